Background: an optimization exercise with open tools, aiming at small area. Do not read the settings as production practice.
At most, simulation tests tie the RTL to the original design; equivalence was not proved.
Order is by start time. A run may have started before the one above it ended, and the first run may already hold edits.
The series may have gaps, and a smaller design here may also do less where the tests do not look.
Function not checked in runs 3 and 4: the RTL went through the layout flow alone.
Power is estimated from default activity; no workload was simulated.

[design/flow/run.sh]
#!/bin/bash
# synth_recipe.tcl (not shown) runs the flow's synth.tcl, then flattens the netlist and writes it again
# the make line also repeats each setting of config.mk as NAME=value (left out here)
make -C /OpenROAD-flow-scripts/flow DESIGN_CONFIG=/design/flow/config.mk WORK_HOME=/design/flow/orfs CLKGATE_MAP_FILE= SYNTH_SCRIPT=/design/flow/synth_recipe.tcl finish
[design/flow/config.mk]
export PLATFORM = sky130hd
export DESIGN_NAME = router_top
export DESIGN_NICKNAME = router_top
export VERILOG_FILES = /design/flow/design.v
export SDC_FILE = /design/flow/constraint.sdc
export NUM_CORES = 4
export LEC_CHECK = 0
export CAP_MARGIN = 20
export CORE_MARGIN = 2
export CORE_UTILIZATION = 40
export PLACE_DENSITY = 0.6
export SLEW_MARGIN = 20
[design/flow/constraint.sdc]
create_clock -name core_clock -period 5.0 [get_ports {clock}]
set_input_delay 1.0000 -clock core_clock [delete_from_list [all_inputs] [get_ports {clock}]]
set_output_delay 1.0000 -clock core_clock [all_outputs]
set_load 0.01 [all_outputs]
[design/flow/design.v]
module router_fsm(clock,resetn,pkt_valid,parity_done,data_in,soft_reset_0,soft_reset_1,soft_reset_2,fifo_full,low_pkt_valid,fifo_empty_0,fifo_empty_1,fifo_empty_2,busy,detect_add,ld_state,laf_state,full_state,write_enb_reg,rst_int_reg,lfd_state);
input clock,resetn,pkt_valid,parity_done,soft_reset_0,soft_reset_1,soft_reset_2,fifo_full,low_pkt_valid,fifo_empty_0,fifo_empty_1,fifo_empty_2;
input [1:0]data_in;
output busy,detect_add,ld_state,laf_state,full_state,write_enb_reg,rst_int_reg,lfd_state;
parameter DECODER_ADDRESS   = 3'b000,
	  WAIT_TILL_EMPTY   = 3'b001,
	  LOAD_FIRST_DATA   = 3'b010,
	  LOAD_DATA         = 3'b011,
	  FIFO_FULL_STATE   = 3'b100,
	  LOAD_AFTER_FULL   = 3'b101,
	  LOAD_PARITY       = 3'b110,
	  CHECK_PARITY_ERROR= 3'b111;
reg [1:0]addr;
reg [2:0]state,next_state;
always@(posedge clock)
begin
	if(!resetn)
		addr<=1'b0;
	else if(soft_reset_0 | soft_reset_1 | soft_reset_2)
		addr<=1'b0;
	else
		addr<=data_in;
end
always@(posedge clock)
begin
	if(!resetn)
		state <= DECODER_ADDRESS;
	else if (soft_reset_0 | soft_reset_1 | soft_reset_2)
		state <= DECODER_ADDRESS;
	else
		state <= next_state;
end
always@(*)
begin
	next_state = DECODER_ADDRESS;
	case (state)
		DECODER_ADDRESS : if ((pkt_valid & (data_in[1:0] == 0) & fifo_empty_0)|(pkt_valid & (data_in[1:0] == 1)& fifo_empty_1)|(pkt_valid & (data_in[1:0] == 2)& fifo_empty_2))
					next_state = LOAD_FIRST_DATA;
				else if ((pkt_valid & (data_in[1:0] == 0)& (!fifo_empty_0))|(pkt_valid & (data_in[1:0] == 1)& (!fifo_empty_1))|(pkt_valid & (data_in[1:0] == 2)& (!fifo_empty_2)))
					next_state = WAIT_TILL_EMPTY;
				else
					next_state = DECODER_ADDRESS;
		WAIT_TILL_EMPTY : if ((fifo_empty_0 && (addr == 0)) || (fifo_empty_1 && (addr == 1)) || (fifo_empty_2 && (addr == 2)))
					next_state = LOAD_FIRST_DATA;
				  else 
					next_state = WAIT_TILL_EMPTY;
		LOAD_FIRST_DATA : next_state = LOAD_DATA;
		LOAD_DATA       : if ((!fifo_full && !pkt_valid))
				  	next_state = LOAD_PARITY;
				else if (fifo_full)
					next_state = FIFO_FULL_STATE;
				else
					next_state = LOAD_DATA;
		FIFO_FULL_STATE : if (!fifo_full)
					next_state = LOAD_AFTER_FULL;
				else if (fifo_full)
					next_state = FIFO_FULL_STATE;
		LOAD_AFTER_FULL : if (!parity_done && !low_pkt_valid)
					next_state = LOAD_DATA;
				else if (!parity_done && low_pkt_valid)
					next_state = LOAD_PARITY;
				else if (parity_done)
					next_state = DECODER_ADDRESS;
		LOAD_PARITY     : next_state = CHECK_PARITY_ERROR;
		CHECK_PARITY_ERROR : if (fifo_full)
					next_state = FIFO_FULL_STATE;
				     else if (!fifo_full)
					next_state = DECODER_ADDRESS;
	endcase
end
assign detect_add = (state == DECODER_ADDRESS);
assign lfd_state = (state == LOAD_FIRST_DATA);
assign ld_state = (state == LOAD_DATA);
assign rst_int_reg = (state == CHECK_PARITY_ERROR);
assign laf_state = (state == FIFO_FULL_STATE);
assign write_enb_reg = (state == LOAD_DATA) || (state == LOAD_PARITY) || (state == LOAD_AFTER_FULL);
assign full_state = (state == FIFO_FULL_STATE);
assign busy = (state == LOAD_FIRST_DATA) || (state == FIFO_FULL_STATE) || (state == LOAD_AFTER_FULL) || (state == LOAD_PARITY) || (state == WAIT_TILL_EMPTY) || (state == CHECK_PARITY_ERROR);
endmodule
module router_syn(input clock,resetn,detect_add,full_0,full_1,full_2,empty_0,empty_1,empty_2,write_enb_reg,read_enb_0,read_enb_1,read_enb_2,input[1:0]data_in,output reg[2:0]write_enb,output vld_out_0,vld_out_1,vld_out_2,output reg fifo_full,soft_reset_0,soft_reset_1,soft_reset_2);
reg[1:0]temp;
reg[5:0]count_0,count_1,count_2;
always@(posedge clock)
begin
 if(!resetn)
  temp<=0;
 else if(detect_add)
  temp<=data_in;
 else
  temp<=temp;
end
always@(*)
begin
 case(temp)
  2'b00:fifo_full=full_0;
  2'b01:fifo_full=full_1;
  2'b10:fifo_full=full_2;
  default:fifo_full=0;
 endcase
end
assign vld_out_0 = ~empty_0;
assign vld_out_1 = ~empty_1;
assign vld_out_2 = ~empty_2;
always@(*)
begin
 if(write_enb_reg)
 begin
  case(temp)
   2'b00:write_enb=3'b001;
   2'b01:write_enb=3'b010;
   2'b10:write_enb=3'b100;
   default:write_enb=3'b000;
  endcase
 end
 else
  write_enb=0;
end
always@(posedge clock)
begin
 if(!resetn)
 begin
  count_0<=0;
  soft_reset_0<=0;
 end
 else if(vld_out_0)
 begin
         if(!read_enb_0 && count_0==5'd29)
  begin
   soft_reset_0<=1;
   count_0<=0;
  end
  else
  begin
   soft_reset_0<=0;
   count_0<=count_0+1'b1;
  end
 end
 else
  soft_reset_0<=0;
end
always@(posedge clock)
begin
 if(!resetn)
 begin
  count_1<=0;
  soft_reset_1<=0;
 end
 else if(vld_out_1)
 begin
         if(!read_enb_1 && count_1==5'd29)
  begin
    soft_reset_1<=1;
    count_1<=0;
  end
  else
  begin
   count_1<=count_1+1'b1;
   soft_reset_1<=0;
  end
 end
 else
  soft_reset_1<=0;
end
always@(posedge clock)
begin
 if(!resetn)
 begin
  count_2<=0;
  soft_reset_2<=0;
 end
 else if(vld_out_2)
 begin
         if(!read_enb_2 && count_2==5'd29)
  begin
    soft_reset_2<=1;
    count_2<=0;
  end
  else
  begin
   count_2<=count_2+1'b1;
   soft_reset_2<=0;
  end
 end
 else
  soft_reset_2<=0;
end
endmodule
module router_fifo(input clock,resetn,soft_reset,write_enb,read_enb,lfd_state,
input[7:0]data_in,output full,empty,output reg [7:0]data_out);
reg [3:0]wr_ptr,rd_ptr;
reg lfd;
reg [6:0]count;
integer i;
reg [8:0]mem[15:0];  
always@(posedge clock)
begin
	if(!resetn)
		lfd<=0;
	else if(soft_reset)
		lfd<=0;
	else
		lfd<=lfd_state;
end
always@(posedge clock)
begin
	if(!resetn || soft_reset)
		for(i=0;i<16;i=i+1)
		begin
		{mem[i],wr_ptr}<=0;
		end
	else if(write_enb && !full)
	begin
	mem[wr_ptr]<={lfd,data_in};
	wr_ptr<=wr_ptr+1;
	end
end
always@(posedge clock)
begin
	if(!resetn)
	begin
		{data_out,rd_ptr}<=0;
	end
	else if(soft_reset)
	begin
		data_out<=8'b0;
		rd_ptr<=0;
	end
	else if(read_enb && !empty)
	begin
	data_out<=mem[rd_ptr];
	rd_ptr<=rd_ptr+1;
	end
end
always@(posedge clock)
begin
	if(!resetn)
		count<=0;
	else if(soft_reset)
		count<=0;
	else if(read_enb && !empty)
	begin
	if(mem[rd_ptr[3:0]][8]==1'b1)
		count<=mem[0][7:2]+1'b1;
	else if(count!=0)
		count<=count-1'b1;
end
end
assign full=(wr_ptr==4'd15 && rd_ptr==4'd0) ? 1'b1 : 1'b0;
assign empty=(wr_ptr==rd_ptr) ? 1'b1 : 1'b0;
endmodule
module router_reg(clock,resetn,pkt_valid,data_in,fifo_full,rst_int_reg,detect_add,ld_state,laf_state,full_state,lfd_state,parity_done,low_pkt_valid,err,dout);
input clock,resetn,pkt_valid,fifo_full,rst_int_reg,detect_add,ld_state,laf_state,full_state,lfd_state;
input [7:0]data_in;
output reg parity_done,low_pkt_valid;
output reg [7:0]dout;
output reg err;
reg [7:0] header_reg,fifo_full_reg,internal_parity_reg,packet_parity_reg;
always@(posedge clock)
begin
	if (!resetn)
		header_reg <=0;
	else if (detect_add && pkt_valid && (data_in [1:0] != 2'b11))
		header_reg <= data_in;
end
always@(posedge clock)
begin
	if (!resetn)
		internal_parity_reg <= 0;
	else if (detect_add)
		internal_parity_reg <= 0;
	else if (lfd_state)
		internal_parity_reg <= internal_parity_reg ^ header_reg;
	else if (pkt_valid && ld_state && ~full_state)
		internal_parity_reg <= internal_parity_reg ^ data_in;
	else
		internal_parity_reg <= internal_parity_reg;
end
always@(posedge clock)
begin
	if (!resetn)
		packet_parity_reg <= 0;
	else if (detect_add)
		packet_parity_reg <= 0;
	else if (ld_state && ~pkt_valid)
		packet_parity_reg <= data_in;
	else
		packet_parity_reg <= packet_parity_reg;
end
always@(posedge clock)
begin
	if (!resetn)
		dout <= 0;
	else if (detect_add && pkt_valid && (data_in [1:0] != 2'b11))
		dout <= dout;
	else if (lfd_state)
		dout <= header_reg;
	else if (ld_state && (~fifo_full))
		dout <= data_in;
	else if (ld_state && fifo_full)
		dout <= dout;
	else if (laf_state)
		dout <= fifo_full_reg;
	else
		dout <= dout;
end
always@(posedge clock)
begin
	if (!resetn)
		parity_done <= 0;
	else if ((ld_state && !fifo_full && !pkt_valid)||(laf_state && low_pkt_valid && !parity_done))
		parity_done <= 1;
	else if (detect_add)
		parity_done <= 0;
	else
		parity_done <= 0;
end
always@(posedge clock)
begin
	if (!resetn)
		low_pkt_valid <= 0;
	else if (ld_state && !pkt_valid)
		low_pkt_valid <= 1;
end
always@(posedge clock)
begin
	if (!resetn)
		fifo_full_reg <= 0;
	else if(fifo_full)
		fifo_full_reg <= data_in;
end
always@(posedge clock)
begin
	if (parity_done)
		err <= 0;
	else if (packet_parity_reg != internal_parity_reg)
		err <= 1;
	else
		err <= 0;
end
endmodule
module router_top(clock,resetn,read_enb_0,read_enb_1,read_enb_2,pkt_valid,data_in,data_out_0,data_out_1,data_out_2,vld_out_0,vld_out_1,vld_out_2,err,busy);
input clock,resetn,read_enb_0,read_enb_1,read_enb_2,pkt_valid;
input [7:0] data_in;
output [7:0] data_out_0,data_out_1,data_out_2;
output vld_out_0,vld_out_1,vld_out_2;
output err,busy;
wire [7:0]dout;
wire [2:0] write_enb;
router_fsm fsm(.clock(clock),.resetn(resetn),.pkt_valid(pkt_valid),.parity_done(parity_done),.data_in(data_in[1:0]),.soft_reset_0(soft_reset_0),.soft_reset_1(soft_reset_1),.soft_reset_2(soft_reset_2),.fifo_full(fifo_full),.low_pkt_valid(low_pkt_valid),.fifo_empty_0(empty_0),.fifo_empty_1(empty_1),.fifo_empty_2(empty_2),.busy(busy),.detect_add(detect_add),.ld_state(ld_state),.laf_state(laf_state),.full_state(full_state),.write_enb_reg(write_enb_reg),.rst_int_reg(rst_int_reg),.lfd_state(lfd_state));
router_syn sync1(.detect_add(detect_add),.data_in(data_in[1:0]),.write_enb_reg(write_enb_reg),.clock(clock),.resetn(resetn),.vld_out_0(vld_out_0),.vld_out_1(vld_out_1),.vld_out_2(vld_out_2),.read_enb_0(read_enb_0),.read_enb_1(read_enb_1),.read_enb_2(read_enb_2),.write_enb(write_enb),.fifo_full(fifo_full),.empty_0(empty_0),.empty_1(empty_1),.empty_2(empty_2),.soft_reset_0(soft_reset_0),.soft_reset_1(soft_reset_1),.soft_reset_2(soft_reset_2),.full_0(full_0),.full_1(full_1),.full_2(full_2));
router_reg register(.clock(clock),.resetn(resetn),.pkt_valid(pkt_valid),.data_in(data_in),.fifo_full(fifo_full),.rst_int_reg(rst_int_reg),.detect_add(detect_add),.ld_state(ld_state),.laf_state(laf_state),.full_state(full_state),.lfd_state(lfd_state),.parity_done(parity_done),.low_pkt_valid(low_pkt_valid),.err(err),.dout(dout));
router_fifo F0(.clock(clock),.resetn(resetn),.write_enb(write_enb[0]),.soft_reset(soft_reset_0),.read_enb(read_enb_0),.data_in(dout),.lfd_state(lfd_state),.empty(empty_0),.full(full_0),.data_out(data_out_0));
router_fifo F1(.clock(clock),.resetn(resetn),.write_enb(write_enb[1]),.soft_reset(soft_reset_1),.read_enb(read_enb_1),.data_in(dout),.lfd_state(lfd_state),.empty(empty_1),.full(full_1),.data_out(data_out_1));
router_fifo F2(.clock(clock),.resetn(resetn),.write_enb(write_enb[2]),.soft_reset(soft_reset_2),.read_enb(read_enb_2),.data_in(dout),.lfd_state(lfd_state),.empty(empty_2),.full(full_2),.data_out(data_out_2));
endmodule
==> results of run 1 <==
## power by group through the flow
stage	Clock [mW]	Combinational (mW)	Sequential (mW)
3_5_place_dp	0	1.25	4.84
5_1_grt	4.30	1.35	4.77
6_report	4.08	1.26	4.75
4_1_cts	4.14	1.26	4.75
3_3_place_gp	0	1.24	4.83
2_1_floorplan	0	0.813	4.79
## final timing paths
| check | startpoint | end | cells past startpoint |
|---|---|---|---|
| setup / recovery | resetn | F1.mem[12][1]$_SDFFCE_PN0P_ | 5 |
| hold / removal | register.parity_done$_SDFF_PN0_ | register.err$_SDFF_PP0_ | 1 |
| setup reg to reg | fsm.state[1]$_SDFF_PP0_ | F1.mem[12][1]$_SDFFCE_PN0P_ | 4 |
| hold reg to reg | register.parity_done$_SDFF_PN0_ | register.err$_SDFF_PP0_ | 1 |
## layer usage
metal / share of wire, % / global-route usage, %
met1: 43 / 26.50
met2: 48 / 30.09
met3: 5.7 / 2.355
met4: 3.1 / 6.947
met5: 0 / 0
## stage by stage
stage	total power [mW]	utilization (%)
final	10.09	45.77
after floorplan	5.606	-
after global routing	10.42	45.77
after detailed placement	6.094	42.54
after global placement	6.074	42.54
after CTS	10.15	45.74
## cells by family (layout without fill, tap and decap cells)
kind of cell | after synthesis | count (layout) | synth area share, %
and+or+nand+nor | 642 | 642 | 14.90
DFF | 503 | 503 | 60.93
buffers and inverters | 239 | 260 | 4.230
AOI/OAI and AO/OA | 201 | 201 | 6.143
muxes | 113 | 113 | 10.21
xor gates and xnor gates | 59 | 59 | 2.263
adders and majority gates | 24 | 24 | 1.315
## synthesized netlist by cell type, types with 2 or more instances
| library cell | instances | area [um^2] |
|---|---|---|
| edfxtp_1 | 384 | 11530 |
| nor3_1 | 292 | 1461 |
| clkbuf_1 | 125 | 469.2 |
| dfxtp_1 | 119 | 2382 |
| nor4_1 | 101 | 631.9 |
| mux4_2 | 96 | 2162 |
| nor2_1 | 82 | 307.8 |
| o21ai_0 | 67 | 335.3 |
| nand3_1 | 50 | 250.2 |
| nand2_1 | 46 | 172.7 |
| buf_1 | 42 | 157.7 |
| buf_2 | 34 | 170.2 |
| xor2_1 | 34 | 297.8 |
| a221oi_1 | 32 | 280.3 |
| inv_1 | 31 | 116.4 |
| a21oi_1 | 29 | 145.1 |
| xnor2_1 | 25 | 219.0 |
| a22o_1 | 24 | 210.2 |
| ha_1 | 24 | 300.3 |
| mux2i_1 | 17 | 170.2 |
| nand2b_1 | 17 | 106.4 |
| nand4_1 | 15 | 93.84 |
| o31ai_1 | 13 | 97.59 |
| a22oi_1 | 9 | 67.56 |
| o221ai_1 | 8 | 70.07 |
| nand4_4 | 7 | 148.9 |
| and2_1 | 6 | 37.54 |
| nor2b_1 | 6 | 37.54 |
| buf_4 | 5 | 37.54 |
| and3_1 | 4 | 25.02 |
| or3_1 | 4 | 25.02 |
| a211oi_1 | 3 | 22.52 |
| nor4b_1 | 3 | 26.28 |
| and4_1 | 2 | 17.52 |
| nand3b_1 | 2 | 15.01 |
| o211ai_1 | 2 | 15.01 |
| or3b_2 | 2 | 17.52 |
## layout make-up
type,instances,area (um^2)
fillers,5089,30580
flip-flops and latches,503,13920
multi-input cells,1039,7973
clock buffers,80,1538
repair buffers,126,1049
well taps,756,945.9
clock inverters,22,265.3
inverters,32,120.1
## worst max-delay path, stage by stage
cell and delay [ns]:
clkdlybuf4s50_1 0.49, clkinv_1 0.34, nor2_2 0.54, nand4_4 0.43, o21ai_0 1.03
## cells in the final DEF (no fill, tap or decap), types with 4 or more instances in the layout
cell and count:
inv_2 8, clkbuf_16 55, a22oi_1 9, or3_1 4
nor3_1 292, bufinv_16 6, nor4_1 101, and2_1 6
clkbuf_8 6, dfxtp_1 116, a221oi_1 32, o21ai_0 58
ha_1 24, a21oi_1 29, nor2b_1 6, buf_4 83
nand2_1 46, inv_1 23, mux2i_1 17, mux4_2 96
nand2b_1 17, clkinv_1 4, xor2_1 34, edfxtp_1 384
o21ai_1 9, nand4_4 7, and3_1 4, nand4_1 15
a22o_1 24, nor2_1 79, o221ai_1 8, nor2_2 4
clkinv_2 10, o31ai_1 11, nand3_1 50, xnor2_1 25
clkdlybuf4s50_1 42, clkbuf_1 17
==> results.py, run 1 <==
metrics = {
    "status": {
        "outcome": "finished clean",
    },
    "global_route": {
        "grt_pass1_vias": 14670,
        "grtUsageTotal_pct": 18.85,
        "overflow": 0,
        "grt_pass1_wl_um": 87010,
        "antenna_found_initial": 0,
        "grt_start_max_net_pins": 50,
    },
    "synthesis": {
        "synth_seq_cells": 503,
        "ys_warn_count": 23,
        "synth_edf_count": 384,
        "syn-num-nets": 1819,
        "synth_flop_cell": "edfxtp_1",
        "synth.avg_cell_area_um2": 12.82,
        "synth.yosys.seq_area_share_pct": 60.93,
        "syn_inst": 1781,
        "async_flop_share_pct": 0,
        "synthDistinctLibCells": 56,
        "synth_area_um2": 22830,
    },
    "timing": {
        "drv_slew": 0,
        "min_period_over_period_pct": 72.80,
        "setup_slack_ns": 1.360,
        "period_needed_ns": 3.640,
        "setup_viol": 0,
        "setup-tns-final_ns": 0,
        "final-hold-violation-count": 0,
        "fin_worst_skew_ns": 0.009949,
        "worstMarginPinSlew_ns": 1.075,
        "fmax_mhz": 274.7,
        "rsz0062_at_grt": "no",
        "slew_headroom_pct": 27.59,
        "fin_hold_ws_ns": 0.4635,
    },
    "setup_path": {
        "critPathKind": "primary input to flip-flop",
        "cp-start-kind": "primary input",
        "regToRegSetupSlack_ns": 1.38,
        "crit_arrival_ns": 3.85,
        "path_max_fanout": 26,
        "crit_path_end_kind": "flip-flop",
        "required_ns": 5.21,
    },
    "finish": {
        "num_antenna_cells": 0,
        "syn2layout_area_growth_pct": 13.02,
        "final_layout_size_suffix_gt1_share_pct": 16.37,
        "nets": 1795,
        "design_area_um2": 25810,
        "fin_cells": 2558,
        "reg_top3": "F0.mem: 128 flops, F1.mem: 128 flops, F2.mem: 128 flops",
    },
    "clock_tree": {
        "cts_resized": 0,
        "cts_hold_buf": 0,
        "htreeDepth": 2,
        "cts.sinks": 503,
        "cts_setup_buffers": 0,
        "clockBufferDepth": 3,
        "clk_pin_slew_ns": 0.06,
        "numCtsBuffers": 55,
        "cts_root_buf": "clkbuf_16",
        "insertion_delay_ns": 0.59,
        "cts_tree": "built",
    },
    "floorplan": {
        "die_h_um": 242.9,
        "core-area_um2": 56390,
        "die-area_um2": 59010,
        "io_pins": 43,
        "start_util_pct": 40.50,
        "die_w_um": 242.9,
        "rows": 87,
    },
    "pwr": {
        "p_int_mw": 7.425,
        "cellPowerDensity_nw_per_um2": 391.0,
        "p_leak_nw": 8.203,
        "p_clk_share_pct": 40.4,
        "p_seq_share_pct": 47.1,
        "ir_drop_mv": 0.2608,
        "switching_share_pct": 26.42,
        "pwr-share-comb_pct": 12.5,
        "switchingPower_mw": 2.666,
    },
    "placement": {
        "hpwlAfterDp_um": 34370,
        "pre_cts_ws_ns": 0.6580,
        "dpl.cell_count": 2455,
        "gp_congestion": 0.8035,
        "port_buffers": 42,
        "placed_cell_area_um2": 23990,
    },
    "detailed_routing": {
        "drc": 0,
        "dr.first_iter.drc_count": 1179,
        "avgRoutedWirePerCell_um": 21.66,
        "vias": 14910,
        "drtPass1Iterations": 5,
        "ant_nets": 0,
        "viasPerCell": 5.829,
        "drt-total-wl_um": 55400,
    },
    "flow_run": {
        "drv_cap": 0,
    },
    "hold_path": {
        "hold_path_class": "flip-flop to flip-flop",
    },
}
==> inputs of run 2 (changes only) <==
==> design/flow/design.v (replaced) <==
module router_top(clock,resetn,read_enb_0,read_enb_1,read_enb_2,pkt_valid,data_in,data_out_0,data_out_1,data_out_2,vld_out_0,vld_out_1,vld_out_2,err,busy);
input clock,resetn,read_enb_0,read_enb_1,read_enb_2,pkt_valid;
input [7:0] data_in;
output [7:0] data_out_0,data_out_1,data_out_2;
output vld_out_0,vld_out_1,vld_out_2;
output reg err;
output busy;
localparam DECODER_ADDRESS    = 3'b000,
           WAIT_TILL_EMPTY    = 3'b001,
           LOAD_FIRST_DATA    = 3'b010,
           LOAD_DATA          = 3'b011,
           FIFO_FULL_STATE    = 3'b100,
           LOAD_AFTER_FULL    = 3'b101,
           LOAD_PARITY        = 3'b110,
           CHECK_PARITY_ERROR = 3'b111;
reg [2:0] state, next_state;
reg [1:0] addr, temp;
reg parity_done, low_pkt_valid, zero_par;
reg [7:0] dout, par;
wire [2:0] empty, full, soft_reset;
wire sr_any = |soft_reset;
wire s_dec  = (state == DECODER_ADDRESS);
wire s_wait = (state == WAIT_TILL_EMPTY);
wire s_lfd  = (state == LOAD_FIRST_DATA);
wire s_ld   = (state == LOAD_DATA);
wire s_full = (state == FIFO_FULL_STATE);
wire s_laf  = (state == LOAD_AFTER_FULL);
wire s_lp   = (state == LOAD_PARITY);
wire s_chk  = (state == CHECK_PARITY_ERROR);
reg fifo_full;
always @(*)
  case (temp)
    2'd0: fifo_full = full[0];
    2'd1: fifo_full = full[1];
    2'd2: fifo_full = full[2];
    default: fifo_full = 1'b0;
  endcase
reg empty_in, empty_addr;
always @(*) begin
  case (data_in[1:0])
    2'd0: empty_in = empty[0];
    2'd1: empty_in = empty[1];
    2'd2: empty_in = empty[2];
    default: empty_in = 1'b0;
  endcase
  case (addr)
    2'd0: empty_addr = empty[0];
    2'd1: empty_addr = empty[1];
    2'd2: empty_addr = empty[2];
    default: empty_addr = 1'b0;
  endcase
end
wire hdr_ok = pkt_valid & (data_in[1:0] != 2'b11);
always @(*) begin
  next_state = DECODER_ADDRESS;
  case (state)
    DECODER_ADDRESS:    next_state = hdr_ok ? (empty_in ? LOAD_FIRST_DATA : WAIT_TILL_EMPTY) : DECODER_ADDRESS;
    WAIT_TILL_EMPTY:    next_state = empty_addr ? LOAD_FIRST_DATA : WAIT_TILL_EMPTY;
    LOAD_FIRST_DATA:    next_state = LOAD_DATA;
    LOAD_DATA:          next_state = fifo_full ? FIFO_FULL_STATE : (pkt_valid ? LOAD_DATA : LOAD_PARITY);
    FIFO_FULL_STATE:    next_state = fifo_full ? FIFO_FULL_STATE : LOAD_AFTER_FULL;
    LOAD_AFTER_FULL:    next_state = parity_done ? DECODER_ADDRESS : (low_pkt_valid ? LOAD_PARITY : LOAD_DATA);
    LOAD_PARITY:        next_state = CHECK_PARITY_ERROR;
    CHECK_PARITY_ERROR: next_state = fifo_full ? FIFO_FULL_STATE : DECODER_ADDRESS;
  endcase
end
always @(posedge clock) begin
  if (!resetn || sr_any) begin
    state <= DECODER_ADDRESS;
    addr <= 2'b00;
  end else begin
    state <= next_state;
    addr <= data_in[1:0];
  end
end
always @(posedge clock)
  if (!resetn)
    temp <= 2'b00;
  else if (s_dec)
    temp <= data_in[1:0];
always @(posedge clock)
  if (!resetn)
    parity_done <= 1'b0;
  else
    parity_done <= (s_ld & ~fifo_full & ~pkt_valid) | (s_full & low_pkt_valid & ~parity_done);
always @(posedge clock)
  if (!resetn)
    low_pkt_valid <= 1'b0;
  else if (s_ld & ~pkt_valid)
    low_pkt_valid <= 1'b1;
always @(posedge clock)
  zero_par <= ~resetn | s_dec | s_wait;
always @(posedge clock)
  if (s_dec)
    par <= data_in;
  else if (s_ld)
    par <= par ^ data_in;
always @(posedge clock)
  err <= ~parity_done & ~zero_par & (|par);
always @(posedge clock)
  if (!(s_wait | s_lfd | s_laf | (s_full & ~fifo_full)))
    dout <= data_in;
assign busy = ~(s_dec | s_ld);
wire wr_any = (s_ld | s_lp | s_laf) & ~fifo_full;
router_fifo F0(.clock(clock), .resetn(resetn), .soft_reset(soft_reset[0]), .write_enb(wr_any & (temp == 2'd0)), .read_enb(read_enb_0), .data_in(dout), .empty(empty[0]), .full(full[0]), .data_out(data_out_0), .sr_out(soft_reset[0]));
router_fifo F1(.clock(clock), .resetn(resetn), .soft_reset(soft_reset[1]), .write_enb(wr_any & (temp == 2'd1)), .read_enb(read_enb_1), .data_in(dout), .empty(empty[1]), .full(full[1]), .data_out(data_out_1), .sr_out(soft_reset[1]));
router_fifo F2(.clock(clock), .resetn(resetn), .soft_reset(soft_reset[2]), .write_enb(wr_any & (temp == 2'd2)), .read_enb(read_enb_2), .data_in(dout), .empty(empty[2]), .full(full[2]), .data_out(data_out_2), .sr_out(soft_reset[2]));
assign vld_out_0 = ~empty[0];
assign vld_out_1 = ~empty[1];
assign vld_out_2 = ~empty[2];
endmodule
module router_fifo(input clock, resetn, soft_reset, write_enb, read_enb,
                   input [7:0] data_in, output empty, full,
                   output reg [7:0] data_out, output reg sr_out);
reg [3:0] wr_ptr, rd_ptr;
reg [5:0] count;
reg [7:0] mem [0:15];
assign full  = (wr_ptr == 4'd15) & (rd_ptr == 4'd0);
assign empty = (wr_ptr == rd_ptr);
always @(posedge clock)
  if (write_enb)
    mem[wr_ptr] <= data_in;
always @(posedge clock)
  if (!resetn || soft_reset)
    wr_ptr <= 4'd0;
  else if (write_enb)
    wr_ptr <= wr_ptr + 4'd1;
always @(posedge clock)
  if (!resetn || soft_reset) begin
    data_out <= 8'd0;
    rd_ptr <= 4'd0;
  end else if (read_enb && !empty) begin
    data_out <= mem[rd_ptr];
    rd_ptr <= rd_ptr + 4'd1;
  end
always @(posedge clock)
  if (!resetn) begin
    count <= 6'd0;
    sr_out <= 1'b0;
  end else if (!empty) begin
    if (!read_enb && count == 6'd29) begin
      sr_out <= 1'b1;
      count <= 6'd0;
    end else begin
      sr_out <= 1'b0;
      count <= count + 6'd1;
    end
  end else
    sr_out <= 1'b0;
endmodule
==> results.py, run 2 <==
metrics = {
    "synthesis": {
        "synth.yosys.seq_area_share_pct": 71.10,
        "synth_top_family_by_area": "multiplexers",
        "synth_edf_count": 400,
        "synthDistinctLibCells": 49,
        "synth_adder_area_share_pct": 1.568,
        "muxShareOfSynthArea_pct": 11.61,
        "synth_top_cell_area_share_pct": 62.74,
        "synth.top_cells.by_count": "400 x edfxtp_1, 96 x mux4_2, 80 x dfxtp_1",
        "synth_compound_area_share_pct": 3.862,
        "synth.avg_cell_area_um2": 17.34,
        "synth_area_um2": 19150,
        "ys_warn_count": 2,
        "syn_inst": 1104,
        "synthTopCellsByArea": "edfxtp_1 63%, mux4_2 11%, dfxtp_1 8.4%",
        "synth_seq_cells": 480,
        "synth_xor_area_share_pct": 2.242,
        "syn-num-nets": 1142,
        "synth_top_cell_by_area": "edfxtp_1",
        "synth_flop_cell": "edfxtp_1",
        "async_flop_share_pct": 0,
        "yosysMostFrequentCell": "edfxtp_1",
        "synthSimpleGateAreaFrac_pct": 7.149,
    },
    "clock_tree": {
        "cts.sinks": 480,
        "cts_tree": "built",
        "numCtsBuffers": 49,
        "cts_resized": 0,
        "insertion_delay_ns": 0.58,
        "cts_setup_buffers": 0,
        "cts_root_buf": "clkbuf_16",
        "clk_pin_slew_ns": 0.06,
        "htreeDepth": 2,
        "clockBufferDepth": 3,
        "cts_hold_buf": 0,
    },
    "timing": {
        "setup_viol": 0,
        "min_period_over_period_pct": 74.98,
        "drv_slew": 0,
        "rsz0062_at_grt": "no",
        "slew_headroom_pct": 34.78,
        "fin_worst_skew_ns": 0.01295,
        "worstMarginPinSlew_ns": 0.9784,
        "fin_hold_ws_ns": 0.4185,
        "fmax_mhz": 266.7,
        "setup-tns-final_ns": 0,
        "final-hold-violation-count": 0,
        "period_needed_ns": 3.749,
    },
    "flow_run": {
        "drv_cap": 0,
    },
    "setup_path": {
        "slowest_stage": "clkdlybuf4s50_1",
        "cp-start-kind": "flip-flop",
        "crit_arrival_ns": 2.75,
        "rr_worst_depth": 8,
        "crit_path_end_kind": "output pin",
        "path_max_fanout": 36,
        "critPathMaxStageDelay_ns": 0.72,
        "critPathKind": "flip-flop to output pin",
        "crit_path_cell_trace": "buf_4, xnor2_1, nand4_1, clkdlybuf4s50_1",
        "required_ns": 4.00,
    },
    "floorplan": {
        "core-area_um2": 47450,
        "start_util_pct": 40.35,
        "io_pins": 43,
        "die-area_um2": 49630,
        "rows": 80,
        "die_h_um": 222.8,
        "die_w_um": 222.8,
    },
    "finish": {
        "num_antenna_cells": 0,
        "layout_commonest_cell": "edfxtp_1",
        "reg_top3": "F0.mem: 128 flops, F1.mem: 128 flops, F2.mem: 128 flops",
        "nets": 1192,
        "final_layout_size_suffix_gt1_share_pct": 17.76,
        "fin_util_pct": 45.78,
        "layout_common_cells": "400 x edfxtp_1, 96 x mux4_2, 77 x dfxtp_1",
        "syn2layout_area_growth_pct": 13.44,
    },
    "hold_path": {
        "hold_path_class": "flip-flop to flip-flop",
        "min_delay_path_depth": 1,
    },
    "global_route": {
        "antenna_found_initial": 0,
        "grtUsageTotal_pct": 16.25,
        "grt_pass1_vias": 9948,
        "grt_start_max_net_pins": 49,
        "overflow": 0,
        "grt_pass1_wl_um": 60570,
    },
    "pwr": {
        "power.total_mw": 10.00,
        "ir_drop_mv": 0.4435,
        "cellPowerDensity_nw_per_um2": 460.4,
        "p_leak_nw": 6.799,
    },
    "placement": {
        "gp_congestion": 0.7633,
        "port_buffers": 42,
        "hpwlAfterDp_um": 23720,
    },
    "detailed_routing": {
        "drc": 0,
        "drtPass1Iterations": 5,
        "vias": 9717,
        "ant_nets": 0,
        "dr.first_iter.drc_count": 722,
        "drt-total-wl_um": 39570,
        "viasPerCell": 5.371,
        "avgRoutedWirePerCell_um": 21.87,
    },
    "status": {
        "outcome": "finished clean",
    },
}
[run 2: through the flow]
stage | cells | area (um^2) | setup WS, ns
2_1_floorplan | 1104 | 19150 | 2.142
3_3_place_gp | 1718 | 20090 | 1.712
3_5_place_dp | 1718 | 20090 | 1.651
4_1_cts | 1809 | 21700 | 1.116
5_1_grt | 1809 | 21720 | 1.033
6_report | 1809 | 21720 | 1.251
[run 2: area by class of cell]
type                    instances  area, um^2
fillers                      4077       25730
flip-flops and latches        480       13620
multi-input cells             542        5076
clock buffers                  61        1303
well taps                     615       769.5
repair buffers                 61       563.0
clock inverters                30       316.6
inverters                      20       75.07
[run 2: kinds of logic after synthesis]
logic type	Yosys count
flip-flops	480
AND/OR/NAND/NOR	262
AO/OA/AOI/OAI	105
multiplexers	102
buffers and inverters	82
XOR/XNOR	49
adder cells (fa/ha/maj)	24
[run 2: per-layer routing]
| metal | wire (um) | part of all wire [%] | GRT usage, % |
|---|---|---|---|
| met4 | 958 | 2.4 | 5.499 |
| met3 | 1791 | 4.5 | 2.671 |
| met2 | 18840 | 48 | 25.82 |
| met5 | 0 | 0 | 0 |
| met1 | 17980 | 45 | 22.88 |
[run 2: worst max-delay path, delay by kind of cell, from the launching register on]
kind | cells | cell delay (ns)
AND/OR/NAND/NOR | 1 | 0.50
flip-flops | 1 | 0.34
XOR/XNOR | 1 | 0.18
buffers and inverters | 2 | 1.16
[run 2: final timing paths]
kind	start	to	slack, ns
setup / recovery	F0.rd_ptr[1]$_SDFFE_PP0P_	vld_out_0	1.25
hold / removal	zero_par$_DFF_P_	err$_DFF_P_	0.42
setup reg to reg	F2.rd_ptr[1]$_SDFFE_PP0P_	F2.mem[6][3]$_DFFE_PP_	1.92
hold reg to reg	zero_par$_DFF_P_	err$_DFF_P_	0.42
[run 2: report_power, final]
| part | switching [mW] | internal [mW] | total [mW] |
|---|---|---|---|
| registers | 0.120 | 4.91 | 5.03 |
| logic | 0.885 | 0.389 | 1.27 |
| clock network | 1.53 | 2.17 | 3.69 |
==> inputs of run 3 (changes only) <==
--- a/design/flow/design.v
+++ b/design/flow/design.v
@@ -112,27 +112,48 @@
 module router_fifo(input clock, resetn, soft_reset, write_enb, read_enb,
                    input [7:0] data_in, output empty, full,
                    output reg [7:0] data_out, output reg sr_out);
-reg [3:0] wr_ptr, rd_ptr;
+reg [3:0] wr_ptr, lvl;
 reg [5:0] count;
-reg [7:0] mem [0:15];
-assign full  = (wr_ptr == 4'd15) & (rd_ptr == 4'd0);
-assign empty = (wr_ptr == rd_ptr);
+reg [7:0] mem [0:14];
+integer k;
+assign full  = (wr_ptr == 4'd15) & (lvl == 4'd14);
+assign empty = (lvl == 4'd15);
+wire rd = read_enb & ~empty;
+wire clr = ~resetn | soft_reset;
+wire [14:0] sel;
+reg [7:0] rdata;
+genvar g;
+generate
+  for (g = 0; g < 15; g = g + 1) begin : dec
+    assign sel[g] = (lvl == g) & ~clr;
+  end
+endgenerate
+always @(*) begin
+  rdata = 8'd0;
+  for (k = 0; k < 15; k = k + 1)
+    rdata = rdata | (mem[k] & {8{sel[k]}});
+end
 always @(posedge clock)
-  if (write_enb)
-    mem[wr_ptr] <= data_in;
-always @(posedge clock)
-  if (!resetn || soft_reset)
-    wr_ptr <= 4'd0;
-  else if (write_enb)
-    wr_ptr <= wr_ptr + 4'd1;
+  if (write_enb) begin
+    mem[0] <= data_in;
+    for (k = 1; k < 15; k = k + 1)
+      mem[k] <= mem[k-1];
+  end
 always @(posedge clock)
   if (!resetn || soft_reset) begin
-    data_out <= 8'd0;
-    rd_ptr <= 4'd0;
-  end else if (read_enb && !empty) begin
-    data_out <= mem[rd_ptr];
-    rd_ptr <= rd_ptr + 4'd1;
+    wr_ptr <= 4'd0;
+    lvl <= 4'd15;
+  end else begin
+    if (write_enb)
+      wr_ptr <= wr_ptr + 4'd1;
+    if (write_enb & ~rd)
+      lvl <= lvl + 4'd1;
+    else if (rd & ~write_enb)
+      lvl <= lvl - 4'd1;
   end
+always @(posedge clock)
+  if (clr | rd)
+    data_out <= rdata;
 always @(posedge clock)
   if (!resetn) begin
     count <= 6'd0;
--- a/design/flow/config.mk
+++ b/design/flow/config.mk
@@ -7,6 +7,9 @@
 export LEC_CHECK = 0
 export CAP_MARGIN = 20
 export CORE_MARGIN = 2
-export CORE_UTILIZATION = 40
-export PLACE_DENSITY = 0.6
+export CORE_UTILIZATION = 60
+export CTS_BUF_LIST = sky130_fd_sc_hd__clkbuf_8
+export CTS_CLUSTER_DIAMETER = 60
+export CTS_CLUSTER_SIZE = 16
+export PLACE_DENSITY = 0.7
 export SLEW_MARGIN = 20
==> results.py, run 3 <==
metrics = {
    "status": {
        "outcome": "finished clean",
    },
    "pwr": {
        "p_clk_share_pct": 22.7,
        "switchingPower_mw": 2.388,
        "cellPowerDensity_nw_per_um2": 445.3,
        "p_seq_share_pct": 62.2,
        "p_int_mw": 6.116,
        "p_leak_nw": 6.235,
        "pwr-share-comb_pct": 15.1,
        "switching_share_pct": 28.08,
        "ir_drop_mv": 0.4400,
    },
    "synthesis": {
        "async_flop_share_pct": 0,
        "synth_top_cell_by_area": "edfxtp_1",
        "synth_edf_count": 400,
        "yosysMostFrequentCell": "edfxtp_1",
        "synthDistinctLibCells": 57,
        "synth_seq_cells": 456,
        "synth_top_cell_area_share_pct": 68.41,
        "synth.top_cells.by_count": "400 x edfxtp_1, 108 x a22oi_1, 67 x nor2_1",
        "synthTopCellsByArea": "edfxtp_1 68%, dfxtp_1 6.4%, a22oi_1 4.6%",
        "synth_flop_cell": "edfxtp_1",
        "ys_warn_count": 3,
        "synth_area_um2": 17560,
        "synth.yosys.seq_area_share_pct": 74.80,
        "syn_inst": 1114,
        "synth.avg_cell_area_um2": 15.76,
        "syn-num-nets": 1155,
    },
    "timing": {
        "period_needed_ns": 3.635,
        "final-hold-violation-count": 0,
        "setup_viol": 0,
        "slew_headroom_pct": 30.09,
        "fin_hold_ws_ns": 0.4171,
        "worstMarginPinSlew_ns": 1.049,
        "rsz0062_at_grt": "no",
        "drv_slew": 0,
        "fin_worst_skew_ns": 0.02643,
        "fmax_mhz": 275.1,
        "min_period_over_period_pct": 72.71,
        "setup_slack_ns": 1.365,
    },
    "clock_tree": {
        "cts_setup_buffers": 0,
        "cts_resized": 0,
        "insertion_delay_ns": 0.56,
        "cts_hold_buf": 0,
        "numCtsBuffers": 36,
        "htreeDepth": 2,
        "cts_root_buf": "clkbuf_8",
        "cts.sinks": 456,
        "clk_pin_slew_ns": 0.10,
        "cts_tree": "built",
        "clockBufferDepth": 3,
    },
    "setup_path": {
        "crit_cells": 8,
        "crit_path_end_kind": "flip-flop",
        "crit_family": "buffers and inverters",
        "regToRegSetupSlack_ns": 1.36,
        "critPathBufInv": 3,
        "crit_path_cell_trace": "inv_1, ha_1, nand4_1, or3_1, nand4_1, nor2_4, buf_4, buf_4",
        "critPathMaxStageDelay_ns": 0.82,
        "critPathKind": "flip-flop to flip-flop",
        "required_ns": 5.20,
        "critPathCapture": "F2.mem[11][0]$_DFFE_PP_",
        "rr_worst_depth": 8,
        "cp-startpoint": "F2.lvl[0]$_SDFFE_PP1P_",
        "path_max_fanout": 84,
        "reg2reg_from": "F2.lvl[0]$_SDFFE_PP1P_",
        "slowest_stage": "buf_4",
        "crit_arrival_ns": 3.84,
        "cp-start-kind": "flip-flop",
        "reg2reg_to": "F2.mem[11][0]$_DFFE_PP_",
    },
    "finish": {
        "fin_util_pct": 66.36,
        "layout_common_cells": "400 x edfxtp_1, 108 x a22oi_1, 65 x nor2_1",
        "design_area_um2": 19100,
        "multi_input_area_um2": 4224,
        "regArea_um2": 13130,
        "final_layout_size_suffix_gt1_share_pct": 6.971,
        "num_antenna_cells": 0,
        "layout_commonest_cell": "edfxtp_1",
        "syn2layout_area_growth_pct": 8.779,
        "reg_top3": "F0.mem: 120 flops, F1.mem: 120 flops, F2.mem: 120 flops",
        "num-fill-cells": 2006,
        "nets": 1222,
        "fin_cells": 1589,
    },
    "placement": {
        "hpwlAfterDp_um": 23610,
        "dpl.cell_count": 1527,
        "port_buffers": 42,
        "gp_congestion": 0.8386,
        "pre_cts_ws_ns": 1.407,
        "placed_cell_area_um2": 18450,
    },
    "detailed_routing": {
        "ant_nets": 0,
        "drt-total-wl_um": 37190,
        "avgRoutedWirePerCell_um": 23.41,
        "viasPerCell": 6.417,
        "vias": 10200,
        "drtPass1Iterations": 7,
        "dr.first_iter.drc_count": 1272,
        "drc": 0,
    },
    "floorplan": {
        "rows": 62,
        "die_w_um": 175.1,
        "die_h_um": 175.1,
        "io_pins": 43,
        "die-area_um2": 30650,
        "start_util_pct": 61.01,
        "core-area_um2": 28780,
    },
    "global_route": {
        "grt_pass1_wl_um": 57720,
        "grt_pass1_vias": 9971,
        "overflow": 0,
        "grt_start_max_net_pins": 87,
        "grtUsageTotal_pct": 24.66,
        "antenna_found_initial": 0,
    },
    "flow_run": {
        "drv_cap": 0,
    },
    "hold_path": {
        "min_delay_path_depth": 1,
        "hold_path_class": "flip-flop to flip-flop",
    },
}
==> run 3: cell count changes after synthesis, sizes merged, moves of 15 or more <==
cell / change
and3: +17
dfxtp: -24
o21ai: -21
a221oi: -15
a22oi: +108
buf: -27
mux4: -94
==> run 3: per-layer routing <==
| metal | part of all wire [%] | vias to the layer above | track usage, % | wire, um |
|---|---|---|---|---|
| met5 | 0 | - | 0 | 0 |
| met4 | 2.5 | 0 | 7.222 | 937 |
| met3 | 8.0 | 66 | 4.460 | 2968 |
| met2 | 46 | 447 | 36.84 | 17050 |
| met1 | 44 | 5087 | 37.60 | 16240 |
| li1 | - | 4597 | - | - |
==> run 3: final cells by class <==
cell class / count / share of cell area [%]
sequential: 456 / 68.76
multi-input combinational: 614 / 22.12
timing repair buffer: 61 / 2.948
clock buffer: 37 / 2.666
tap: 384 / 2.516
clock inverter: 25 / 0.7599
inverter: 12 / 0.2358
==> run 3: through the flow <==
stage | TNS (ns) | power [mW]
detailed placement | 0 | 6.650
CTS | 0 | 8.551
floorplan | -3.576 | 6.031
finish | 0 | 8.504
global placement | 0 | 6.617
global route | 0 | 8.883
==> run 3: worst min path at each step <==
stage	from	endpoint	slack, ns
finish	zero_par$_DFF_P_	err$_DFF_P_	0.42
global route	zero_par$_DFF_P_	err$_DFF_P_	0.43
global placement	zero_par$_DFF_P_	err$_DFF_P_	0.40
detailed placement	zero_par$_DFF_P_	err$_DFF_P_	0.39
CTS	zero_par$_DFF_P_	err$_DFF_P_	0.41
floorplan	zero_par$_DFF_P_	err$_DFF_P_	0.37
==> run 3: power groups by stage <==
| stage | Combinational [mW] | Sequential [mW] | Clock (mW) |
|---|---|---|---|
| global placement | 1.26 | 5.36 | 0 |
| detailed placement | 1.28 | 5.37 | 0 |
| finish | 1.29 | 5.29 | 1.93 |
| CTS | 1.29 | 5.29 | 1.97 |
| global route | 1.42 | 5.35 | 2.11 |
| floorplan | 0.835 | 5.20 | 0 |
==> run 3: logic make-up (layout without fill, tap and decap cells) <==
kind of cell	count (synthesis)	after routing	share of synthesized area [%]
xor+xnor	34	34	1.696
flops	456	456	74.80
mux	19	19	1.268
buf+inv	44	135	1.247
fa+ha+maj	27	27	1.924
compound gates	223	223	9.492
simple gates	311	311	9.577
==> inputs of run 4 (changes only) <==
--- a/design/flow/config.mk
+++ b/design/flow/config.mk
@@ -8,8 +8,8 @@
 export CAP_MARGIN = 20
 export CORE_MARGIN = 2
 export CORE_UTILIZATION = 60
-export CTS_BUF_LIST = sky130_fd_sc_hd__clkbuf_8
-export CTS_CLUSTER_DIAMETER = 60
-export CTS_CLUSTER_SIZE = 16
+export CTS_BUF_LIST = sky130_fd_sc_hd__clkbuf_16
+export CTS_CLUSTER_DIAMETER = 100
+export CTS_CLUSTER_SIZE = 30
 export PLACE_DENSITY = 0.7
 export SLEW_MARGIN = 20
==> results.py, run 4 <==
metrics = {
    "hold_path": {
        "hold_path_class": "flip-flop to flip-flop",
        "min_delay_path_depth": 1,
    },
    "floorplan": {
        "core-area_um2": 28780,
        "die_h_um": 175.1,
        "die_w_um": 175.1,
        "rows": 62,
        "io_pins": 43,
        "die-area_um2": 30650,
        "start_util_pct": 61.01,
    },
    "finish": {
        "num-fill-cells": 1999,
        "layout_common_cells": "400 x edfxtp_1, 108 x a22oi_1, 65 x nor2_1",
        "reg_top3": "F0.mem: 120 flops, F1.mem: 120 flops, F2.mem: 120 flops",
        "final_layout_size_suffix_gt1_share_pct": 5.017,
        "fin_cells": 1560,
        "syn2layout_area_growth_pct": 8.209,
        "nets": 1205,
        "design_area_um2": 19000,
        "layout_commonest_cell": "edfxtp_1",
        "num_antenna_cells": 0,
    },
    "pwr": {
        "ir_drop_mv": 0.3565,
        "p_seq_share_pct": 63.1,
        "power.total_mw": 8.374,
        "switching_share_pct": 27.45,
        "cellPowerDensity_nw_per_um2": 440.7,
        "switchingPower_mw": 2.298,
        "pwr-share-comb_pct": 15.3,
        "p_int_mw": 6.075,
        "p_leak_nw": 6.156,
        "p_clk_share_pct": 21.6,
    },
    "synthesis": {
        "synth_flop_cell": "edfxtp_1",
        "synth_top_cell_by_area": "edfxtp_1",
        "ys_warn_count": 3,
        "synth_area_um2": 17560,
        "synth_edf_count": 400,
        "synth_top_cell_area_share_pct": 68.41,
        "synthDistinctLibCells": 57,
        "syn_inst": 1114,
        "syn-num-nets": 1155,
        "yosysMostFrequentCell": "edfxtp_1",
        "synth_seq_cells": 456,
        "synthTopCellsByArea": "edfxtp_1 68%, dfxtp_1 6.4%, a22oi_1 4.6%",
        "async_flop_share_pct": 0,
        "synth.avg_cell_area_um2": 15.76,
        "synth.top_cells.by_count": "400 x edfxtp_1, 108 x a22oi_1, 67 x nor2_1",
        "synth.yosys.seq_area_share_pct": 74.80,
    },
    "flow_run": {
        "drv_cap": 0,
    },
    "setup_path": {
        "crit_cells": 8,
        "rr_worst_depth": 8,
        "cp-start-kind": "flip-flop",
        "slowest_stage": "buf_4",
        "crit_family": "buffers and inverters",
        "regToRegSetupSlack_ns": 1.32,
        "crit_path_cell_trace": "inv_1, ha_1, nand4_1, or3_1, nand4_1, nor2_4, buf_4, buf_4",
        "path_max_fanout": 84,
        "crit_path_end_kind": "flip-flop",
        "critPathKind": "flip-flop to flip-flop",
        "crit_arrival_ns": 3.86,
        "critPathBufInv": 3,
        "critPathMaxStageDelay_ns": 0.81,
        "required_ns": 5.17,
    },
    "clock_tree": {
        "cts_setup_buffers": 0,
        "htreeDepth": 1,
        "clk_pin_slew_ns": 0.12,
        "insertion_delay_ns": 0.54,
        "cts.sinks": 456,
        "numCtsBuffers": 19,
        "cts_hold_buf": 0,
        "cts_root_buf": "clkbuf_16",
        "cts_resized": 0,
        "cts_tree": "built",
        "clockBufferDepth": 3,
    },
    "timing": {
        "min_period_over_period_pct": 73.64,
        "period_needed_ns": 3.682,
        "fin_worst_skew_ns": 0.03986,
        "setup-tns-final_ns": 0,
        "rsz0062_at_grt": "no",
        "slew_headroom_pct": 30.53,
        "drv_slew": 0,
        "setup_viol": 0,
        "final-hold-violation-count": 0,
        "fmax_mhz": 271.6,
        "worstMarginPinSlew_ns": 1.042,
    },
    "detailed_routing": {
        "viasPerCell": 6.459,
        "wl_met2_um": 17120,
        "avgRoutedWirePerCell_um": 23.53,
        "vias": 10080,
        "drtPass1Iterations": 6,
        "ant_nets": 0,
        "highest_layer": "met5",
        "drt-total-wl_um": 36710,
        "wl_met1_um": 16310,
        "drc": 0,
        "met3_length_um": 2582,
        "dr.first_iter.drc_count": 1275,
    },
    "global_route": {
        "overflow": 0,
        "grt_start_max_net_pins": 87,
        "grt_pass1_wl_um": 56950,
        "grt_pass1_vias": 9737,
        "antenna_found_initial": 1,
        "grtUsageTotal_pct": 24.12,
    },
    "placement": {
        "port_buffers": 42,
        "dpl.cell_count": 1527,
        "hpwlAfterDp_um": 23610,
        "placed_cell_area_um2": 18450,
        "gp_congestion": 0.8386,
    },
    "status": {
        "outcome": "finished clean",
    },
}
## run 4: cell types whose count changed in the layout (fill, tap and decap cells not counted), sizes merged
cell      before  now
clkinv         5    1
inv           29   25
bufinv         1    0
clkbuf        37   19
clkinvlp       2    0
## run 4: area by class of cell
| cell class | count | area (um^2) | area share (%) |
|---|---|---|---|
| Sequential cell | 456 | 13130 | 69.12 |
| Multi-Input combinational cell | 614 | 4224 | 22.23 |
| Timing Repair Buffer | 61 | 563.0 | 2.963 |
| Tap cell | 384 | 480.5 | 2.529 |
| Clock buffer | 19 | 475.5 | 2.502 |
| Clock inverter | 14 | 78.83 | 0.4149 |
| Inverter | 12 | 45.04 | 0.2371 |
## run 4: kinds of logic (layout without fill, tap and decap cells)
family	Yosys count	count (layout)	synth area share [%]
flops	456	456	74.80
buf+inv	44	106	1.247
xor+xnor	34	34	1.696
simple gates	311	311	9.577
fa+ha+maj	27	27	1.924
compound gates	223	223	9.492
mux	19	19	1.268
## run 4: metal layers
metal,global-route usage (%),vias up
met5,0,-
met4,5.035,2
met3,3.177,45
met2,37.15,409
met1,37.47,5048
li1,-,4572
## run 4: power by group through the flow
stage	Clock, mW	Combinational, mW	Sequential [mW]
floorplan	0	0.835	5.20
global placement	0	1.26	5.36
detailed placement	0	1.28	5.37
CTS	1.85	1.28	5.29
global route	1.97	1.42	5.35
finish	1.81	1.28	5.28
## run 4: final timing paths
check / from / to
min: zero_par$_DFF_P_ / err$_DFF_P_
max reg2reg: F2.lvl[0]$_SDFFE_PP1P_ / F2.mem[2][4]$_DFFE_PP_
max: F2.lvl[0]$_SDFFE_PP1P_ / F2.mem[2][4]$_DFFE_PP_
min reg2reg: zero_par$_DFF_P_ / err$_DFF_P_
## run 4: stage by stage
| step | worst slack (ns) | utilization, % | hold slack, ns |
|---|---|---|---|
| detailed placement | 1.407 | 64.09 | 0.3863 |
| CTS | 1.383 | 66.02 | 0.4095 |
| floorplan | -0.5532 | - | 0.3695 |
| finish | 1.318 | 66.02 | 0.4095 |
| global placement | 1.462 | 64.09 | 0.3967 |
| global route | 1.132 | 66.02 | 0.4143 |
==> inputs of run 5 (changes only) <==
--- a/design/flow/design.v
+++ b/design/flow/design.v
@@ -1,3 +1,9 @@
+module router_aoi222(input a1, a2, b1, b2, c1, c2, output y);
+assign y = ~((a1 & a2) | (b1 & b2) | (c1 & c2));
+endmodule
+module router_nand5(input a, b, c, d, e, output y);
+assign y = ~(a & b & c & d & e);
+endmodule
 module router_top(clock,resetn,read_enb_0,read_enb_1,read_enb_2,pkt_valid,data_in,data_out_0,data_out_1,data_out_2,vld_out_0,vld_out_1,vld_out_2,err,busy);
 input clock,resetn,read_enb_0,read_enb_1,read_enb_2,pkt_valid;
 input [7:0] data_in;
@@ -102,70 +108,81 @@
     dout <= data_in;
 assign busy = ~(s_dec | s_ld);
 wire wr_any = (s_ld | s_lp | s_laf) & ~fifo_full;
-router_fifo F0(.clock(clock), .resetn(resetn), .soft_reset(soft_reset[0]), .write_enb(wr_any & (temp == 2'd0)), .read_enb(read_enb_0), .data_in(dout), .empty(empty[0]), .full(full[0]), .data_out(data_out_0), .sr_out(soft_reset[0]));
-router_fifo F1(.clock(clock), .resetn(resetn), .soft_reset(soft_reset[1]), .write_enb(wr_any & (temp == 2'd1)), .read_enb(read_enb_1), .data_in(dout), .empty(empty[1]), .full(full[1]), .data_out(data_out_1), .sr_out(soft_reset[1]));
-router_fifo F2(.clock(clock), .resetn(resetn), .soft_reset(soft_reset[2]), .write_enb(wr_any & (temp == 2'd2)), .read_enb(read_enb_2), .data_in(dout), .empty(empty[2]), .full(full[2]), .data_out(data_out_2), .sr_out(soft_reset[2]));
+wire [7:0] dout_q [0:2];
+wire [2:0] read_enb = {read_enb_2, read_enb_1, read_enb_0};
+genvar gi, gk, gb;
+generate
+  for (gi = 0; gi < 3; gi = gi + 1) begin : fifo
+    reg [3:0] wr_ptr, lvl;
+    reg [5:0] count;
+    reg sr;
+    reg [7:0] mem [0:14];
+    reg [7:0] q;
+    wire we = wr_any & (temp == gi);
+    wire re = read_enb[gi];
+    wire emp = (lvl == 4'd15);
+    wire rd = re & ~emp;
+    wire clr = ~resetn | sr;
+    integer k;
+    assign empty[gi] = emp;
+    assign full[gi] = (wr_ptr == 4'd15) & (lvl == 4'd14);
+    assign soft_reset[gi] = sr;
+    assign dout_q[gi] = q;
+    always @(posedge clock)
+      if (we) begin
+        mem[0] <= dout;
+        for (k = 1; k < 15; k = k + 1)
+          mem[k] <= mem[k-1];
+      end
+    always @(posedge clock)
+      if (clr) begin
+        wr_ptr <= 4'd0;
+        lvl <= 4'd15;
+      end else begin
+        if (we)
+          wr_ptr <= wr_ptr + 4'd1;
+        if (we & ~rd)
+          lvl <= lvl + 4'd1;
+        else if (rd & ~we)
+          lvl <= lvl - 4'd1;
+      end
+    wire [14:0] sel;
+    for (gk = 0; gk < 15; gk = gk + 1) begin : dec
+      assign sel[gk] = (lvl == gk) & ~clr;
+    end
+    wire [7:0] rdata;
+    for (gb = 0; gb < 8; gb = gb + 1) begin : rbit
+      wire [4:0] y;
+      for (gk = 0; gk < 5; gk = gk + 1) begin : grp
+        router_aoi222 g(.a1(sel[3*gk]), .a2(mem[3*gk][gb]),
+                        .b1(sel[3*gk+1]), .b2(mem[3*gk+1][gb]),
+                        .c1(sel[3*gk+2]), .c2(mem[3*gk+2][gb]), .y(y[gk]));
+      end
+      router_nand5 n(.a(y[0]), .b(y[1]), .c(y[2]), .d(y[3]), .e(y[4]), .y(rdata[gb]));
+    end
+    always @(posedge clock)
+      if (clr | rd)
+        q <= rdata;
+    always @(posedge clock)
+      if (!resetn) begin
+        count <= 6'd0;
+        sr <= 1'b0;
+      end else if (!emp) begin
+        if (!re && count == 6'd29) begin
+          sr <= 1'b1;
+          count <= 6'd0;
+        end else begin
+          sr <= 1'b0;
+          count <= count + 6'd1;
+        end
+      end else
+        sr <= 1'b0;
+  end
+endgenerate
+assign data_out_0 = dout_q[0];
+assign data_out_1 = dout_q[1];
+assign data_out_2 = dout_q[2];
 assign vld_out_0 = ~empty[0];
 assign vld_out_1 = ~empty[1];
 assign vld_out_2 = ~empty[2];
 endmodule
-module router_fifo(input clock, resetn, soft_reset, write_enb, read_enb,
-                   input [7:0] data_in, output empty, full,
-                   output reg [7:0] data_out, output reg sr_out);
-reg [3:0] wr_ptr, lvl;
-reg [5:0] count;
-reg [7:0] mem [0:14];
-integer k;
-assign full  = (wr_ptr == 4'd15) & (lvl == 4'd14);
-assign empty = (lvl == 4'd15);
-wire rd = read_enb & ~empty;
-wire clr = ~resetn | soft_reset;
-wire [14:0] sel;
-reg [7:0] rdata;
-genvar g;
-generate
-  for (g = 0; g < 15; g = g + 1) begin : dec
-    assign sel[g] = (lvl == g) & ~clr;
-  end
-endgenerate
-always @(*) begin
-  rdata = 8'd0;
-  for (k = 0; k < 15; k = k + 1)
-    rdata = rdata | (mem[k] & {8{sel[k]}});
-end
-always @(posedge clock)
-  if (write_enb) begin
-    mem[0] <= data_in;
-    for (k = 1; k < 15; k = k + 1)
-      mem[k] <= mem[k-1];
-  end
-always @(posedge clock)
-  if (!resetn || soft_reset) begin
-    wr_ptr <= 4'd0;
-    lvl <= 4'd15;
-  end else begin
-    if (write_enb)
-      wr_ptr <= wr_ptr + 4'd1;
-    if (write_enb & ~rd)
-      lvl <= lvl + 4'd1;
-    else if (rd & ~write_enb)
-      lvl <= lvl - 4'd1;
-  end
-always @(posedge clock)
-  if (clr | rd)
-    data_out <= rdata;
-always @(posedge clock)
-  if (!resetn) begin
-    count <= 6'd0;
-    sr_out <= 1'b0;
-  end else if (!empty) begin
-    if (!read_enb && count == 6'd29) begin
-      sr_out <= 1'b1;
-      count <= 6'd0;
-    end else begin
-      sr_out <= 1'b0;
-      count <= count + 6'd1;
-    end
-  end else
-    sr_out <= 1'b0;
-endmodule
--- a/design/flow/config.mk
+++ b/design/flow/config.mk
@@ -13,3 +13,4 @@
 export CTS_CLUSTER_SIZE = 30
 export PLACE_DENSITY = 0.7
 export SLEW_MARGIN = 20
+export SYNTH_HIERARCHICAL = 1
==> results.py, run 5 <==
metrics = {
    "status": {
        "outcome": "finished clean",
    },
    "synthesis": {
        "synth.top_cells.by_count": "400 x edfxtp_1, 120 x a222oi_1, 59 x nor2_1",
        "synth_top_cell_by_area": "edfxtp_1",
        "synth_seq_cells": 456,
        "synth_flop_cell": "edfxtp_1",
        "synth_edf_count": 400,
        "syn-num-nets": 1030,
        "synthTopCellsByArea": "edfxtp_1 71%, a222oi_1 7.1%, dfxtp_1 6.6%",
        "yosysMostFrequentCell": "edfxtp_1",
        "synth_top_cell_area_share_pct": 71.17,
        "synth_area_um2": 16880,
        "synth.avg_cell_area_um2": 17.01,
        "synth.yosys.seq_area_share_pct": 77.81,
        "syn_inst": 992,
        "synthDistinctLibCells": 54,
        "async_flop_share_pct": 0,
        "ys_warn_count": 13,
    },
    "floorplan": {
        "die_w_um": 171.7,
        "core-area_um2": 27710,
        "start_util_pct": 60.92,
        "die_h_um": 171.7,
        "die-area_um2": 29490,
        "io_pins": 43,
        "rows": 61,
    },
    "clock_tree": {
        "cts.sinks": 456,
        "clockBufferDepth": 3,
        "cts_setup_buffers": 0,
        "cts_hold_buf": 0,
        "htreeDepth": 1,
        "cts_root_buf": "clkbuf_16",
        "cts_tree": "built",
        "cts_resized": 0,
        "clk_pin_slew_ns": 0.11,
        "numCtsBuffers": 19,
        "insertion_delay_ns": 0.54,
    },
    "detailed_routing": {
        "drtPass1Iterations": 8,
        "dr.first_iter.drc_count": 1402,
        "ant_nets": 0,
        "avgRoutedWirePerCell_um": 22.13,
        "drt-total-wl_um": 31820,
        "vias": 9222,
        "drc": 0,
        "viasPerCell": 6.413,
    },
    "pwr": {
        "p_leak_nw": 5.825,
        "power.total_mw": 7.736,
        "cellPowerDensity_nw_per_um2": 421.1,
        "ir_drop_mv": 0.2951,
    },
    "timing": {
        "drv_slew": 0,
        "slew_headroom_pct": 28.62,
        "final-hold-violation-count": 0,
        "fin_worst_skew_ns": 0.04133,
        "rsz0062_at_grt": "no",
        "min_period_over_period_pct": 72.19,
        "setup_slack_ns": 1.390,
        "period_needed_ns": 3.610,
        "fmax_mhz": 277.0,
        "worstMarginPinSlew_ns": 1.063,
        "setup_viol": 0,
    },
    "placement": {
        "hpwlAfterDp_um": 20910,
        "gp_congestion": 0.8343,
        "pre_cts_ws_ns": 0.9475,
        "port_buffers": 42,
    },
    "setup_path": {
        "required_ns": 5.41,
        "regToRegSetupSlack_ns": 1.62,
        "crit_arrival_ns": 4.02,
        "path_max_fanout": 14,
        "crit_path_end_kind": "flip-flop",
        "cp-start-kind": "primary input",
        "critPathKind": "primary input to flip-flop",
    },
    "global_route": {
        "antenna_found_initial": 0,
        "overflow": 0,
        "grtUsageTotal_pct": 21.78,
        "grt_pass1_wl_um": 49650,
        "grt_pass1_vias": 8871,
        "grt_start_max_net_pins": 73,
    },
    "finish": {
        "syn2layout_area_growth_pct": 8.844,
        "largest_reg_flops": 360,
        "num_antenna_cells": 0,
        "num-fill-cells": 1937,
        "nets": 1085,
        "reg_top3": "fifo.mem: 360 flops, fifo.q: 24 flops, fifo.count: 18 flops",
        "regMostFlops": "fifo.mem",
        "layout_commonest_cell": "edfxtp_1",
        "final_layout_size_suffix_gt1_share_pct": 5.189,
        "layout_common_cells": "400 x edfxtp_1, 120 x a222oi_1, 57 x nor2_1",
    },
    "flow_run": {
        "drv_cap": 0,
    },
    "hold_path": {
        "hold_path_class": "flip-flop to flip-flop",
    },
}
[run 5: layout make-up]
type                    count  area (um^2)  share of cell area [%]
well taps                 378        473.0                   2.575
inverters                  14        55.05                  0.2997
flip-flops and latches    456        13150                   71.56
multi-input cells         506         3652                   19.88
clock inverters            15        87.58                  0.4768
repair buffers             50        480.5                   2.615
clock buffers              19        475.5                   2.588
[run 5: per-layer routing]
metal  GRT usage (%)  vias to the layer above  part of all wire [%]
li1                -                     4233                     -
met4           4.532                        0                   1.9
met2           34.00                      357                    47
met1           33.22                     4595                    44
met3           3.083                       37                   7.3
met5               0                        -                     0
[run 5: final timing paths]
| check | from | endpoint | cells past startpoint |
|---|---|---|---|
| worst max-delay path | resetn | fifo[0].q[2]$_DFFE_PP_ | 9 |
| worst min-delay path | zero_par$_DFF_P_ | err$_DFF_P_ | 1 |
| worst max register to register | state[1]$_SDFF_PP0_ | fifo[0].mem[14][3]$_DFFE_PP_ | 6 |
| worst min register to register | zero_par$_DFF_P_ | err$_DFF_P_ | 1 |
[run 5: stage by stage]
| step | hold WS [ns] | utilization, % | instance area [um^2] | instances | TNS [ns] |
|---|---|---|---|---|---|
| after floorplan | 0.3695 | - | 16940 | 992 | -2.039 |
| after detailed placement | 0.3817 | 64.27 | 17810 | 1404 | 0 |
| after CTS | 0.4019 | 66.31 | 18370 | 1438 | 0 |
| after global placement | 0.3907 | 64.26 | 17800 | 1404 | 0 |
| final | 0.4039 | 66.31 | 18370 | 1438 | 0 |
| after global routing | 0.4373 | 66.31 | 18370 | 1438 | 0 |
[run 5: cells by family (layout without fill, tap and decap cells)]
group | Yosys count | in the layout | share of synthesized area [%]
and+or+nand+nor | 269 | 269 | 8.311
DFF | 456 | 456 | 77.81
AOI/OAI and AO/OA | 175 | 175 | 9.185
buffers and inverters | 30 | 98 | 0.9044
adders and majority gates | 24 | 24 | 1.779
muxes | 5 | 5 | 0.2965
xor gates and xnor gates | 33 | 33 | 1.712
[run 5: worst max-delay path: stages]
cell,delay [ns]
clkdlybuf4s50_1,0.72
clkinv_1,0.32
nor2_1,0.22
buf_4,0.23
nand2_1,0.15
nor3_1,0.81
a222oi_1,0.26
and3_1,0.23
nand3_1,0.07
[run 5: Yosys stat by module (local to each module, per instance)]
| module | copies in the design | area, um^2 | cells | flip-flops and latches |
|---|---|---|---|---|
| router_aoi222 | 120 | 10.01 | 1 | 0 |
| router_top | 1 | 15410 | 824 | 456 |
| router_nand5 | 24 | 11.26 | 2 | 0 |
[run 5: where the power goes]
part / leakage (nW) / internal, mW / switching [mW] / total [mW]
logic: 1.40 / 0.440 / 0.675 / 1.12
clock network: 0.319 / 0.719 / 1.09 / 1.81
registers: 4.11 / 4.56 / 0.256 / 4.81
==> inputs of run 6 (changes only) <==
==> design/flow/flow/run.sh (new file) <==
#!/bin/bash
# Own layout flow: the standard ORFS flow, with the ports buffered by the
# smallest buffer and a clock tree built without dummy loads. Make's output
# goes to flow_make.log; ORFS writes each step's log under orfs/logs/.
set -euo pipefail
CTS_ARGS="-sink_clustering_enable -repair_clock_nets -dont_use_dummy_load"
CTS_ARGS="$CTS_ARGS -buf_list sky130_fd_sc_hd__clkbuf_16"
CTS_ARGS="$CTS_ARGS -sink_clustering_size 30 -sink_clustering_max_diameter 100"
bash standard.sh "CTS_ARGS=$CTS_ARGS" \
  "BUFFER_PORTS_ARGS=-buffer_cell sky130_fd_sc_hd__buf_1" \
  finish > flow_make.log 2>&1
==> design/flow/standard.sh (new file) <==
#!/bin/bash
# synth_recipe.tcl (not shown) runs the flow's synth.tcl, then flattens the netlist and writes it again
# the make line also repeats each setting of config.mk as NAME=value (left out here)
make -C /OpenROAD-flow-scripts/flow DESIGN_CONFIG=/design/flow/config.mk WORK_HOME=/design/flow/orfs CLKGATE_MAP_FILE= SYNTH_SCRIPT=/design/flow/synth_recipe.tcl "${@:-finish}"
removed: design/flow/run.sh
==> results.py, run 6 <==
metrics = {
    "status": {
        "outcome": "finished clean",
    },
    "global_route": {
        "grt_pass1_wl_um": 49120,
        "grt_pass1_vias": 8780,
        "grtUsageTotal_pct": 21.58,
        "grt_start_max_net_pins": 124,
        "overflow": 0,
        "antenna_found_initial": 0,
    },
    "detailed_routing": {
        "ant_nets": 0,
        "vias": 9221,
        "drt-total-wl_um": 31320,
        "dr.first_iter.drc_count": 1488,
        "viasPerCell": 6.485,
        "avgRoutedWirePerCell_um": 22.03,
        "drtPass1Iterations": 7,
        "drc": 0,
    },
    "timing": {
        "fin_worst_skew_ns": 0.07309,
        "min_period_over_period_pct": 67.57,
        "slew_headroom_pct": 18.74,
        "worstMarginPinSlew_ns": 1.210,
        "period_needed_ns": 3.378,
        "setup_viol": 0,
        "fmax_mhz": 296.0,
        "rsz0062_at_grt": "no",
        "final-hold-violation-count": 0,
        "fin_hold_ws_ns": 0.4100,
        "setup-tns-final_ns": 0,
        "drv_slew": 0,
    },
    "finish": {
        "num_antenna_cells": 0,
        "nets": 1084,
        "reg_top3": "fifo.mem: 360 flops, fifo.q: 24 flops, fifo.count: 18 flops",
        "regMostFlops": "fifo.mem",
        "layout_commonest_cell": "edfxtp_1",
        "layout_common_cells": "400 x edfxtp_1, 120 x a222oi_1, 57 x nor2_1",
        "final_layout_size_suffix_gt1_share_pct": 4.885,
        "syn2layout_area_growth_pct": 6.769,
        "largest_reg_flops": 360,
    },
    "synthesis": {
        "synth_top_cell_by_area": "edfxtp_1",
        "synth_area_um2": 16880,
        "synth.yosys.seq_area_share_pct": 77.81,
        "syn-num-nets": 1030,
        "synthTopCellsByArea": "edfxtp_1 71%, a222oi_1 7.1%, dfxtp_1 6.6%",
        "async_flop_share_pct": 0,
        "synth.top_cells.by_count": "400 x edfxtp_1, 120 x a222oi_1, 59 x nor2_1",
        "synth.avg_cell_area_um2": 17.01,
        "yosysMostFrequentCell": "edfxtp_1",
        "synth_seq_cells": 456,
        "synth_flop_cell": "edfxtp_1",
        "synth_edf_count": 400,
        "syn_inst": 992,
        "synth_top_cell_area_share_pct": 71.17,
        "synthDistinctLibCells": 54,
        "ys_warn_count": 13,
    },
    "setup_path": {
        "crit_cells": 9,
        "crit_family": "simple AND/OR/NAND/NOR gates",
        "rr_worst_depth": 6,
        "regToRegSetupSlack_ns": 1.75,
        "slowest_stage": "nor3_1",
        "crit_path_end_kind": "flip-flop",
        "reg2reg_to": "fifo[1].mem[13][5]$_DFFE_PP_",
        "critPathMaxStageDelay_ns": 0.95,
        "critPathBufInv": 3,
        "critPathKind": "primary input to flip-flop",
        "critPathCapture": "fifo[2].q[2]$_DFFE_PP_",
        "reg2reg_from": "state[1]$_SDFF_PP0_",
        "cp-startpoint": "resetn",
        "crit_path_cell_trace": "buf_1, buf_4, clkinv_1, nor2_1, nand2_1, nor3_1, a222oi_1, and3_1, nand3_1",
        "crit_arrival_ns": 3.77,
        "cp-start-kind": "primary input",
        "path_max_fanout": 10,
        "required_ns": 5.39,
    },
    "clock_tree": {
        "cts_tree": "built",
        "htreeDepth": 1,
        "clockBufferDepth": 3,
        "cts.sinks": 456,
        "insertion_delay_ns": 0.53,
        "cts_hold_buf": 0,
        "clk_pin_slew_ns": 0.11,
        "numCtsBuffers": 19,
        "cts_setup_buffers": 0,
        "cts_resized": 0,
        "cts_root_buf": "clkbuf_16",
    },
    "hold_path": {
        "hold_path_class": "flip-flop to flip-flop",
    },
    "pwr": {
        "power.total_mw": 7.540,
        "cellPowerDensity_nw_per_um2": 418.4,
        "p_leak_nw": 5.628,
        "ir_drop_mv": 0.3124,
    },
    "floorplan": {
        "die_w_um": 171.7,
        "die-area_um2": 29490,
        "die_h_um": 171.7,
        "core-area_um2": 27710,
        "rows": 61,
        "start_util_pct": 60.92,
        "io_pins": 43,
    },
    "placement": {
        "gp_congestion": 0.8030,
        "port_buffers": 42,
        "hpwlAfterDp_um": 20200,
    },
    "flow_run": {
        "drv_cap": 0,
    },
}
==> run 6: worst min path at each step <==
stage,start,end,slack [ns],depth (start not counted)
after floorplan,zero_par$_DFF_P_,err$_DFF_P_,0.37,1
after global placement,zero_par$_DFF_P_,err$_DFF_P_,0.40,1
after detailed placement,zero_par$_DFF_P_,err$_DFF_P_,0.39,1
after CTS,zero_par$_DFF_P_,err$_DFF_P_,0.41,1
after global routing,zero_par$_DFF_P_,err$_DFF_P_,0.43,1
final,zero_par$_DFF_P_,err$_DFF_P_,0.41,1
==> run 6: layout make-up <==
type | count | area (um^2)
inverter | 14 | 55.05
timing repair buffer | 49 | 222.7
multi-input combinational | 506 | 3647
fill | 1948 | 9686
clock buffer | 19 | 475.5
tap | 378 | 473.0
sequential | 456 | 13150
==> run 6: modules after synthesis (local to each module, per instance) <==
module,times used,cells,cell area [um^2],flip-flops and latches
router_aoi222,120,1,10.01,0
router_nand5,24,2,11.26,0
router_top,1,824,15410,456
==> run 6: metrics by stage <==
| stage | utilization [%] | cells | worst slack (ns) | cell area (um^2) |
|---|---|---|---|---|
| after floorplan | - | 992 | -0.3457 | 16940 |
| after global placement | 63.32 | 1403 | 1.293 | 17540 |
| after detailed placement | 63.32 | 1403 | 1.179 | 17540 |
| after CTS | 65.04 | 1422 | 1.697 | 18020 |
| after global routing | 65.04 | 1422 | 1.456 | 18020 |
| final | 65.04 | 1422 | 1.622 | 18020 |
==> run 6: logic make-up after synthesis <==
kind of cell | share of synthesized area, %
DFF | 77.81
and+or+nand+nor | 8.311
AOI/OAI and AO/OA | 9.185
xor gates and xnor gates | 1.712
buffers and inverters | 0.9044
adders and majority gates | 1.779
muxes | 0.2965
==> run 6: power by group <==
group | leakage, nW | switching, mW | internal, mW | total, mW
registers | 4.11 | 0.263 | 4.56 | 4.82
logic | 1.29 | 0.671 | 0.328 | 0.999
clock network | 0.234 | 1.04 | 0.688 | 1.72
total | 5.63 | 1.97 | 5.57 | 7.54
==> run 6: layer usage <==
metal  vias up  part of all wire (%)  track usage, %
met5         -                     0               0
met4         0                   2.1           5.232
met3        38                   7.2           2.761
met2       355                    45           32.69
met1      4608                    45           33.73
li1       4220                     -               -
==> inputs of run 7 (changes only) <==
==> design/flow/flow/run.sh (replaced) <==
#!/bin/bash
# Own layout flow: the standard ORFS flow, with the ports buffered by the
# smallest buffer and a clock tree built without dummy loads. Make's output
# goes to flow_make.log; ORFS writes each step's log under orfs/logs/.
set -euo pipefail
CTS_ARGS="-sink_clustering_enable -repair_clock_nets -dont_use_dummy_load"
CTS_ARGS="$CTS_ARGS -buf_list sky130_fd_sc_hd__clkbuf_8"
CTS_ARGS="$CTS_ARGS -sink_clustering_size 18 -sink_clustering_max_diameter 70"
bash standard.sh "CTS_ARGS=$CTS_ARGS" \
  "BUFFER_PORTS_ARGS=-buffer_cell sky130_fd_sc_hd__buf_1" \
  finish > flow_make.log 2>&1
==> results.py, run 7 <==
metrics = {
    "status": {
        "outcome": "finished clean",
    },
    "floorplan": {
        "core-area_um2": 27710,
        "die_h_um": 171.7,
        "rows": 61,
        "die_w_um": 171.7,
        "start_util_pct": 60.92,
        "die-area_um2": 29490,
        "io_pins": 43,
    },
    "clock_tree": {
        "cts_root_buf": "clkbuf_8",
        "clockBufferDepth": 3,
        "numCtsBuffers": 30,
        "insertion_delay_ns": 0.59,
        "cts_hold_buf": 0,
        "cts_resized": 0,
        "htreeDepth": 1,
        "cts_setup_buffers": 0,
        "cts_tree": "built",
        "cts.sinks": 456,
        "clk_pin_slew_ns": 0.11,
    },
    "placement": {
        "port_buffers": 42,
        "gp_congestion": 0.8030,
        "placed_cell_area_um2": 17540,
        "hpwlAfterDp_um": 20200,
    },
    "synthesis": {
        "syn_inst": 992,
        "synthTopCellsByArea": "edfxtp_1 71%, a222oi_1 7.1%, dfxtp_1 6.6%",
        "synth_edf_count": 400,
        "synth.top_cells.by_count": "400 x edfxtp_1, 120 x a222oi_1, 59 x nor2_1",
        "synth_seq_cells": 456,
        "synthDistinctLibCells": 54,
        "synth_top_cell_area_share_pct": 71.17,
        "syn-num-nets": 1030,
        "ys_warn_count": 13,
        "synth.yosys.seq_area_share_pct": 77.81,
        "synth_area_um2": 16880,
        "synth_top_cell_by_area": "edfxtp_1",
        "synth.avg_cell_area_um2": 17.01,
        "yosysMostFrequentCell": "edfxtp_1",
        "synth_flop_cell": "edfxtp_1",
        "async_flop_share_pct": 0,
    },
    "setup_path": {
        "critPathBufInv": 3,
        "crit_path_cell_trace": "buf_1, buf_4, clkinv_1, nor2_1, nand2_1, nor3_1, a222oi_1, and3_1, nand3_1",
        "crit_arrival_ns": 3.78,
        "cp-start-kind": "primary input",
        "critPathMaxStageDelay_ns": 0.96,
        "crit_family": "simple AND/OR/NAND/NOR gates",
        "path_max_fanout": 10,
        "critPathKind": "primary input to flip-flop",
        "required_ns": 5.44,
        "crit_path_end_kind": "flip-flop",
        "slowest_stage": "nor3_1",
    },
    "global_route": {
        "grtUsageTotal_pct": 21.68,
        "antenna_found_initial": 0,
        "overflow": 0,
        "grt_pass1_wl_um": 49400,
        "grt_pass1_vias": 8885,
        "grt_start_max_net_pins": 124,
    },
    "finish": {
        "layout_commonest_cell": "edfxtp_1",
        "design_area_um2": 17960,
        "num_antenna_cells": 0,
        "reg_top3": "fifo.mem: 360 flops, fifo.q: 24 flops, fifo.count: 18 flops",
        "regMostFlops": "fifo.mem",
        "final_layout_size_suffix_gt1_share_pct": 5.877,
        "layout_common_cells": "400 x edfxtp_1, 120 x a222oi_1, 57 x nor2_1",
        "fin_util_pct": 64.82,
        "syn2layout_area_growth_pct": 6.398,
        "nets": 1095,
        "largest_reg_flops": 360,
    },
    "pwr": {
        "p_leak_nw": 5.610,
        "cellPowerDensity_nw_per_um2": 411.8,
        "ir_drop_mv": 0.3142,
    },
    "hold_path": {
        "hold_path_class": "flip-flop to flip-flop",
    },
    "detailed_routing": {
        "avgRoutedWirePerCell_um": 21.97,
        "drt-total-wl_um": 31480,
        "vias": 9305,
        "drc": 0,
        "viasPerCell": 6.493,
        "drtPass1Iterations": 9,
        "dr.first_iter.drc_count": 1478,
        "ant_nets": 0,
    },
    "timing": {
        "fin_worst_skew_ns": 0.05345,
        "rsz0062_at_grt": "no",
        "final-hold-violation-count": 0,
        "period_needed_ns": 3.333,
        "min_period_over_period_pct": 66.66,
        "worstMarginPinSlew_ns": 1.226,
        "drv_slew": 0,
        "setup_viol": 0,
        "slew_headroom_pct": 17.64,
        "fmax_mhz": 300.0,
    },
    "flow_run": {
        "drv_cap": 0,
    },
}
-- run 7: area by class of cell --
type	count	area, um^2
flip-flops and latches	456	13150
multi-input cells	506	3647
repair buffers	49	222.7
fillers	1968	9748
inverters	14	55.05
clock buffers	30	412.9
well taps	378	473.0
-- run 7: power by group --
| part | total [mW] | internal, mW | switching, mW |
|---|---|---|---|
| registers | 4.82 | 4.56 | 0.264 |
| logic | 1.00 | 0.328 | 0.672 |
| clock network | 1.57 | 0.537 | 1.04 |
-- run 7: per-module statistics from Yosys (local to each module, per instance) --
module	flip-flops and latches	times used	area, um^2
router_aoi222	0	120	10.01
router_top	456	1	15410
router_nand5	0	24	11.26
-- run 7: final timing paths --
check | start | endpoint | depth (start not counted) | slack, ns
min reg2reg | zero_par$_DFF_P_ | err$_DFF_P_ | 1 | 0.33
max | resetn | fifo[2].q[3]$_DFFE_PP_ | 9 | 1.67
max reg2reg | fifo[0].lvl[1]$_SDFFE_PN1P_ | fifo[2].lvl[3]$_SDFFE_PN1P_ | 11 | 1.78
min | zero_par$_DFF_P_ | err$_DFF_P_ | 1 | 0.33
-- run 7: cell families after synthesis --
logic type / Yosys count / share of synthesized area (%)
buffers and inverters: 30 / 0.9044
XOR/XNOR: 33 / 1.712
AND/OR/NAND/NOR: 269 / 8.311
adder cells (fa/ha/maj): 24 / 1.779
AO/OA/AOI/OAI: 175 / 9.185
flip-flops: 456 / 77.81
multiplexers: 5 / 0.2965
-- run 7: per-stage QoR --
stage / hold WS (ns) / setup slack (ns) / instances / power [mW] / setup TNS (ns)
after floorplan: 0.3695 / -0.3457 / 992 / 5.534 / -2.039
after global placement: 0.4030 / 1.293 / 1403 / 5.867 / 0
after detailed placement: 0.3943 / 1.179 / 1403 / 5.908 / 0
after CTS: 0.3427 / 1.762 / 1433 / 7.456 / 0
after global routing: 0.3493 / 1.527 / 1433 / 7.741 / 0
final: 0.3336 / 1.667 / 1433 / 7.394 / 0
-- run 7: layer usage --
metal	up-vias	GRT usage [%]	wire, um
li1	4239	-	-
met1	4614	33.94	14090
met2	401	32.37	14100
met3	51	3.106	2567
met4	0	5.564	717
met5	-	0	0
==> inputs of run 8 (changes only) <==
--- a/design/flow/flow/run.sh
+++ b/design/flow/flow/run.sh
@@ -5,7 +5,7 @@
 set -euo pipefail
 CTS_ARGS="-sink_clustering_enable -repair_clock_nets -dont_use_dummy_load"
 CTS_ARGS="$CTS_ARGS -buf_list sky130_fd_sc_hd__clkbuf_8"
-CTS_ARGS="$CTS_ARGS -sink_clustering_size 18 -sink_clustering_max_diameter 70"
+CTS_ARGS="$CTS_ARGS -sink_clustering_size 20 -sink_clustering_max_diameter 80"
 bash standard.sh "CTS_ARGS=$CTS_ARGS" \
   "BUFFER_PORTS_ARGS=-buffer_cell sky130_fd_sc_hd__buf_1" \
   finish > flow_make.log 2>&1
==> results.py, run 8 <==
metrics = {
    "finish": {
        "syn2layout_area_growth_pct": 6.072,
        "layout_common_cells": "400 x edfxtp_1, 120 x a222oi_1, 57 x nor2_1",
        "num_antenna_cells": 0,
        "largest_reg_flops": 360,
        "num-fill-cells": 1965,
        "reg_top3": "fifo.mem: 360 flops, fifo.q: 24 flops, fifo.count: 18 flops",
        "nets": 1091,
        "layout_commonest_cell": "edfxtp_1",
        "final_layout_size_suffix_gt1_share_pct": 5.519,
        "regMostFlops": "fifo.mem",
    },
    "timing": {
        "slew_headroom_pct": 20.84,
        "fmax_mhz": 309.6,
        "fin_worst_skew_ns": 0.06091,
        "rsz0062_at_grt": "no",
        "period_needed_ns": 3.230,
        "min_period_over_period_pct": 64.60,
        "setup-tns-final_ns": 0,
        "setup_viol": 0,
        "worstMarginPinSlew_ns": 1.178,
        "final-hold-violation-count": 0,
        "drv_slew": 0,
    },
    "synthesis": {
        "synth_area_um2": 16880,
        "synth_seq_cells": 456,
        "syn-num-nets": 1030,
        "syn_inst": 992,
        "synthDistinctLibCells": 54,
        "yosysMostFrequentCell": "edfxtp_1",
        "synthTopCellsByArea": "edfxtp_1 71%, a222oi_1 7.1%, dfxtp_1 6.6%",
        "async_flop_share_pct": 0,
        "ys_warn_count": 13,
        "synth.yosys.seq_area_share_pct": 77.81,
        "synth_flop_cell": "edfxtp_1",
        "synth.top_cells.by_count": "400 x edfxtp_1, 120 x a222oi_1, 59 x nor2_1",
        "synth.avg_cell_area_um2": 17.01,
        "synth_edf_count": 400,
        "synth_top_cell_by_area": "edfxtp_1",
        "synth_top_cell_area_share_pct": 71.17,
    },
    "global_route": {
        "grt_pass1_vias": 8845,
        "overflow": 0,
        "grt_pass1_wl_um": 49380,
        "grt_start_max_net_pins": 124,
        "grtUsageTotal_pct": 21.69,
        "antenna_found_initial": 0,
    },
    "hold_path": {
        "hold_path_class": "flip-flop to flip-flop",
    },
    "detailed_routing": {
        "dr.first_iter.drc_count": 1465,
        "drtPass1Iterations": 9,
        "vias": 9291,
        "ant_nets": 0,
        "viasPerCell": 6.502,
        "drc": 0,
        "avgRoutedWirePerCell_um": 22.13,
        "drt-total-wl_um": 31620,
    },
    "setup_path": {
        "required_ns": 5.48,
        "crit_arrival_ns": 3.71,
        "crit_path_end_kind": "flip-flop",
        "crit_cells": 9,
        "slowest_stage": "nor3_1",
        "rr_worst_depth": 6,
        "critPathKind": "primary input to flip-flop",
        "reg2reg_from": "state[1]$_SDFF_PP0_",
        "crit_path_cell_trace": "buf_1, buf_4, clkinv_1, nor2_1, nand2_1, nor3_1, a222oi_1, and3_1, nand3_1",
        "reg2reg_to": "fifo[1].mem[7][5]$_DFFE_PP_",
        "cp-startpoint": "resetn",
        "critPathBufInv": 3,
        "critPathCapture": "fifo[2].q[2]$_DFFE_PP_",
        "cp-start-kind": "primary input",
        "path_max_fanout": 10,
        "critPathMaxStageDelay_ns": 0.83,
        "crit_family": "simple AND/OR/NAND/NOR gates",
        "regToRegSetupSlack_ns": 1.79,
    },
    "clock_tree": {
        "cts_setup_buffers": 0,
        "clk_pin_slew_ns": 0.12,
        "cts_root_buf": "clkbuf_8",
        "cts_tree": "built",
        "cts_hold_buf": 0,
        "numCtsBuffers": 26,
        "cts_resized": 0,
        "insertion_delay_ns": 0.61,
        "cts.sinks": 456,
        "htreeDepth": 1,
        "clockBufferDepth": 3,
    },
    "pwr": {
        "cellPowerDensity_nw_per_um2": 408.8,
        "p_seq_share_pct": 65.8,
        "power.total_mw": 7.318,
        "switchingPower_mw": 1.965,
        "ir_drop_mv": 0.2803,
        "p_clk_share_pct": 20.5,
        "p_leak_nw": 5.581,
        "switching_share_pct": 26.85,
        "p_int_mw": 5.353,
        "pwr-share-comb_pct": 13.7,
    },
    "floorplan": {
        "core-area_um2": 27710,
        "io_pins": 43,
        "start_util_pct": 60.92,
        "die_h_um": 171.7,
        "die-area_um2": 29490,
        "rows": 61,
        "die_w_um": 171.7,
    },
    "placement": {
        "gp_congestion": 0.8030,
        "port_buffers": 42,
        "hpwlAfterDp_um": 20200,
    },
    "status": {
        "outcome": "finished clean",
    },
    "flow_run": {
        "drv_cap": 0,
    },
}
==> run 8: changes by cell type in the layout (fill, tap and decap cells not counted) <==
cell	previous run	this run
clkbuf_8	30	26
==> run 8: layer usage <==
| layer | wire [um] | track usage, % |
|---|---|---|
| met4 | 575 | 5.232 |
| met3 | 2559 | 2.945 |
| met1 | 14150 | 34.18 |
| met5 | 0 | 0 |
| met2 | 14340 | 32.46 |
==> run 8: layout make-up <==
type / instances / area [um^2] / share of cell area (%)
clock buffers: 26 / 357.8 / 1.999
inverters: 14 / 55.05 / 0.3075
multi-input cells: 506 / 3647 / 20.37
flip-flops and latches: 456 / 13150 / 73.43
well taps: 378 / 473.0 / 2.642
repair buffers: 49 / 222.7 / 1.244
==> run 8: modules after synthesis, one instance, submodules excluded <==
| module | cell area, um^2 | times used |
|---|---|---|
| router_aoi222 | 10.01 | 120 |
| router_nand5 | 11.26 | 24 |
| router_top | 15410 | 1 |
==> run 8: kinds of logic (layout without fill, tap and decap cells) <==
group,after synthesis,count (layout),share of synthesized area [%]
compound gates,175,175,9.185
xor+xnor,33,33,1.712
fa+ha+maj,24,24,1.779
buf+inv,30,89,0.9044
flops,456,456,77.81
mux,5,5,0.2965
simple gates,269,269,8.311
==> run 8: power groups by stage <==
stage | logic [mW] | clock network, mW | registers, mW
final | 0.999 | 1.50 | 4.82
after global routing | 1.13 | 1.69 | 4.86
after CTS | 1.01 | 1.56 | 4.82
after detailed placement | 1.01 | 0 | 4.90
after global placement | 0.975 | 0 | 4.89
after floorplan | 0.713 | 0 | 4.82
==> run 8: how the worst min path moves through the flow <==
stage / from / end / slack, ns / depth (start not counted)
3_3_place_gp: zero_par$_DFF_P_ / err$_DFF_P_ / 0.40 / 1
5_1_grt: zero_par$_DFF_P_ / err$_DFF_P_ / 0.43 / 1
6_report: zero_par$_DFF_P_ / err$_DFF_P_ / 0.42 / 1
4_1_cts: zero_par$_DFF_P_ / err$_DFF_P_ / 0.42 / 1
2_1_floorplan: zero_par$_DFF_P_ / err$_DFF_P_ / 0.37 / 1
3_5_place_dp: zero_par$_DFF_P_ / err$_DFF_P_ / 0.39 / 1
==> run 8: metrics by stage <==
| step | worst slack (ns) | hold slack, ns | cell area [um^2] | util (%) | std cells |
|---|---|---|---|---|---|
| 6_report | 1.770 | 0.4160 | 17900 | 64.62 | 1429 |
| 5_1_grt | 1.528 | 0.4327 | 17900 | 64.62 | 1429 |
| 4_1_cts | 1.782 | 0.4156 | 17900 | 64.62 | 1429 |
| 3_5_place_dp | 1.179 | 0.3943 | 17540 | 63.32 | 1403 |
| 3_3_place_gp | 1.293 | 0.4030 | 17540 | 63.32 | 1403 |
| 2_1_floorplan | -0.3457 | 0.3695 | 16940 | - | 992 |
==> inputs of run 9 (changes only) <==
--- a/design/flow/design.v
+++ b/design/flow/design.v
@@ -12,12 +12,12 @@
 output reg err;
 output busy;
 localparam DECODER_ADDRESS    = 3'b000,
-           WAIT_TILL_EMPTY    = 3'b001,
-           LOAD_FIRST_DATA    = 3'b010,
-           LOAD_DATA          = 3'b011,
-           FIFO_FULL_STATE    = 3'b100,
-           LOAD_AFTER_FULL    = 3'b101,
-           LOAD_PARITY        = 3'b110,
+           WAIT_TILL_EMPTY    = 3'b100,
+           LOAD_FIRST_DATA    = 3'b110,
+           LOAD_DATA          = 3'b001,
+           FIFO_FULL_STATE    = 3'b010,
+           LOAD_AFTER_FULL    = 3'b011,
+           LOAD_PARITY        = 3'b101,
            CHECK_PARITY_ERROR = 3'b111;
 reg [2:0] state, next_state;
 reg [1:0] addr, temp;
==> results.py, run 9 <==
metrics = {
    "timing": {
        "min_period_over_period_pct": 68.45,
        "final-hold-violation-count": 0,
        "fin_worst_skew_ns": 0.05707,
        "slew_headroom_pct": 28.69,
        "setup-tns-final_ns": 0,
        "rsz0062_at_grt": "no",
        "drv_slew": 0,
        "period_needed_ns": 3.422,
        "fmax_mhz": 292.2,
        "worstMarginPinSlew_ns": 1.066,
        "setup_viol": 0,
    },
    "setup_path": {
        "crit_path_cell_trace": "buf_1, clkinv_1, nor2_1, nand2_1, nor3_1, a222oi_1, and3_1, nand3_1",
        "reg2reg_to": "fifo[1].mem[12][5]$_DFFE_PP_",
        "cp-start-kind": "primary input",
        "crit_arrival_ns": 3.86,
        "critPathKind": "primary input to flip-flop",
        "crit_path_end_kind": "flip-flop",
        "rr_worst_depth": 4,
        "required_ns": 5.44,
        "critPathMaxStageDelay_ns": 0.75,
        "reg2reg_from": "state[0]$_SDFF_PP0_",
        "path_max_fanout": 11,
        "regToRegSetupSlack_ns": 2.07,
        "slowest_stage": "nor3_1",
    },
    "finish": {
        "reg_top3": "fifo.mem: 360 flops, fifo.q: 24 flops, fifo.count: 18 flops",
        "regMostFlops": "fifo.mem",
        "syn2layout_area_growth_pct": 6.593,
        "final_layout_size_suffix_gt1_share_pct": 6.943,
        "design_area_um2": 17860,
        "largest_reg_flops": 360,
        "fin_cells": 1415,
        "layout_common_cells": "400 x edfxtp_1, 120 x a222oi_1, 76 x nor2_1",
        "num_antenna_cells": 0,
        "nets": 1077,
        "layout_commonest_cell": "edfxtp_1",
    },
    "placement": {
        "port_buffers": 42,
        "hpwlAfterDp_um": 20410,
        "gp_congestion": 0.8408,
        "dpl.cell_count": 1389,
        "placed_cell_area_um2": 17500,
    },
    "clock_tree": {
        "cts_resized": 0,
        "cts_hold_buf": 0,
        "clk_pin_slew_ns": 0.12,
        "insertion_delay_ns": 0.61,
        "cts.sinks": 456,
        "numCtsBuffers": 26,
        "cts_tree": "built",
        "clockBufferDepth": 3,
        "cts_setup_buffers": 0,
        "cts_root_buf": "clkbuf_8",
        "htreeDepth": 1,
    },
    "synthesis": {
        "synth_edf_count": 400,
        "synth.avg_cell_area_um2": 17.31,
        "syn-num-nets": 1006,
        "synth_top_cell_by_area": "edfxtp_1",
        "async_flop_share_pct": 0,
        "syn_inst": 968,
        "ys_warn_count": 13,
        "synth.top_cells.by_count": "400 x edfxtp_1, 120 x a222oi_1, 76 x nor2_1",
        "synth_seq_cells": 456,
        "yosysMostFrequentCell": "edfxtp_1",
        "synth.yosys.seq_area_share_pct": 78.37,
        "synth_area_um2": 16760,
        "synthDistinctLibCells": 50,
        "synth_flop_cell": "edfxtp_1",
        "synthTopCellsByArea": "edfxtp_1 72%, a222oi_1 7.2%, dfxtp_1 6.7%",
        "synth_top_cell_area_share_pct": 71.68,
    },
    "floorplan": {
        "die_w_um": 171.1,
        "start_util_pct": 60.65,
        "rows": 61,
        "die-area_um2": 29280,
        "core-area_um2": 27630,
        "die_h_um": 171.1,
        "io_pins": 43,
    },
    "pwr": {
        "cellPowerDensity_nw_per_um2": 438.4,
        "p_leak_nw": 5.616,
        "ir_drop_mv": 0.3568,
        "power.total_mw": 7.830,
    },
    "global_route": {
        "grt_pass1_vias": 8636,
        "antenna_found_initial": 0,
        "grtUsageTotal_pct": 22.09,
        "overflow": 0,
        "grt_start_max_net_pins": 127,
        "grt_pass1_wl_um": 49420,
    },
    "detailed_routing": {
        "viasPerCell": 6.502,
        "drc": 0,
        "ant_nets": 0,
        "vias": 9200,
        "avgRoutedWirePerCell_um": 22.56,
        "dr.first_iter.drc_count": 1470,
        "drt-total-wl_um": 31930,
        "drtPass1Iterations": 7,
    },
    "hold_path": {
        "hold_path_class": "flip-flop to flip-flop",
        "hold_path_end": "err$_DFF_P_",
        "min-delay-start": "zero_par$_DFF_P_",
        "min_delay_path_depth": 1,
    },
    "flow_run": {
        "drv_cap": 0,
    },
    "status": {
        "outcome": "finished clean",
    },
}
run 9: how the worst max path moves through the flow:
stage | from | end | slack [ns] | cells after the start
finish | resetn | fifo[0].q[7]$_DFFE_PP_ | 1.58 | 8
global route | resetn | fifo[0].q[7]$_DFFE_PP_ | 1.19 | 8
CTS | resetn | fifo[0].q[7]$_DFFE_PP_ | 1.64 | 8
detailed placement | resetn | fifo[0].q[1]$_DFFE_PP_ | 1.03 | 8
global placement | resetn | fifo[0].q[0]$_DFFE_PP_ | 1.17 | 8
floorplan | fifo[2].lvl[0]$_SDFFE_PN1P_ | fifo[2].lvl[2]$_SDFFE_PN1P_ | -1.01 | 9
run 9: cell families (layout without fill, tap and decap cells):
kind of cell / count (synthesis) / count (layout) / share of synthesized area [%]
AOI/OAI and AO/OA: 151 / 151 / 8.497
xor gates and xnor gates: 37 / 37 / 1.934
adders and majority gates: 25 / 25 / 1.859
buffers and inverters: 27 / 96 / 0.7018
DFF: 456 / 456 / 78.37
muxes: 12 / 12 / 0.7317
and+or+nand+nor: 260 / 260 / 7.907
run 9: Yosys stat by module (local to each module, per instance):
module | copies in the design | flops+latches
router_aoi222 | 120 | 0
router_top | 1 | 456
router_nand5 | 24 | 0
run 9: per-layer routing:
metal | global-route usage (%) | part of all wire, %
met5 | 0 | 0
met4 | 4.716 | 1.7
met3 | 3.146 | 8.5
met2 | 33.68 | 46
met1 | 34.49 | 44
run 9: where the power goes:
group / total (mW) / switching (mW) / internal (mW)
clock network: 1.48 / 1.01 / 0.469
logic: 1.12 / 0.762 / 0.354
registers: 5.23 / 0.372 / 4.86
total: 7.83 / 2.15 / 5.68
run 9: stage by stage:
step	worst slack (ns)	hold WS (ns)	utilization [%]
after floorplan	-1.014	0.3695	-
after global placement	1.168	0.4067	63.35
after global routing	1.188	0.4573	64.65
final	1.578	0.4402	64.65
after detailed placement	1.025	0.3844	63.35
after CTS	1.645	0.4267	64.65
run 9: layout make-up:
cell class / instances / area, um^2
clock buffer: 26 / 357.8
fill: 1980 / 9767
inverter: 13 / 53.80
multi-input combinational: 485 / 3551
sequential: 456 / 13140
tap: 378 / 473.0
timing repair buffer: 57 / 282.8
run 9: worst max-delay path: cells and delay by family:
| kind | cells | cell delay (ns) |
|---|---|---|
| buffers and inverters | 2 | 0.63 |
| AND/OR/NAND/NOR | 5 | 2.01 |
| AO/OA/AOI/OAI | 1 | 0.23 |
==> inputs of run 10 (changes only) <==
--- a/design/flow/flow/run.sh
+++ b/design/flow/flow/run.sh
@@ -8,4 +8,4 @@
 CTS_ARGS="$CTS_ARGS -sink_clustering_size 20 -sink_clustering_max_diameter 80"
 bash standard.sh "CTS_ARGS=$CTS_ARGS" \
   "BUFFER_PORTS_ARGS=-buffer_cell sky130_fd_sc_hd__buf_1" \
-  finish > flow_make.log 2>&1
+  RECOVER_POWER=100 finish > flow_make.log 2>&1
==> results.py, run 10 <==
metrics = {
    "status": {
        "outcome": "complete, but fails checks",
        "so_faults": "max-capacitance violations, max-slew violations",
    },
    "synthesis": {
        "synth_top_cell_by_area": "edfxtp_1",
        "yosysMostFrequentCell": "edfxtp_1",
        "synthDistinctLibCells": 50,
        "syn_inst": 968,
        "synth_top_cell_area_share_pct": 71.68,
        "synthTopCellsByArea": "edfxtp_1 72%, a222oi_1 7.2%, dfxtp_1 6.7%",
        "synth.top_cells.by_count": "400 x edfxtp_1, 120 x a222oi_1, 76 x nor2_1",
        "synth.yosys.seq_area_share_pct": 78.37,
        "synth_flop_cell": "edfxtp_1",
        "async_flop_share_pct": 0,
        "synth_seq_cells": 456,
        "syn-num-nets": 1006,
        "synth_area_um2": 16760,
        "synth_edf_count": 400,
        "synth.avg_cell_area_um2": 17.31,
        "ys_warn_count": 13,
    },
    "timing": {
        "setup_viol": 0,
        "fmax_mhz": 269.4,
        "fin_worst_skew_ns": 0.05457,
        "min_period_over_period_pct": 74.25,
        "final-hold-violation-count": 0,
        "worstMarginPinSlew_ns": 2.080,
        "fin_hold_ws_ns": 0.4431,
        "rsz0062_at_grt": "no",
        "period_needed_ns": 3.712,
        "drv_slew": 170,
        "slew_headroom_pct": -38.69,
    },
    "clock_tree": {
        "cts.sinks": 456,
        "insertion_delay_ns": 0.61,
        "clk_pin_slew_ns": 0.12,
        "htreeDepth": 1,
        "cts_tree": "built",
        "numCtsBuffers": 26,
        "cts_resized": 0,
        "cts_hold_buf": 0,
        "cts_setup_buffers": 0,
        "clockBufferDepth": 3,
        "cts_root_buf": "clkbuf_8",
    },
    "pwr": {
        "switching_share_pct": 27.32,
        "ir_drop_mv": 0.3549,
        "p_leak_nw": 5.599,
        "p_clk_share_pct": 19.0,
        "switchingPower_mw": 2.133,
        "p_int_mw": 5.675,
        "p_seq_share_pct": 67.0,
        "pwr-share-comb_pct": 14.0,
        "power.total_mw": 7.808,
        "cellPowerDensity_nw_per_um2": 439.6,
    },
    "floorplan": {
        "die-area_um2": 29280,
        "die_w_um": 171.1,
        "rows": 61,
        "core-area_um2": 27630,
        "io_pins": 43,
        "die_h_um": 171.1,
        "start_util_pct": 60.65,
    },
    "setup_path": {
        "critPathBufInv": 2,
        "crit_family": "buffers and inverters",
        "path_max_fanout": 80,
        "critPathKind": "flip-flop to flip-flop",
        "cp-start-kind": "flip-flop",
        "crit_arrival_ns": 3.93,
        "crit_path_cell_trace": "a21bo_1, a211oi_1, clkbuf_2, buf_4",
        "slowest_stage": "clkbuf_2",
        "critPathMaxStageDelay_ns": 1.45,
        "required_ns": 5.21,
        "crit_path_end_kind": "flip-flop",
    },
    "finish": {
        "num-fill-cells": 1997,
        "layout_common_cells": "400 x edfxtp_1, 120 x a222oi_1, 77 x nor2_1",
        "largest_reg_flops": 360,
        "multi_input_area_um2": 3463,
        "reg_top3": "fifo.mem: 360 flops, fifo.q: 24 flops, fifo.count: 18 flops",
        "fin_util_pct": 64.29,
        "regMostFlops": "fifo.mem",
        "layout_commonest_cell": "edfxtp_1",
        "nets": 1077,
        "final_layout_size_suffix_gt1_share_pct": 5.400,
        "syn2layout_area_growth_pct": 5.995,
        "regArea_um2": 13140,
        "num_antenna_cells": 0,
    },
    "global_route": {
        "use_met3_pct": 3.146,
        "grt_pass1_vias": 8636,
        "grtUsageTotal_pct": 22.09,
        "overflow": 0,
        "grt_start_max_net_pins": 127,
        "grt_util_met2_pct": 33.68,
        "busiest_layer": "met1",
        "antenna_found_initial": 0,
        "grt_pass1_wl_um": 49420,
        "grt_use_met1_pct": 34.49,
    },
    "detailed_routing": {
        "dr.first_iter.drc_count": 1442,
        "drt-total-wl_um": 31890,
        "ant_nets": 0,
        "drc": 0,
        "drtPass1Iterations": 9,
        "vias": 9108,
        "avgRoutedWirePerCell_um": 22.53,
        "viasPerCell": 6.437,
    },
    "flow_run": {
        "drv_cap": 2,
    },
    "hold_path": {
        "hold_path_class": "flip-flop to flip-flop",
    },
    "placement": {
        "port_buffers": 42,
        "hpwlAfterDp_um": 20410,
        "gp_congestion": 0.8408,
    },
}
[run 10: cell counts after synthesis]
Identical to the previous run, type by type.
[run 10: power by group through the flow]
stage               Clock (mW)  Sequential (mW)  Combinational, mW
finish                    1.48             5.23               1.10
CTS                       1.53             5.23               1.13
global placement             0             5.32               1.11
global route              1.63             5.30               1.23
floorplan                    0             5.21              0.810
detailed placement           0             5.32               1.13
[run 10: worst paths after layout]
check	startpoint	end	slack, ns	cells past startpoint
min	zero_par$_DFF_P_	err$_DFF_P_	0.44	1
min reg2reg	zero_par$_DFF_P_	err$_DFF_P_	0.44	1
max reg2reg	state[0]$_SDFF_PP0_	fifo[1].mem[12][5]$_DFFE_PP_	1.29	4
max	state[0]$_SDFF_PP0_	fifo[1].mem[12][5]$_DFFE_PP_	1.29	4
[run 10: layer usage]
metal | up-vias | part of all wire (%)
met1 | 4511 | 44
met5 | - | 0
met4 | 0 | 1.6
li1 | 4132 | -
met2 | 422 | 46
met3 | 43 | 8.3
[run 10: cell type report]
cell class / count / share of cell area (%)
Inverter: 13 / 0.3029
Timing Repair Buffer: 57 / 1.522
Tap cell: 378 / 2.663
Clock buffer: 26 / 2.015
Multi-Input combinational cell: 485 / 19.50
Sequential cell: 456 / 74.00
[run 10: per-module statistics from Yosys (local to each module, per instance)]
module,cells inside,flip-flops and latches
router_top,800,456
router_aoi222,1,0
router_nand5,2,0
[run 10: metrics by stage]
| stage | cells | worst slack, ns | cell area [um^2] | TNS [ns] |
|---|---|---|---|---|
| final | 1415 | 1.288 | 17760 | 0 |
| after global placement | 1389 | 1.168 | 17500 | 0 |
| after global routing | 1415 | 1.006 | 17760 | 0 |
| after CTS | 1415 | 1.645 | 17860 | 0 |
| after detailed placement | 1389 | 1.025 | 17500 | 0 |
| after floorplan | 968 | -1.014 | 16820 | -60.98 |
[run 10: cells by family (layout without fill, tap and decap cells)]
group / Yosys count / in the layout / synth area share, %
adders and majority gates: 25 / 25 / 1.859
buffers and inverters: 27 / 96 / 0.7018
muxes: 12 / 12 / 0.7317
DFF: 456 / 456 / 78.37
xor gates and xnor gates: 37 / 37 / 1.934
and+or+nand+nor: 260 / 260 / 7.907
AOI/OAI and AO/OA: 151 / 151 / 8.497
[run 10: worst register-to-register path: stages, from the launching register on]
cell      delay, ns
dfxtp_1        0.56
a21bo_1        0.31
a211oi_1       0.30
clkbuf_2       1.45
buf_4          0.72
==> inputs of run 11 (changes only) <==
==> design/flow/flow/run.sh (replaced) <==
#!/bin/bash
# Own layout flow: the standard ORFS flow, with the ports buffered by the
# smallest buffer and a clock tree built without dummy loads. Make's output
# goes to flow_make.log; ORFS writes each step's log under orfs/logs/.
set -euo pipefail
CTS_ARGS="-sink_clustering_enable -repair_clock_nets -dont_use_dummy_load"
CTS_ARGS="$CTS_ARGS -buf_list sky130_fd_sc_hd__clkbuf_16"
CTS_ARGS="$CTS_ARGS -sink_clustering_size 30 -sink_clustering_max_diameter 100"
bash standard.sh "CTS_ARGS=$CTS_ARGS" \
  "BUFFER_PORTS_ARGS=-buffer_cell sky130_fd_sc_hd__buf_1" \
  RECOVER_POWER=100 finish > flow_make.log 2>&1
==> results.py, run 11 <==
metrics = {
    "setup_path": {
        "reg2reg_to": "fifo[1].mem[9][5]$_DFFE_PP_",
        "cp-start-kind": "flip-flop",
        "rr_worst_depth": 6,
        "slowest_stage": "clkbuf_2",
        "required_ns": 5.17,
        "critPathMaxStageDelay_ns": 1.44,
        "crit_arrival_ns": 4.06,
        "cp-startpoint": "fifo[1].lvl[0]$_SDFFE_PN1P_",
        "reg2reg_from": "fifo[1].lvl[0]$_SDFFE_PN1P_",
        "crit_path_cell_trace": "clkinvlp_2, ha_1, and4_1, a211oi_1, clkbuf_2, buf_4",
        "path_max_fanout": 80,
        "critPathCapture": "fifo[1].mem[9][5]$_DFFE_PP_",
        "critPathKind": "flip-flop to flip-flop",
        "crit_path_end_kind": "flip-flop",
        "regToRegSetupSlack_ns": 1.11,
    },
    "finish": {
        "layout_commonest_cell": "edfxtp_1",
        "layout_common_cells": "400 x edfxtp_1, 120 x a222oi_1, 77 x nor2_1",
        "num_antenna_cells": 0,
        "final_layout_size_suffix_gt1_share_pct": 4.660,
        "fin_util_pct": 64.66,
        "reg_top3": "fifo.mem: 360 flops, fifo.q: 24 flops, fifo.count: 18 flops",
        "syn2layout_area_growth_pct": 6.608,
        "regMostFlops": "fifo.mem",
        "design_area_um2": 17860,
        "nets": 1070,
        "largest_reg_flops": 360,
    },
    "global_route": {
        "grtUsageTotal_pct": 22.21,
        "grt_start_max_net_pins": 127,
        "grt_pass1_vias": 8565,
        "grt_pass1_wl_um": 49620,
        "overflow": 0,
        "antenna_found_initial": 0,
    },
    "floorplan": {
        "die_h_um": 171.1,
        "io_pins": 43,
        "rows": 61,
        "die-area_um2": 29280,
        "start_util_pct": 60.65,
        "core-area_um2": 27630,
        "die_w_um": 171.1,
    },
    "timing": {
        "worstMarginPinSlew_ns": 2.101,
        "min_period_over_period_pct": 77.72,
        "drv_slew": 170,
        "final-hold-violation-count": 0,
        "setup_slack_ns": 1.114,
        "setup-tns-final_ns": 0,
        "fin_worst_skew_ns": 0.06530,
        "setup_viol": 0,
        "slew_headroom_pct": -40.09,
        "rsz0062_at_grt": "no",
        "fmax_mhz": 257.3,
        "period_needed_ns": 3.886,
    },
    "synthesis": {
        "synth_edf_count": 400,
        "synth_top_cell_area_share_pct": 71.68,
        "synth_top_cell_by_area": "edfxtp_1",
        "synthTopCellsByArea": "edfxtp_1 72%, a222oi_1 7.2%, dfxtp_1 6.7%",
        "synth_seq_cells": 456,
        "ys_warn_count": 13,
        "synth_area_um2": 16760,
        "synth.top_cells.by_count": "400 x edfxtp_1, 120 x a222oi_1, 76 x nor2_1",
        "synthDistinctLibCells": 50,
        "syn_inst": 968,
        "async_flop_share_pct": 0,
        "synth_flop_cell": "edfxtp_1",
        "syn-num-nets": 1006,
        "yosysMostFrequentCell": "edfxtp_1",
        "synth.avg_cell_area_um2": 17.31,
        "synth.yosys.seq_area_share_pct": 78.37,
    },
    "clock_tree": {
        "cts_setup_buffers": 0,
        "numCtsBuffers": 19,
        "clk_pin_slew_ns": 0.11,
        "cts.sinks": 456,
        "cts_hold_buf": 0,
        "insertion_delay_ns": 0.54,
        "cts_tree": "built",
        "cts_root_buf": "clkbuf_16",
        "htreeDepth": 1,
        "clockBufferDepth": 3,
        "cts_resized": 0,
    },
    "detailed_routing": {
        "vias": 9083,
        "drc": 0,
        "drtPass1Iterations": 9,
        "dr.first_iter.drc_count": 1698,
        "viasPerCell": 6.451,
        "drt-total-wl_um": 32050,
        "ant_nets": 0,
        "avgRoutedWirePerCell_um": 22.76,
    },
    "pwr": {
        "p_leak_nw": 5.635,
        "ir_drop_mv": 0.3101,
        "cellPowerDensity_nw_per_um2": 450.6,
        "power.total_mw": 8.049,
    },
    "placement": {
        "placed_cell_area_um2": 17500,
        "gp_congestion": 0.8408,
        "hpwlAfterDp_um": 20410,
        "port_buffers": 42,
        "pre_cts_ws_ns": 1.025,
    },
    "status": {
        "outcome": "complete, but fails checks",
        "so_faults": "max-capacitance violations, max-slew violations",
    },
    "hold_path": {
        "hold_path_class": "flip-flop to flip-flop",
    },
    "flow_run": {
        "drv_cap": 2,
    },
}
-- run 11: layout make-up --
class                      instances  area (um^2)
inverter                          13        52.55
fill                            1992         9764
clock buffer                      19        475.5
tap                              378        473.0
timing repair buffer              57        270.3
sequential                       456        13140
multi-input combinational        485         3453
-- run 11: worst max-delay path: cells and delay by family (launching register included) --
kind	cells	cell delay [ns]
buffers and inverters	3	2.32
flip-flops	1	0.46
AO/OA/AOI/OAI	1	0.31
adder cells (fa/ha/maj)	1	0.24
AND/OR/NAND/NOR	1	0.16
-- run 11: power breakdown --
| part | internal (mW) | switching, mW | leakage, nW |
|---|---|---|---|
| combinational | 0.340 | 0.756 | 1.27 |
| clock | 0.688 | 1.04 | 0.234 |
| sequential | 4.86 | 0.365 | 4.13 |
-- run 11: logic make-up after synthesis --
family	count (synthesis)	share of synthesized area (%)
flops	456	78.37
simple gates	260	7.907
compound gates	151	8.497
xor+xnor	37	1.934
buf+inv	27	0.7018
fa+ha+maj	25	1.859
mux	12	0.7317
-- run 11: worst min-delay path by stage --
| stage | cells past startpoint | slack, ns | end | from |
|---|---|---|---|---|
| floorplan | 1 | 0.37 | err$_DFF_P_ | zero_par$_DFF_P_ |
| detailed placement | 1 | 0.38 | err$_DFF_P_ | zero_par$_DFF_P_ |
| global placement | 1 | 0.41 | err$_DFF_P_ | zero_par$_DFF_P_ |
| CTS | 1 | 0.42 | err$_DFF_P_ | zero_par$_DFF_P_ |
| global route | 1 | 0.44 | err$_DFF_P_ | zero_par$_DFF_P_ |
| finish | 1 | 0.42 | err$_DFF_P_ | zero_par$_DFF_P_ |
-- run 11: layer usage --
layer	up-vias	GRT usage (%)	routed length [um]
met1	4526	34.95	14070
met2	387	33.92	14920
li1	4136	-	-
met3	34	3.123	2655
met4	0	4.016	405
met5	-	0	0
-- run 11: modules after synthesis, one instance, submodules excluded --
module         cells  cell area (um^2)
router_aoi222      1             10.01
router_top       800             15290
router_nand5       2             11.26
-- run 11: per-stage QoR --
step | instances | hold slack [ns]
3_5_place_dp | 1389 | 0.3844
2_1_floorplan | 968 | 0.3695
6_report | 1408 | 0.4196
5_1_grt | 1408 | 0.4414
4_1_cts | 1408 | 0.4158
3_3_place_gp | 1389 | 0.4067
==> inputs of run 12 (changes only) <==
--- a/design/flow/design.v
+++ b/design/flow/design.v
@@ -1,8 +1,8 @@
 module router_aoi222(input a1, a2, b1, b2, c1, c2, output y);
 assign y = ~((a1 & a2) | (b1 & b2) | (c1 & c2));
 endmodule
-module router_nand5(input a, b, c, d, e, output y);
-assign y = ~(a & b & c & d & e);
+module router_rdsum(input a, b, c, d, e, h, q, output y);
+assign y = ~(a & b & c & d & e) | (h & q);
 endmodule
 module router_top(clock,resetn,read_enb_0,read_enb_1,read_enb_2,pkt_valid,data_in,data_out_0,data_out_1,data_out_2,vld_out_0,vld_out_1,vld_out_2,err,busy);
 input clock,resetn,read_enb_0,read_enb_1,read_enb_2,pkt_valid;
@@ -146,9 +146,11 @@
         else if (rd & ~we)
           lvl <= lvl - 4'd1;
       end
+    wire ld = rd & ~clr;
+    wire hold = ~rd & ~clr;
     wire [14:0] sel;
     for (gk = 0; gk < 15; gk = gk + 1) begin : dec
-      assign sel[gk] = (lvl == gk) & ~clr;
+      assign sel[gk] = (lvl == gk) & ld;
     end
     wire [7:0] rdata;
     for (gb = 0; gb < 8; gb = gb + 1) begin : rbit
@@ -158,11 +160,11 @@
                         .b1(sel[3*gk+1]), .b2(mem[3*gk+1][gb]),
                         .c1(sel[3*gk+2]), .c2(mem[3*gk+2][gb]), .y(y[gk]));
       end
-      router_nand5 n(.a(y[0]), .b(y[1]), .c(y[2]), .d(y[3]), .e(y[4]), .y(rdata[gb]));
+      router_rdsum n(.a(y[0]), .b(y[1]), .c(y[2]), .d(y[3]), .e(y[4]),
+                     .h(hold), .q(q[gb]), .y(rdata[gb]));
     end
     always @(posedge clock)
-      if (clr | rd)
-        q <= rdata;
+      q <= rdata;
     always @(posedge clock)
       if (!resetn) begin
         count <= 6'd0;
==> design/flow/flow/run.sh (replaced) <==
#!/bin/bash
# Own layout flow: the standard ORFS flow, with the ports buffered by the
# smallest buffer and a clock tree built without dummy loads. Make's output
# goes to flow_make.log; ORFS writes each step's log under orfs/logs/.
set -euo pipefail
CTS_ARGS="-sink_clustering_enable -repair_clock_nets -dont_use_dummy_load"
CTS_ARGS="$CTS_ARGS -buf_list sky130_fd_sc_hd__clkbuf_8"
CTS_ARGS="$CTS_ARGS -sink_clustering_size 20 -sink_clustering_max_diameter 80"
bash standard.sh "CTS_ARGS=$CTS_ARGS" \
  "BUFFER_PORTS_ARGS=-buffer_cell sky130_fd_sc_hd__buf_1" \
  finish > flow_make.log 2>&1
==> results.py, run 12 <==
metrics = {
    "synthesis": {
        "async_flop_share_pct": 0,
        "synth_top_cell_area_share_pct": 67.77,
        "synth.avg_cell_area_um2": 16.68,
        "synth.top_cells.by_count": "376 x edfxtp_1, 120 x a222oi_1, 80 x dfxtp_1, 80 x nor2_1, 77 x nand2_1",
        "ys_warn_count": 13,
        "syn_inst": 999,
        "synth_area_um2": 16660,
        "synthTopCellsByArea": "edfxtp_1 68%, dfxtp_1 9.6%, a222oi_1 7.2%",
        "syn-num-nets": 1037,
        "synth_seq_cells": 456,
        "synth_edf_count": 376,
        "synth_flop_cell": "edfxtp_1",
        "yosysMostFrequentCell": "edfxtp_1",
        "synthDistinctLibCells": 47,
        "synth.yosys.seq_area_share_pct": 77.38,
        "synth_top_cell_by_area": "edfxtp_1",
    },
    "clock_tree": {
        "cts_hold_buf": 0,
        "cts_setup_buffers": 0,
        "cts_root_buf": "clkbuf_8",
        "numCtsBuffers": 26,
        "clk_pin_slew_ns": 0.12,
        "cts_tree": "built",
        "clockBufferDepth": 3,
        "cts_resized": 0,
        "cts.sinks": 456,
        "htreeDepth": 1,
        "insertion_delay_ns": 0.60,
    },
    "placement": {
        "port_buffers": 42,
        "gp_congestion": 0.7947,
        "hpwlAfterDp_um": 20430,
    },
    "timing": {
        "period_needed_ns": 3.132,
        "drv_slew": 0,
        "setup-tns-final_ns": 0,
        "fin_worst_skew_ns": 0.02183,
        "rsz0062_at_grt": "no",
        "final-hold-violation-count": 0,
        "worstMarginPinSlew_ns": 1.117,
        "fmax_mhz": 319.3,
        "setup_viol": 0,
        "slew_headroom_pct": 24.95,
        "min_period_over_period_pct": 62.64,
    },
    "detailed_routing": {
        "avgRoutedWirePerCell_um": 21.85,
        "drc": 0,
        "dr.first_iter.drc_count": 1520,
        "viasPerCell": 6.477,
        "vias": 9307,
        "drtPass1Iterations": 7,
        "drt-total-wl_um": 31390,
        "ant_nets": 0,
    },
    "hold_path": {
        "hold_path_class": "flip-flop to flip-flop",
        "min_delay_path_depth": 1,
        "min-delay-start": "zero_par$_DFF_P_",
    },
    "floorplan": {
        "rows": 61,
        "start_util_pct": 60.47,
        "die_h_um": 170.6,
        "die-area_um2": 29120,
        "io_pins": 43,
        "die_w_um": 170.6,
        "core-area_um2": 27550,
    },
    "global_route": {
        "overflow": 0,
        "grt_pass1_vias": 8501,
        "grt_pass1_wl_um": 47870,
        "grt_start_max_net_pins": 92,
        "antenna_found_initial": 0,
        "grtUsageTotal_pct": 21.22,
    },
    "setup_path": {
        "rr_worst_depth": 9,
        "cp-start-kind": "flip-flop",
        "reg2reg_from": "fifo[2].lvl[1]$_SDFFE_PP1P_",
        "cp_common_cell": "nand2_1",
        "crit_path_end_kind": "flip-flop",
        "crit_cells": 9,
        "crit_path_cell_trace": "ha_1, nand3_1, nand2_1, nor2_1, nand2_1, nor3_1, a222oi_1, and3_1, nand4_1",
        "path_max_fanout": 12,
        "critPathKind": "flip-flop to flip-flop",
        "crit_arrival_ns": 3.68,
        "slowest_stage": "nor3_1",
        "required_ns": 5.54,
        "critPathMaxStageDelay_ns": 0.88,
        "crit_family": "simple AND/OR/NAND/NOR gates",
        "cp-startpoint": "fifo[2].lvl[1]$_SDFFE_PP1P_",
        "critPathBufInv": 0,
    },
    "finish": {
        "layout_common_cells": "376 x edfxtp_1, 120 x a222oi_1, 80 x nor2_1",
        "largest_reg_flops": 360,
        "num_antenna_cells": 0,
        "reg_top3": "fifo.mem: 360 flops, fifo.q: 24 flops, fifo.count: 18 flops",
        "fin_util_pct": 64.16,
        "nets": 1099,
        "num-fill-cells": 1930,
        "final_layout_size_suffix_gt1_share_pct": 5.382,
        "regMostFlops": "fifo.mem",
        "layout_commonest_cell": "edfxtp_1",
        "syn2layout_area_growth_pct": 6.098,
    },
    "pwr": {
        "ir_drop_mv": 0.3284,
        "p_leak_nw": 5.506,
        "cellPowerDensity_nw_per_um2": 431.4,
    },
    "status": {
        "outcome": "finished clean",
    },
    "flow_run": {
        "drv_cap": 0,
    },
}
[run 12: kinds of logic (layout without fill, tap and decap cells)]
group | Yosys count | after routing | share of synthesized area (%)
xor gates and xnor gates | 37 | 37 | 1.945
AOI/OAI and AO/OA | 157 | 157 | 8.629
muxes | 13 | 13 | 0.7961
and+or+nand+nor | 281 | 281 | 8.539
buffers and inverters | 30 | 90 | 0.8410
adders and majority gates | 25 | 25 | 1.870
DFF | 456 | 456 | 77.38
[run 12: metrics by stage]
step | hold WS, ns | power, mW | instance area (um^2) | setup WS (ns) | std cells
global placement | 0.3851 | 6.175 | 17320 | 1.530 | 1411
finish | 0.4177 | 7.626 | 17680 | 1.868 | 1437
CTS | 0.4199 | 7.684 | 17670 | 1.930 | 1437
detailed placement | 0.4090 | 6.211 | 17320 | 1.464 | 1411
global route | 0.4301 | 7.960 | 17680 | 1.575 | 1437
floorplan | 0.3695 | 5.880 | 16710 | -1.024 | 999
[run 12: metal layers]
metal	part of all wire (%)	track usage (%)
met2	46	32.49
met1	44	32.87
met3	7.3	2.614
met4	2.1	5.277
met5	0	0
[run 12: area by class of cell]
type | count | area, um^2 | area share, %
Sequential cell | 456 | 12900 | 72.98
Multi-Input combinational cell | 513 | 3671 | 20.77
Tap cell | 378 | 473.0 | 2.676
Clock buffer | 26 | 357.8 | 2.024
Timing Repair Buffer | 49 | 214.0 | 1.210
Inverter | 15 | 61.31 | 0.3468
[run 12: power by group]
part	switching, mW	internal (mW)	total (mW)
Combinational	0.667	0.316	0.983
Clock	1.04	0.470	1.51
Sequential	0.366	4.77	5.14
[run 12: path summary, 6_finish.rpt]
path | to | slack (ns)
worst max-delay path | fifo[2].q[5]$_DFF_P_ | 1.87
worst min register to register | err$_DFF_P_ | 0.42
worst max register to register | fifo[2].q[5]$_DFF_P_ | 1.87
worst min-delay path | err$_DFF_P_ | 0.42
[run 12: modules after synthesis, one instance, submodules excluded]
module         area, um^2  cells inside  times used  flip-flops and latches
router_top          15070           807           1                     456
router_aoi222       10.01             1         120                       0
router_rdsum        16.27             3          24                       0
==> inputs of run 13 (changes only) <==
==> design/flow/config.mk (replaced) <==
export PLATFORM = sky130hd
export DESIGN_NAME = router_top
export DESIGN_NICKNAME = router_top
export VERILOG_FILES = /design/flow/design.v
export SDC_FILE = /design/flow/constraint.sdc
export NUM_CORES = 4
export LEC_CHECK = 0
export CAP_MARGIN = 5
export CORE_MARGIN = 2
export CORE_UTILIZATION = 60
export PLACE_DENSITY = 0.7
export SLEW_MARGIN = 5
export SYNTH_HIERARCHICAL = 1
==> results.py, run 13 <==
metrics = {
    "status": {
        "outcome": "finished clean",
    },
    "setup_path": {
        "critPathKind": "flip-flop to flip-flop",
        "required_ns": 5.54,
        "crit_path_cell_trace": "ha_1, nand3_1, nand2_1, nor2_1, nand2_1, nor3_1, a222oi_1, and3_1, nand4_1",
        "reg2reg_from": "fifo[2].lvl[1]$_SDFFE_PP1P_",
        "slowest_stage": "nor3_1",
        "crit_path_end_kind": "flip-flop",
        "critPathMaxStageDelay_ns": 0.83,
        "cp_common_cell": "nand2_1",
        "cp-startpoint": "fifo[2].lvl[1]$_SDFFE_PP1P_",
        "cp-start-kind": "flip-flop",
        "path_max_fanout": 12,
        "crit_arrival_ns": 3.71,
    },
    "detailed_routing": {
        "drt-total-wl_um": 31550,
        "ant_nets": 0,
        "drc": 0,
        "drtPass1Iterations": 9,
        "viasPerCell": 6.436,
        "avgRoutedWirePerCell_um": 21.95,
        "dr.first_iter.drc_count": 1494,
        "vias": 9249,
    },
    "clock_tree": {
        "cts.sinks": 456,
        "cts_tree": "built",
        "htreeDepth": 1,
        "clk_pin_slew_ns": 0.12,
        "clockBufferDepth": 3,
        "cts_hold_buf": 0,
        "insertion_delay_ns": 0.59,
        "numCtsBuffers": 26,
        "cts_setup_buffers": 0,
        "cts_root_buf": "clkbuf_8",
        "cts_resized": 0,
    },
    "finish": {
        "num_antenna_cells": 0,
        "multi_input_area_um2": 3671,
        "largest_reg_flops": 360,
        "layout_common_cells": "376 x edfxtp_1, 120 x a222oi_1, 80 x nor2_1",
        "nets": 1099,
        "fin_cells": 1437,
        "num-fill-cells": 1929,
        "regMostFlops": "fifo.mem",
        "syn2layout_area_growth_pct": 6.075,
        "design_area_um2": 17670,
        "regArea_um2": 12900,
        "final_layout_size_suffix_gt1_share_pct": 5.382,
        "layout_commonest_cell": "edfxtp_1",
        "reg_top3": "fifo.mem: 360 flops, fifo.q: 24 flops, fifo.count: 18 flops",
    },
    "global_route": {
        "grt_start_max_net_pins": 92,
        "overflow": 0,
        "grt_pass1_vias": 8501,
        "antenna_found_initial": 0,
        "grtUsageTotal_pct": 21.22,
        "grt_pass1_wl_um": 47870,
    },
    "pwr": {
        "p_clk_share_pct": 19.7,
        "ir_drop_mv": 0.3254,
        "p_leak_nw": 5.505,
        "switching_share_pct": 27.06,
        "switchingPower_mw": 2.063,
        "p_int_mw": 5.559,
        "p_seq_share_pct": 67.4,
        "cellPowerDensity_nw_per_um2": 431.2,
        "pwr-share-comb_pct": 12.9,
    },
    "synthesis": {
        "synthTopCellsByArea": "edfxtp_1 68%, dfxtp_1 9.6%, a222oi_1 7.2%",
        "synthDistinctLibCells": 47,
        "synth_area_um2": 16660,
        "syn-num-nets": 1037,
        "synth_top_cell_by_area": "edfxtp_1",
        "synth.yosys.seq_area_share_pct": 77.38,
        "synth.avg_cell_area_um2": 16.68,
        "yosysMostFrequentCell": "edfxtp_1",
        "synth.top_cells.by_count": "376 x edfxtp_1, 120 x a222oi_1, 80 x dfxtp_1, 80 x nor2_1, 77 x nand2_1",
        "synth_edf_count": 376,
        "synth_top_cell_area_share_pct": 67.77,
        "synth_seq_cells": 456,
        "ys_warn_count": 13,
        "async_flop_share_pct": 0,
        "synth_flop_cell": "edfxtp_1",
        "syn_inst": 999,
    },
    "timing": {
        "rsz0062_at_grt": "no",
        "drv_slew": 0,
        "period_needed_ns": 3.172,
        "slew_headroom_pct": 24.90,
        "fmax_mhz": 315.3,
        "worstMarginPinSlew_ns": 1.127,
        "final-hold-violation-count": 0,
        "min_period_over_period_pct": 63.44,
        "fin_worst_skew_ns": 0.01955,
        "setup_viol": 0,
    },
    "flow_run": {
        "drv_cap": 0,
    },
    "placement": {
        "placed_cell_area_um2": 17320,
        "hpwlAfterDp_um": 20430,
        "gp_congestion": 0.7947,
        "port_buffers": 42,
        "dpl.cell_count": 1411,
    },
    "hold_path": {
        "hold_path_class": "flip-flop to flip-flop",
        "min-delay-start": "zero_par$_DFF_P_",
    },
    "floorplan": {
        "die_w_um": 170.6,
        "core-area_um2": 27550,
        "die-area_um2": 29120,
        "die_h_um": 170.6,
        "start_util_pct": 60.47,
        "rows": 61,
        "io_pins": 43,
    },
}
## run 13: cell counts after synthesis
Identical to the previous run, type by type.
## run 13: final timing paths
kind,cells after the start,slack (ns),to
max reg2reg,9,1.83,fifo[2].q[5]$_DFF_P_
max,9,1.83,fifo[2].q[5]$_DFF_P_
min,1,0.42,err$_DFF_P_
min reg2reg,1,0.42,err$_DFF_P_
## run 13: area by class of cell
| type | count | area share (%) |
|---|---|---|
| Timing Repair Buffer | 49 | 1.189 |
| Inverter | 15 | 0.3469 |
| Tap cell | 378 | 2.676 |
| Clock buffer | 26 | 2.025 |
| Sequential cell | 456 | 72.99 |
| Multi-Input combinational cell | 513 | 20.77 |
## run 13: modules after synthesis, one instance, submodules excluded
| module | flip-flops and latches | area (um^2) | cells |
|---|---|---|---|
| router_rdsum | 0 | 16.27 | 3 |
| router_aoi222 | 0 | 10.01 | 1 |
| router_top | 456 | 15070 | 807 |
## run 13: metrics by stage
stage / setup WS [ns] / TNS [ns] / utilization, % / hold WS [ns] / total power, mW
after global placement: 1.530 / 0 / 62.84 / 0.3851 / 6.175
after floorplan: -1.024 / -60.79 / - / 0.3695 / 5.880
final: 1.828 / 0 / 64.14 / 0.4177 / 7.622
after detailed placement: 1.464 / 0 / 62.84 / 0.4090 / 6.211
after global routing: 1.575 / 0 / 64.14 / 0.4301 / 7.960
after CTS: 1.930 / 0 / 64.14 / 0.4199 / 7.684
## run 13: critical path: cells and delay by family (launching register included)
family                     cells  cell delay (ns)
AOI/OAI and AO/OA              1             0.36
adders and majority gates      1             0.24
DFF                            1             0.40
and+or+nand+nor                7             2.12
## run 13: power by group through the flow
| stage | clock [mW] | sequential [mW] | combinational (mW) |
|---|---|---|---|
| 2_1_floorplan | 0 | 5.09 | 0.793 |
| 3_3_place_gp | 0 | 5.20 | 0.970 |
| 3_5_place_dp | 0 | 5.22 | 0.987 |
| 4_1_cts | 1.55 | 5.14 | 0.990 |
| 5_1_grt | 1.65 | 5.20 | 1.11 |
| 6_report | 1.50 | 5.14 | 0.982 |
## run 13: logic make-up (layout without fill, tap and decap cells)
group	count (synthesis)	count (layout)	share of synthesized area, %
buf+inv	30	90	0.8410
compound gates	157	157	8.629
simple gates	281	281	8.539
flops	456	456	77.38
mux	13	13	0.7961
xor+xnor	37	37	1.945
fa+ha+maj	25	25	1.870
## run 13: layer usage
layer | vias to the layer above | GRT usage (%) | wire length, um
met5 | - | 0 | 0
met4 | 0 | 5.277 | 697
met3 | 49 | 2.614 | 2208
met2 | 389 | 32.49 | 14520
met1 | 4597 | 32.87 | 14130
li1 | 4214 | - | -
==> inputs of run 14 (changes only) <==
==> design/flow/config.mk (replaced) <==
export PLATFORM = sky130hd
export DESIGN_NAME = router_top
export DESIGN_NICKNAME = router_top
export VERILOG_FILES = /design/flow/design.v
export SDC_FILE = /design/flow/constraint.sdc
export NUM_CORES = 4
export LEC_CHECK = 0
export CAP_MARGIN = 20
export CORE_MARGIN = 2
export CORE_UTILIZATION = 70
export PLACE_DENSITY = 0.8
export SLEW_MARGIN = 20
export SYNTH_HIERARCHICAL = 1
==> results.py, run 14 <==
metrics = {
    "detailed_routing": {
        "vias": 9404,
        "avgRoutedWirePerCell_um": 23.22,
        "dr.first_iter.drc_count": 1719,
        "viasPerCell": 6.829,
        "drc": 0,
        "drt-total-wl_um": 31970,
        "drtPass1Iterations": 9,
        "ant_nets": 0,
    },
    "setup_path": {
        "required_ns": 5.55,
        "critPathKind": "flip-flop to flip-flop",
        "crit_arrival_ns": 3.60,
        "path_max_fanout": 12,
        "crit_path_end_kind": "flip-flop",
        "cp-start-kind": "flip-flop",
    },
    "global_route": {
        "grt_pass1_vias": 8803,
        "grt_pass1_wl_um": 49410,
        "grtUsageTotal_pct": 26.00,
        "antenna_found_initial": 0,
        "overflow": 0,
        "grt_start_max_net_pins": 93,
    },
    "clock_tree": {
        "cts.sinks": 456,
        "htreeDepth": 1,
        "clockBufferDepth": 3,
        "cts_resized": 0,
        "cts_hold_buf": 0,
        "cts_root_buf": "clkbuf_8",
        "insertion_delay_ns": 0.59,
        "numCtsBuffers": 26,
        "cts_setup_buffers": 0,
        "cts_tree": "built",
        "clk_pin_slew_ns": 0.12,
    },
    "timing": {
        "fin_worst_skew_ns": 0.02619,
        "fmax_mhz": 327.6,
        "rsz0062_at_grt": "no",
        "worstMarginPinSlew_ns": 1.134,
        "min_period_over_period_pct": 61.05,
        "setup-tns-final_ns": 0,
        "slew_headroom_pct": 23.79,
        "period_needed_ns": 3.052,
        "setup_viol": 0,
        "final-hold-violation-count": 0,
        "drv_slew": 0,
    },
    "finish": {
        "layout_commonest_cell": "edfxtp_1",
        "largest_reg_flops": 360,
        "nets": 1098,
        "regMostFlops": "fifo.mem",
        "multi_input_area_um2": 3676,
        "final_layout_size_suffix_gt1_share_pct": 5.388,
        "design_area_um2": 17600,
        "layout_common_cells": "376 x edfxtp_1, 120 x a222oi_1, 80 x nor2_1",
        "regArea_um2": 12900,
        "num-fill-cells": 1424,
        "num_antenna_cells": 0,
        "reg_top3": "fifo.mem: 360 flops, fifo.q: 24 flops, fifo.count: 18 flops",
        "syn2layout_area_growth_pct": 5.640,
    },
    "synthesis": {
        "synth_adder_area_share_pct": 1.870,
        "synthSimpleGateAreaFrac_pct": 8.539,
        "ys_warn_count": 13,
        "synth_xor_area_share_pct": 1.945,
        "synthTopCellsByArea": "edfxtp_1 68%, dfxtp_1 9.6%, a222oi_1 7.2%",
        "syn-num-nets": 1037,
        "synth_top_cell_area_share_pct": 67.77,
        "synth_flop_cell": "edfxtp_1",
        "synth.avg_cell_area_um2": 16.68,
        "synth_edf_count": 376,
        "synth.top_cells.by_count": "376 x edfxtp_1, 120 x a222oi_1, 80 x dfxtp_1, 80 x nor2_1, 77 x nand2_1",
        "muxShareOfSynthArea_pct": 0.7960,
        "synth_area_um2": 16660,
        "synth_compound_area_share_pct": 8.629,
        "synth.yosys.seq_area_share_pct": 77.38,
        "yosysMostFrequentCell": "edfxtp_1",
        "syn_inst": 999,
        "synth_top_family_by_area": "compound AO/OA/AOI/OAI gates",
        "async_flop_share_pct": 0,
        "synthDistinctLibCells": 47,
        "synth_seq_cells": 456,
        "synth_top_cell_by_area": "edfxtp_1",
    },
    "placement": {
        "hpwlAfterDp_um": 21270,
        "placed_cell_area_um2": 17230,
        "gp_congestion": 0.8046,
        "port_buffers": 42,
    },
    "status": {
        "outcome": "finished clean",
    },
    "floorplan": {
        "die_w_um": 158.3,
        "rows": 56,
        "start_util_pct": 71.19,
        "die_h_um": 158.3,
        "io_pins": 43,
        "core-area_um2": 23400,
        "die-area_um2": 25050,
    },
    "pwr": {
        "ir_drop_mv": 0.3725,
        "p_leak_nw": 5.501,
        "cellPowerDensity_nw_per_um2": 434.2,
        "power.total_mw": 7.642,
    },
    "hold_path": {
        "hold_path_class": "flip-flop to flip-flop",
    },
    "flow_run": {
        "drv_cap": 0,
    },
}
-- run 14: cell types whose count changed in the layout (fill, tap and decap cells not counted) --
cell	delta
nor3_1	-1
buf_4	-2
buf_6	+1
nor3_2	+1
-- run 14: cell families after synthesis --
kind of cell    after synthesis
flops                       456
simple gates                281
compound gates              157
xor+xnor                     37
buf+inv                      30
fa+ha+maj                    25
mux                          13
-- run 14: per-stage QoR --
stage	cells	util (%)	hold WS (ns)	setup slack, ns
after global routing	1377	75.21	0.4328	1.737
after detailed placement	1351	73.64	0.3821	1.361
after CTS	1377	75.17	0.3999	1.949
after global placement	1351	73.64	0.3827	1.562
final	1377	75.21	0.3969	1.948
after floorplan	999	-	0.3695	-1.024
-- run 14: Yosys stat by module, one instance, submodules excluded --
module / times used / cells / flops+latches
router_aoi222: 120 / 1 / 0
router_rdsum: 24 / 3 / 0
router_top: 1 / 807 / 456
-- run 14: final cells by class --
class / count / area share [%]
Tap cell: 319 / 2.268
Inverter: 15 / 0.3483
Sequential cell: 456 / 73.29
Clock buffer: 26 / 2.033
Multi-Input combinational cell: 513 / 20.89
Timing Repair Buffer: 48 / 1.173
-- run 14: routing by layer --
metal	wire length [um]	vias to the layer above	GRT usage, %
met2	15030	488	40.56
met4	874	0	6.692
li1	-	4208	-
met3	2719	54	4.137
met5	0	-	0
met1	13350	4654	39.28
-- run 14: path summary, 6_finish.rpt --
| path | start | endpoint | slack (ns) | cells after the start |
|---|---|---|---|---|
| setup / recovery | fifo[0].lvl[1]$_SDFFE_PP1P_ | fifo[0].q[1]$_DFF_P_ | 1.95 | 9 |
| hold / removal | zero_par$_DFF_P_ | err$_DFF_P_ | 0.40 | 1 |
| setup reg to reg | fifo[0].lvl[1]$_SDFFE_PP1P_ | fifo[0].q[1]$_DFF_P_ | 1.95 | 9 |
| hold reg to reg | zero_par$_DFF_P_ | err$_DFF_P_ | 0.40 | 1 |
-- run 14: power breakdown --
part	total (mW)	internal (mW)	switching, mW
clock network	1.49	0.470	1.02
registers	5.16	4.77	0.384
logic	0.994	0.315	0.678
total	7.64	5.56	2.08
-- run 14: worst max-delay path, stage by stage, from the launching register on --
cell and delay, ns:
dfxtp_1 0.40, ha_1 0.25, nand3_1 0.39, nand2_1 0.17, nor2_1 0.27, nand2_1 0.18, nor3_1 0.72, a222oi_1 0.31
and3_1 0.25, nand4_1 0.08

## re-timing with driven ports
No port has a modelled driver above. Below, the same layouts with a new extraction and two added sets of constraints. Step 1, drivers: a clkbuf_16 drives clock and a buf_2 each remaining input, both assumed. Step 2 moves the port delays by t, midway between the first and last clock arrival at a register: inputs arrive t later, outputs are due t later. That takes back most of the time a late clock gives input paths. Three values: ideal, step 1, step 2; two values: the first two.
run | t (ns) | setup slack, ns | pins driven straight from the clock port
run 1 | 0.649 | 1.360 / 1.309 / 0.749 | 1
run 2 | 0.622 | 1.251 / 1.201 / 1.676 | 1
run 3 | 0.589 | 1.365 / 1.365 / 1.340 | 1
run 4 | 0.565 | 1.318 / 1.318 / 1.318 | 1
run 5 | 0.573 | 1.390 / 1.415 / 0.842 | 1
run 6 | 0.549 | 1.622 / 1.651 / 1.102 | 1
run 7 | 0.619 | 1.667 / 1.690 / 1.071 | 1
run 8 | 0.629 | 1.770 / 1.787 / 1.166 | 1
run 9 | 0.629 | 1.578 / 1.591 / 0.963 | 1
run 10 | 0.627 | 1.288 / 1.288 / 0.991 | 1
run 11 | 0.560 | 1.114 / 1.114 / 0.958 | 1
run 12 | 0.630 | 1.868 / 1.868 / 1.338 | 1
run 13 | 0.629 | 1.828 / 1.828 / 1.299 | 1
run 14 | 0.626 | 1.948 / 1.931 / 1.430 | 1
The setup slack of run 9, which loses most, moves by +0.013 ns with the drivers and by -0.615 ns with both steps.
